From an optimization exercise on the open Yosys and OpenROAD flow, aimed at small area, a short achievable clock period and few clock cycles; shortcuts taken in it are not production practice.
Function was checked by simulation only, so behaviour that the tests miss may differ from the original.
The runs stand in the order in which they began. Some may have run side by side, so a run need not build on the results above it, and the first need not be the original design.
Some runs may be left out. An edit can pass the tests and still lose a function that they never use.
No activity file was given, so power comes from the tool's default toggle rates.

**flow/config.mk**
```make
export PLATFORM = sky130hd
export DESIGN_NAME = Top
export DESIGN_NICKNAME = Top
export VERILOG_FILES = /design/flow/design.v
export SDC_FILE = /design/flow/constraint.sdc
export NUM_CORES = 4
export LEC_CHECK = 0
export CAP_MARGIN = 20
export CORE_MARGIN = 2
export CORE_UTILIZATION = 40
export SLEW_MARGIN = 20
```
**flow/constraint.sdc**
```tcl
create_clock -name core_clock -period 12.0 [get_ports {clk}]
set_input_delay 2.4000 -clock core_clock [delete_from_list [all_inputs] [get_ports {clk}]]
set_output_delay 2.4000 -clock core_clock [all_outputs]
set_load 0.01 [all_outputs]
```
**flow/design.v**
```verilog
`timescale 1ps/1ps
module debouncer(in,io_sel,tk_inp,start,reset,clk);
 input [3:0]in;
 input clk;
 output reg io_sel,tk_inp,start,reset;
 always@(posedge clk)
 begin
     io_sel<=in[0];
     tk_inp<=in[1];
     start<=in[2];
     reset<=in[3];
 end
endmodule
module comparator(pts,io_sel,tk_inp,led,start,clk,out,reset,wr_en,wr_a,wr_b,wr_w);
 input clk,start,reset;
 output reg [2:0]out;
 input [2:0]pts;
 input io_sel,tk_inp;
 output reg led;
 input wr_en;
 input [2:0]wr_a,wr_b;
 input [5:0]wr_w;
 localparam SEL=2'd0, RELAX=2'd1, BACK=2'd2, DONE=2'd3;
 reg [5:0]wt[63:0];
 reg [8:0]dt[7:0];
 reg [7:0]visited;
 reg [2:0]path[7:0];
 reg [2:0]i_state,f_state,p_state;
 reg [1:0]phase;
 reg [3:0]a,cnt;
 reg [3:0]ct;
 reg [9:0]best;
 reg [2:0]best_n;
 reg found;
 reg tk_d,st_d;
 integer k;
 wire [8:0]cand = dt[p_state]+{3'd0,wt[{p_state,a[2:0]}]};
 wire [8:0]back = dt[a[2:0]]+{3'd0,wt[{a[2:0],p_state}]};
 always@(posedge clk)
 begin
     if(wr_en)
     begin
         wt[{wr_a,wr_b}]<=wr_w;
         wt[{wr_b,wr_a}]<=wr_w;
     end
 end
 always@(posedge clk)
 begin
     tk_d<=tk_inp;
     st_d<=start;
     if(tk_inp && !tk_d)
     begin
         if(io_sel==1'b0)
           i_state<=pts;
         else
           f_state<=pts;
     end
 end
 always@(posedge clk)
 begin
     if(reset==1'b1)
     begin
         phase<=SEL;
         a<=4'd0;
         cnt<=4'd0;
         ct<=4'd0;
         visited<=8'd0;
         best<=10'h3ff;
         found<=1'b0;
         led<=1'b0;
         p_state<=i_state;
         for(k=0;k<8;k=k+1)
           dt[k]<=(k[2:0]==i_state)?9'd0:9'h1ff;
     end
     else
     begin
         case(phase)
             SEL : begin
                 if(a<4'd8)
                 begin
                     if(!visited[a[2:0]] && {1'b0,dt[a[2:0]]}<best)
                     begin
                         best<={1'b0,dt[a[2:0]]};
                         best_n<=a[2:0];
                     end
                     a<=a+4'd1;
                 end
                 else
                 begin
                     p_state<=best_n;
                     visited[best_n]<=1'b1;
                     best<=10'h3ff;
                     a<=4'd0;
                     phase<=RELAX;
                 end
             end
             RELAX : begin
                 if(a<4'd8)
                 begin
                     if(!visited[a[2:0]] && cand<dt[a[2:0]])
                       dt[a[2:0]]<=cand;
                     a<=a+4'd1;
                 end
                 else
                 begin
                     a<=4'd0;
                     if(cnt==4'd7)
                     begin
                         cnt<=4'd1;
                         p_state<=f_state;
                         path[0]<=f_state;
                         phase<=BACK;
                     end
                     else
                     begin
                         cnt<=cnt+4'd1;
                         phase<=SEL;
                     end
                 end
             end
             BACK : begin
                 if(p_state==i_state)
                 begin
                     led<=1'b1;
                     phase<=DONE;
                 end
                 else if(a<4'd8)
                 begin
                     if(!found && a[2:0]!=p_state && back==dt[p_state])
                     begin
                         found<=1'b1;
                         best_n<=a[2:0];
                     end
                     a<=a+4'd1;
                 end
                 else
                 begin
                     found<=1'b0;
                     a<=4'd0;
                     p_state<=best_n;
                     path[cnt[2:0]]<=best_n;
                     cnt<=cnt+4'd1;
                 end
             end
             DONE : begin
                 if(start && !st_d)
                 begin
                     out<=path[ct[2:0]];
                     if(ct+4'd1<cnt)
                       ct<=ct+4'd1;
                 end
             end
         endcase
     end
 end
endmodule
module Top(pts,led,out,clk,IN,wr_en,wr_a,wr_b,wr_w);
 input [2:0]pts;
 input [3:0]IN;
 input clk;
 output led;
 output [2:0]out;
 input wr_en;
 input [2:0]wr_a,wr_b;
 input [5:0]wr_w;
 wire io_sel,tk_inp,start,reset;
 debouncer D1(IN,io_sel,tk_inp,start,reset,clk);
 comparator c1(pts,io_sel,tk_inp,led,start,clk,out,reset,wr_en,wr_a,wr_b,wr_w);
endmodule
```
**flow/run.sh**
```bash
#!/bin/bash
# synth_recipe.tcl (not shown) runs the flow's synth.tcl, then flattens the netlist and writes it again
# the make line also repeats each setting of config.mk as NAME=value (left out here)
make -C /OpenROAD-flow-scripts/flow DESIGN_CONFIG=/design/flow/config.mk WORK_HOME=/design/flow/orfs CLKGATE_MAP_FILE= SYNTH_SCRIPT=/design/flow/synth_recipe.tcl finish
```
==> out/qor.yml, run 1 <==
clock_tree:
  cts_sinks: 373
  post_cts_buffers: 0
  cts_resized: 0
  cts_hold_buf: 0
  numCtsBuffers: 41
  cts.htree.levels: 2
  root_buffer: "clkbuf_16"
  cts_tree: "done"
  clk_latency_ns: 0.58
  clk_pin_slew_ns: 0.06
  clock_tree.buffer_depth: 3
place:
  io_buffers: 24
  dpl.hpwl_mm: 39.8
  pre_cts_slack_ns: 3.99
  gp_congestion: 0.945
  place_area_mm2: 0.0202
setup_path:
  worstPathArrival_ns: 8.17
  required_ns: 12.23
  path_class: "flop to flop"
  critPathLaunchType: "flop"
  crit_fanout: 61
  end_kind: "flop"
sta:
  worstMarginPinSlew_ns: 1.16
  setup_viol: 0
  finalMaxSlewViolations: 0
  slew_headroom: 0.221
  fin_crit_sh: 0.662
  layout_setup_ws_ns: 4.06
  min_period_ns: 7.94
  timing.hold.ws_ns: 0.365
  tns_ns: 0
  rsz0062_at_grt: "false"
  skew_ns: 0.0230
  max_freq_mhz: 126
  hold_viol: 0
detailed_routing:
  drt_first_pass_iters: 6
  viasPerCell: 6.14
  drt_iter0_markers: 1512
  vias: 13000
  drc: 0
  wirelength_mm: 56.9
  wl_per_cell_um: 26.9
  ant_nets: 0
pwr:
  leakage_nw: 7.39
  peakVddDrop_mv: 0.125
  powerDensity_mw_per_mm2: 169
synthesis:
  syn_nets: 1535
  synth.avg_cell_area_um2: 13.2
  ys_types: 82
  ys_ff_latch: 373
  synth_cells: 1468
  syn-cell-area_mm2: 0.0194
  ys_warn_count: 2
  async_flop_share: 0
  yosys_most_used_dff: "edfxtp_1"
  synth-seq-area-share: 0.554
  synth_edf_count: 327
floorplan:
  die_w_um: 224
  die_h_um: 224
  fp-row-count: 80
  die-area_mm2: 0.0502
  pin_count: 25
  initial_core_util: 0.406
  core_area_mm2: 0.0477
finish:
  final_cell_mix: "edfxtp_1 (327), mux2i_1 (121), nor2_1 (103)"
  final_nets: 1536
  antenna_cells: 0
  layout_commonest_cell: "edfxtp_1"
  fin_area_mm2: 0.0216
  area_growth_pct: 11.2
  layout-drive-gt1-share: 0.165
run:
  maxCapViolations: 0
worst_hold_path:
  min_path_type: "flop to flop"
global_routing:
  gr-total-overflow: 0
  antenna_found_initial: 0
  grt_usage: 0.227
  grt_pass1_wl_mm: 83.7
  grt_pass1_vias: 12800
  grt_max_degree: 62
status:
  status: "finished clean"
==> per-stage QoR <==
stage / power, mW / std cells / utilization
floorplan: 2.12 / 1468 / -
global placement: 2.43 / 2036 / 0.424
detailed placement: 2.45 / 2036 / 0.423
CTS: 3.65 / 2111 / 0.450
global route: 3.78 / 2116 / 0.451
finish: 3.65 / 2116 / 0.451
==> final timing paths <==
path	startpoint	endpoint	slack, ns	cells past startpoint
setup / recovery	c1.a[2]	c1.dt[7][1]	4.06	24
hold reg to reg	D1.start	c1.st_d	0.37	0
hold / removal	D1.start	c1.st_d	0.37	0
setup reg to reg	c1.a[2]	c1.dt[7][1]	4.06	24
==> metal layers <==
layer	GRT usage	routed length (µm)	up-vias
met4	0.105	2590	0
met3	0.0345	3650	145
met2	0.381	27700	559
met5	0	0	-
met1	0.290	22900	6542
li1	-	-	5740
==> cells in the mapped netlist (12+ instances only) <==
cell | n | share of area
a21oi_1 | 73 | 0.019
a221oi_1 | 19 | 0.0086
a22oi_1 | 27 | 0.010
a31oi_1 | 25 | 0.0081
buf_1 | 12 | 0.0023
buf_2 | 29 | 0.0075
clkbuf_1 | 63 | 0.012
dfxtp_1 | 46 | 0.047
edfxtp_1 | 327 | 0.51
ha_1 | 44 | 0.028
inv_1 | 43 | 0.0083
mux2_2 | 57 | 0.033
mux2i_1 | 121 | 0.062
mux4_2 | 65 | 0.076
nand2_1 | 74 | 0.014
nand2b_1 | 17 | 0.0055
nand3_1 | 24 | 0.0062
nor2_1 | 104 | 0.020
nor2b_1 | 14 | 0.0045
nor3_1 | 24 | 0.0062
nor3b_1 | 13 | 0.0050
o211ai_1 | 19 | 0.0074
o21ai_0 | 44 | 0.011
xnor2_1 | 19 | 0.0086
==> registers in the layout, summed over array words and instances, names as in the netlist, 2 cells and up, named ones only <==
register and count:
c1.a 4, c1.best 10, c1.best_n 3, c1.cnt 4
c1.ct 4, c1.dt 72, c1.f_state 3, c1.i_state 3
c1.out 3, c1.p_state 3, c1.path 24, c1.phase 2
c1.visited 8, c1.wt 216
==> where the power goes <==
| group | internal, mW | switching (mW) | total (mW) |
|---|---|---|---|
| clock network | 0.690 | 0.521 | 1.21 |
| logic | 0.362 | 0.587 | 0.948 |
| registers | 1.44 | 0.0472 | 1.49 |
| total | 2.50 | 1.15 | 3.65 |
==> final cells by class <==
class                           instances  area (µm²)
Clock buffer                           55        1100
Clock inverter                         20         180
Fill cell                            4260       26200
Inverter                               47         181
Multi-Input combinational cell        939        8030
Sequential cell                       373       10800
Tap cell                              615         769
Timing Repair Buffer                   67         541
==> cell families after synthesis <==
family	after synthesis	share of synthesized area
muxes	254	0.184
xor gates and xnor gates	32	0.0159
adders and majority gates	46	0.0305
DFF	373	0.554
and+or+nand+nor	304	0.0742
buffers and inverters	156	0.0343
AOI/OAI and AO/OA	303	0.107
==> critical path: stages (launching register included) <==
cell and delay (ns):
dfxtp_4 0.89, buf_4 0.80, nor2_1 0.23, buf_4 0.27, a22o_1 0.24, a221oi_1 0.22, o21ai_0 0.13, a21oi_1 0.15
a31oi_1 0.07, mux4_2 0.51, ha_1 0.20, inv_1 0.08, fa_1 0.21, nor2b_1 0.05, o21ai_0 0.24, nand3_1 0.12
nand2b_1 0.41, inv_1 0.11, ha_1 0.33, a21o_1 0.17, a21o_1 0.20, a2111oi_4 0.81, o211ai_1 0.44, buf_2 0.31
nand2b_1 0.37
Testbench counts, summed over its fixed seeds: cycles 41,836.
==> run 2, diff against run 1 <==
==> flow/design.v (replaced) <==
`timescale 1ps/1ps
module Top(pts,led,out,clk,IN,wr_en,wr_a,wr_b,wr_w);
 input [2:0]pts;
 input [3:0]IN;
 input clk;
 output reg led;
 output reg [2:0]out;
 input wr_en;
 input [2:0]wr_a,wr_b;
 input [5:0]wr_w;
 reg io_sel,tk_inp,start,reset;
 reg tk_d,st_d;
 always@(posedge clk)
 begin
     io_sel<=IN[0];
     tk_inp<=IN[1];
     start<=IN[2];
     reset<=IN[3];
     tk_d<=tk_inp;
     st_d<=start;
 end
 reg [2:0]i_state,f_state;
 wire ld=tk_inp&&!tk_d;
 wire ld_src=ld&&!io_sel;
 always@(posedge clk)
 begin
     if(ld_src)
       i_state<=pts;
     if(ld&&io_sel)
       f_state<=pts;
 end
 wire [2:0]src_n=ld_src?pts:i_state;
 reg [5:0]wt[27:0];
 function integer eidx(input integer i,input integer j);
   integer lo,hi;
   begin
     lo=(i<j)?i:j;
     hi=(i<j)?j:i;
     eidx=lo*7-(lo*(lo-1))/2+(hi-lo-1);
   end
 endfunction
 genvar gi,gj;
 generate
   for(gi=0;gi<8;gi=gi+1)
   begin:wi
     for(gj=gi+1;gj<8;gj=gj+1)
     begin:wj
       always@(posedge clk)
         if(wr_en&&((wr_a==gi&&wr_b==gj)||(wr_a==gj&&wr_b==gi)))
           wt[eidx(gi,gj)]<=wr_w;
     end
   end
 endgenerate
 reg [8:0]dt[7:0];
 reg [7:0]visited;
 reg [2:0]pred[7:0];
 wire restart=wr_en||ld_src;
 wire [7:0]sel;
 generate
   for(gi=0;gi<8;gi=gi+1)
   begin:sl
     wire [7:0]ok;
     for(gj=0;gj<8;gj=gj+1)
     begin:sc
       if(gj==gi) assign ok[gj]=1'b1;
       else if(gj>gi) assign ok[gj]=visited[gj]||(dt[gi]<=dt[gj]);
       else assign ok[gj]=visited[gj]||(dt[gi]<dt[gj]);
     end
     assign sel[gi]=!visited[gi]&&(&ok);
   end
 endgenerate
 wire [2:0]p={sel[4]|sel[5]|sel[6]|sel[7],sel[2]|sel[3]|sel[6]|sel[7],sel[1]|sel[3]|sel[5]|sel[7]};
 reg [8:0]dp;
 reg [5:0]wp[7:0];
 integer u,v;
 always@(*)
 begin
     dp=9'd0;
     for(u=0;u<8;u=u+1)
       dp=dp|({9{sel[u]}}&dt[u]);
     for(v=0;v<8;v=v+1)
     begin
       wp[v]=6'd0;
       for(u=0;u<8;u=u+1)
         if(u!=v)
           wp[v]=wp[v]|({6{sel[u]}}&wt[eidx(u,v)]);
     end
 end
 integer k;
 always@(posedge clk)
 begin
     if(restart)
     begin
         visited<=8'd0;
         for(k=0;k<8;k=k+1)
           dt[k]<=(k[2:0]==src_n)?9'd0:9'h1ff;
     end
     else
     begin
         visited<=visited|sel;
         for(k=0;k<8;k=k+1)
           if(!visited[k]&&!sel[k])
           begin
             if(dp+{3'd0,wp[k]}<dt[k])
             begin
               dt[k]<=dp+{3'd0,wp[k]};
               pred[k]<=p;
             end
             else if(dp+{3'd0,wp[k]}==dt[k]&&p<pred[k])
               pred[k]<=p;
           end
     end
 end
 always@(posedge clk)
 begin
     if(IN[3]&&reset)
       led<=1'b0;
     else if(!IN[3]&&(visited[f_state]||sel[f_state]))
       led<=1'b1;
 end
 reg [2:0]cur;
 always@(posedge clk)
 begin
     if(reset)
       cur<=f_state;
     else if(start&&!st_d)
     begin
         out<=cur;
         if(cur!=i_state)
           cur<=pred[cur];
     end
 end
endmodule
==> run 2 against run 1 <==
Net effect:
- still clean on timing, DRC and antenna
- final cell count up 42%
- sequential share of layout area decreased by 16 points
- area after synthesis increased by 17%
- utilization is 0.81 points lower
- critical path type unchanged
==> out/qor.yml, run 2 <==
synthesis:
  synth_top_area_cell: "edfxtp_1"
  syn_nets: 2628
  synth_top_area_share: 0.362
  ys_ff_latch: 291
  synth-seq-area-share: 0.378
  yosysMostFrequentCell: "ha_1"
  ys_warn_count: 5
  synth.avg_cell_area_um2: 10.2
  yosys_most_used_dff: "edfxtp_1"
  async_flop_share: 0
  synth.top_cells.by_count: "ha_1 (388), edfxtp_1 (273), nand2_1 (191)"
  ys_types: 81
  synth_cells: 2211
  syn-cell-area_mm2: 0.0226
  synth_edf_count: 273
  synth_area_leaders: "edfxtp_1 (36%), ha_1 (21%), a222oi_1 (3.6%), a21oi_1 (3.5%), nand2_1 (3.2%)"
floorplan:
  die_h_um: 242
  fp-row-count: 87
  pin_count: 25
  core_area_mm2: 0.0562
  die-area_mm2: 0.0585
  die_w_um: 242
  initial_core_util: 0.403
clock_tree:
  post_cts_buffers: 0
  cts_tree: "done"
  cts_resized: 0
  cts_hold_buf: 0
  numCtsBuffers: 36
  cts_sinks: 291
  root_buffer: "clkbuf_16"
  clk_latency_ns: 0.57
  clock_tree.buffer_depth: 3
  cts.htree.levels: 2
  clk_pin_slew_ns: 0.06
finish:
  fin_cells: 3005
  area_growth_pct: 9.95
  layout_commonest_cell: "ha_1"
  reg_top3: "wt x168, dt x72, pred x24"
  largest_register_ffs: 168
  final.fill_count: 5310
  final_nets: 2639
  final_cell_mix: "ha_1 (388), edfxtp_1 (273), nand2_1 (191)"
  layout-drive-gt1-share: 0.0502
  max_flop_register: "wt"
  antenna_cells: 0
sta:
  min_period_ns: 8.34
  setup_viol: 0
  hold_viol: 0
  finalMaxSlewViolations: 0
  tns_ns: 0
  rsz0062_at_grt: "false"
  max_freq_mhz: 120
  fin_crit_sh: 0.695
  skew_ns: 0.0202
  worstMarginPinSlew_ns: 1.07
  slew_headroom: 0.283
place:
  io_buffers: 24
  dpl.hpwl_mm: 64.1
  gp_congestion: 0.996
  dp.cells: 2940
setup_path:
  path_class: "flop to flop"
  end_kind: "flop"
  crit_fanout: 54
  required_ns: 12.22
  critPathLaunchType: "flop"
  worstPathArrival_ns: 8.56
detailed_routing:
  vias: 19600
  viasPerCell: 6.51
  wirelength_mm: 87.2
  ant_nets: 0
  drt_first_pass_iters: 9
  drc: 0
  drt_iter0_markers: 2877
  wl_per_cell_um: 29.0
global_routing:
  antenna_found_initial: 1
  grt_usage: 0.291
  grt_pass1_wl_mm: 126
  grt_max_degree: 56
  grt_pass1_vias: 19100
  gr-total-overflow: 0
run:
  maxCapViolations: 0
worst_hold_path:
  min_path_type: "flop to flop"
status:
  status: "finished clean"
==> run 2: worst paths after layout <==
path         slack [ns]  depth (start not counted)      from    endpoint
max reg2reg        3.66                         24  dt[5][4]  pred[1][0]
max                3.66                         24  dt[5][4]  pred[1][0]
min reg2reg        0.37                          0    tk_inp        tk_d
min                0.37                          0    tk_inp        tk_d
==> run 2: area by class of cell <==
| type | count | area, µm² | share of cell area |
|---|---|---|---|
| Timing Repair Buffer | 54 | 465 | 0.0187 |
| Sequential cell | 291 | 8560 | 0.344 |
| Clock buffer | 46 | 938 | 0.0377 |
| Clock inverter | 19 | 176 | 0.00709 |
| Inverter | 149 | 559 | 0.0225 |
| Tap cell | 756 | 946 | 0.0380 |
| Multi-Input combinational cell | 1690 | 13300 | 0.532 |
==> run 2: worst max-delay path: stages (launching register included) <==
cell and delay [ns]:
edfxtp_1 0.86, inv_1 0.21, ha_1 0.39, a22o_1 0.23, o41ai_1 0.75, o221ai_1 0.26, nor4b_2 0.60, and2_2 0.24
buf_4 0.58, a22o_1 0.24, a21oi_1 0.05, nand3_1 0.13, buf_4 0.30, ha_1 0.28, a21o_1 0.18, a21oi_1 0.27
o21bai_1 0.10, a21oi_1 0.23, nor2b_1 0.08, o32ai_1 0.16, xor2_1 0.41, ha_1 0.37, nand3b_1 0.28, o41ai_1 0.37
and3_1 0.42
==> run 2: through the flow <==
step	hold WS (ns)	utilization	worst slack [ns]	cell area (µm²)
floorplan	0.336	-	5.49	22600
global placement	0.345	0.423	3.75	23800
detailed placement	0.359	0.423	4.03	23800
CTS	0.366	0.443	3.97	24900
global route	0.396	0.443	3.44	24900
finish	0.366	0.443	3.66	24900
==> run 2: per-layer routing <==
layer  global-route usage  routed length [µm]  vias up
met5                    0                   0        -
met4                0.181                6370        0
met3               0.0471                7900      275
met2                0.469               39300     1171
met1                0.366               33600     9447
li1                     -                   -     8669
==> run 2: cells by family after synthesis <==
family                   share of synthesized area
XOR/XNOR                                    0.0232
flip-flops                                   0.378
adder cells (fa/ha/maj)                      0.221
AO/OA/AOI/OAI                                0.187
AND/OR/NAND/NOR                              0.140
buffers and inverters                       0.0392
multiplexers                                0.0109
Testbench counts for the RTL of run 2, summed over its fixed seeds: cycles 3,879.
Power of run 2 is not shown: the default activity estimate is doubtful for this run.
==> run 3, diff against run 2 <==
--- a/flow/design.v
+++ b/flow/design.v
@@ -54,59 +54,140 @@
  reg [8:0]dt[7:0];
  reg [7:0]visited;
  reg [2:0]pred[7:0];
+ reg relax;
  wire restart=wr_en||ld_src;
- wire [7:0]sel;
+ function kle(input [9:0]x,input [9:0]y);
+   integer b;
+   reg l,e;
+   begin
+     l=1'b0;
+     e=1'b1;
+     for(b=9;b>=0;b=b-1)
+     begin
+       l=l|(e&~x[b]&y[b]);
+       e=e&~(x[b]^y[b]);
+     end
+     kle=l|e;
+   end
+ endfunction
+ wire [9:0]key[7:0];
  generate
    for(gi=0;gi<8;gi=gi+1)
-   begin:sl
-     wire [7:0]ok;
-     for(gj=0;gj<8;gj=gj+1)
-     begin:sc
-       if(gj==gi) assign ok[gj]=1'b1;
-       else if(gj>gi) assign ok[gj]=visited[gj]||(dt[gi]<=dt[gj]);
-       else assign ok[gj]=visited[gj]||(dt[gi]<dt[gj]);
-     end
-     assign sel[gi]=!visited[gi]&&(&ok);
-   end
- endgenerate
- wire [2:0]p={sel[4]|sel[5]|sel[6]|sel[7],sel[2]|sel[3]|sel[6]|sel[7],sel[1]|sel[3]|sel[5]|sel[7]};
+   begin:ky
+     assign key[gi]={visited[gi],dt[gi]};
+   end
+ endgenerate
+ wire [7:0]hw;
+ wire [9:0]mh[1:0];
+ generate
+   for(gi=0;gi<2;gi=gi+1)
+   begin:hf
+     wire l01=kle(key[4*gi],key[4*gi+1]);
+     wire l02=kle(key[4*gi],key[4*gi+2]);
+     wire l03=kle(key[4*gi],key[4*gi+3]);
+     wire l12=kle(key[4*gi+1],key[4*gi+2]);
+     wire l13=kle(key[4*gi+1],key[4*gi+3]);
+     wire l23=kle(key[4*gi+2],key[4*gi+3]);
+     assign hw[4*gi]=l01&l02&l03;
+     assign hw[4*gi+1]=!l01&l12&l13;
+     assign hw[4*gi+2]=!l02&!l12&l23;
+     assign hw[4*gi+3]=!l03&!l13&!l23;
+     assign mh[gi]=({10{hw[4*gi]}}&key[4*gi])|({10{hw[4*gi+1]}}&key[4*gi+1])|
+                   ({10{hw[4*gi+2]}}&key[4*gi+2])|({10{hw[4*gi+3]}}&key[4*gi+3]);
+   end
+ endgenerate
+ wire hi=!kle(mh[0],mh[1]);
+ wire [9:0]m07=hi?mh[1]:mh[0];
+ wire any=!m07[9];
+ wire [7:0]sel={{4{any&hi}}&hw[7:4],{4{any&!hi}}&hw[3:0]};
+ reg [7:0]sel_r;
  reg [8:0]dp;
+ always@(posedge clk)
+ begin
+     sel_r<=sel;
+     dp<=m07[8:0];
+ end
+ wire [2:0]p={sel_r[4]|sel_r[5]|sel_r[6]|sel_r[7],sel_r[2]|sel_r[3]|sel_r[6]|sel_r[7],sel_r[1]|sel_r[3]|sel_r[5]|sel_r[7]};
  reg [5:0]wp[7:0];
  integer u,v;
  always@(*)
  begin
-     dp=9'd0;
-     for(u=0;u<8;u=u+1)
-       dp=dp|({9{sel[u]}}&dt[u]);
      for(v=0;v<8;v=v+1)
      begin
        wp[v]=6'd0;
        for(u=0;u<8;u=u+1)
          if(u!=v)
-           wp[v]=wp[v]|({6{sel[u]}}&wt[eidx(u,v)]);
-     end
- end
+           wp[v]=wp[v]|({6{sel_r[u]}}&wt[eidx(u,v)]);
+     end
+ end
+ function [1:0]cmp3(input [8:0]d,input [8:0]b,input [5:0]w);
+   reg [10:0]x,y,z,s,t,g,pp;
+   reg [10:0]gl,pl,gh,ph;
+   integer i,j;
+   reg c_lt,c_le;
+   begin
+     x={2'b00,d};
+     y=~{2'b00,b};
+     z=~{5'b00000,w};
+     s=x^y^z;
+     t={(x[9:0]&y[9:0])|(x[9:0]&z[9:0])|(y[9:0]&z[9:0]),1'b1};
+     g=s&t;
+     pp=s^t;
+     gl=g;
+     pl=pp;
+     for(j=1;j<10;j=j*2)
+     begin
+       gh=gl;
+       ph=pl;
+       for(i=j;i<10;i=i+1)
+       begin
+         gh[i]=gl[i]|(pl[i]&gl[i-j]);
+         ph[i]=pl[i]&pl[i-j];
+       end
+       gl=gh;
+       pl=ph;
+     end
+     c_lt=gl[9];
+     c_le=gl[9]|pl[9];
+     cmp3={~(pp[10]^c_le),~(pp[10]^c_lt)};
+   end
+ endfunction
+ wire [8:0]sum[7:0];
+ wire [7:0]r_lt,r_le;
+ generate
+   for(gi=0;gi<8;gi=gi+1)
+   begin:sm
+     assign sum[gi]=dp+{3'd0,wp[gi]};
+     assign {r_le[gi],r_lt[gi]}=cmp3(dt[gi],dp,wp[gi]);
+   end
+ endgenerate
  integer k;
  always@(posedge clk)
  begin
      if(restart)
      begin
          visited<=8'd0;
+         relax<=1'b0;
          for(k=0;k<8;k=k+1)
            dt[k]<=(k[2:0]==src_n)?9'd0:9'h1ff;
      end
+     else if(!relax)
+     begin
+         visited<=visited|sel;
+         relax<=any;
+     end
      else
      begin
-         visited<=visited|sel;
+         relax<=1'b0;
          for(k=0;k<8;k=k+1)
-           if(!visited[k]&&!sel[k])
+           if(!visited[k])
            begin
-             if(dp+{3'd0,wp[k]}<dt[k])
+             if(r_lt[k])
              begin
-               dt[k]<=dp+{3'd0,wp[k]};
+               dt[k]<=sum[k];
                pred[k]<=p;
              end
-             else if(dp+{3'd0,wp[k]}==dt[k]&&p<pred[k])
+             else if(r_le[k]&&p<pred[k])
                pred[k]<=p;
            end
      end
@@ -115,7 +196,7 @@
  begin
      if(IN[3]&&reset)
        led<=1'b0;
-     else if(!IN[3]&&(visited[f_state]||sel[f_state]))
+     else if(!IN[3]&&(visited[f_state]||(!relax&&sel[f_state])))
        led<=1'b1;
  end
  reg [2:0]cur;
==> run 3 against run 2 <==
Net effect:
- critical path type is now input pin to flop
- clock-buffer cell count fell by 5
- global-route usage fell by 3.1 points
- routed wire length fell by 15%
- design area fell by 3.9%
- synthesized cell count fell by 4.8%
- clock skew rose by 0.0018 ns
- fmax rose by 76%
- final cell count fell by 6.5%
- critical endpoint is now dt[4][7]
- register-to-register slack improved by 3.7 ns
==> out/qor.yml, run 3 <==
status:
  status: "finished clean"
sta:
  finalMaxSlewViolations: 0
  slew_headroom: 0.303
  skew_ns: 0.0220
  worstMarginPinSlew_ns: 1.04
  setup_viol: 0
  layout_setup_ws_ns: 7.27
  max_freq_mhz: 211
  min_period_ns: 4.73
  hold_viol: 0
  fin_crit_sh: 0.394
  tns_ns: 0
  rsz0062_at_grt: "false"
synthesis:
  ys_types: 96
  yosysMostFrequentCell: "inv_1"
  synth.top_cells.by_count: "inv_1 (287), edfxtp_1 (273), ha_1 (213)"
  synth.avg_cell_area_um2: 10.4
  syn_nets: 2395
  async_flop_share: 0
  synth_edf_count: 273
  synth-seq-area-share: 0.407
  ys_warn_count: 5
  yosys_most_used_dff: "edfxtp_1"
  ys_ff_latch: 309
  synth_cells: 2105
  synth_top_area_share: 0.374
  syn-cell-area_mm2: 0.0219
  synth_top_area_cell: "edfxtp_1"
  synth_area_leaders: "edfxtp_1 (37%), ha_1 (12%), fa_1 (5.1%), inv_1 (4.9%), a22oi_1 (3.7%)"
floorplan:
  pin_count: 25
  core_area_mm2: 0.0540
  die_w_um: 238
  fp-row-count: 85
  die-area_mm2: 0.0567
  initial_core_util: 0.406
  die_h_um: 238
setup_path:
  cpPeakStageDelay_ns: 0.83
  setup.worst_path.start: "pts[1]"
  end_kind: "flop"
  crit_slowest_cell: "o31ai_1"
  path_class: "input pin to flop"
  crit_fanout: 9
  path_cells: "clkdlybuf4s50_1 -> mux2i_1 -> inv_1 -> o31ai_1 -> o21ai_0"
  r2r-start: "dt[6][7]"
  required_ns: 12.23
  worstPathArrival_ns: 4.96
  critPathLaunchType: "input pin"
place:
  dpl.hpwl_mm: 55.6
  io_buffers: 24
  gp_congestion: 0.964
  pre_cts_slack_ns: 6.81
clock_tree:
  cts_tree: "done"
  cts_hold_buf: 0
  numCtsBuffers: 35
  cts_sinks: 309
  clock_tree.buffer_depth: 3
  clk_latency_ns: 0.56
  root_buffer: "clkbuf_16"
  cts.htree.levels: 2
  post_cts_buffers: 0
  cts_resized: 0
  clk_pin_slew_ns: 0.05
detailed_routing:
  drc: 0
  drt_iter0_markers: 2167
  viasPerCell: 6.14
  ant_nets: 0
  wirelength_mm: 73.8
  drt_first_pass_iters: 7
  vias: 17200
  wl_per_cell_um: 26.2
global_routing:
  grt_usage: 0.260
  grt_pass1_vias: 16900
  grt_max_degree: 75
  grt_pass1_wl_mm: 109
  gr-total-overflow: 0
  antenna_found_initial: 0
finish:
  max_flop_register: "wt"
  layout_commonest_cell: "inv_1"
  layout-drive-gt1-share: 0.0634
  reg_top3: "wt x168, dt x72, pred x24"
  final_nets: 2379
  largest_register_ffs: 168
  antenna_cells: 0
  area_growth_pct: 9.17
  final_cell_mix: "inv_1 (287), edfxtp_1 (273), ha_1 (213)"
run:
  maxCapViolations: 0
worst_hold_path:
  min_path_type: "flop to flop"
  min-delay-start: "tk_inp"
run 3: cell types whose count changed in the layout (fill, tap and decap cells not counted), sizes merged, moves of 48 or more:
cell | before | now
nand2 | 191 | 91
a21oi | 157 | 70
inv | 153 | 291
ha | 388 | 213
fa | 8 | 56
a22oi | 58 | 108
run 3: cell families (layout without fill, tap and decap cells):
group,after synthesis,count (layout),share of synthesized area
mux,10,10,0.00697
buf+inv,393,403,0.0704
flops,309,309,0.407
compound gates,576,576,0.192
fa+ha+maj,289,289,0.182
xor+xnor,96,96,0.0384
simple gates,432,432,0.103
run 3: final timing paths:
check / endpoint / slack, ns / depth (start not counted)
hold reg to reg: tk_d / 0.37 / 0
setup reg to reg: led / 7.36 / 14
setup / recovery: dt[4][7] / 7.27 / 5
hold / removal: tk_d / 0.37 / 0
run 3: layout make-up:
type                       instances  area, µm²
clock buffer                      41        898
clock inverter                    22        241
fill                            5114      30100
timing repair buffer              49        423
inverter                         291       1090
tap                              696        871
multi-input combinational       1403      11500
sequential                       309       8920
run 3: critical path: cells and delay by family:
family          cells  cell delay, ns
mux                 1            0.64
buf+inv             2            0.87
compound gates      2            1.05
run 3: routing by layer:
layer,vias to the layer above,GRT usage,wire [µm]
li1,7681,-,-
met1,8524,0.351,30600
met2,891,0.428,34500
met3,152,0.0345,5870
met4,0,0.0938,2790
met5,-,0,0
run 3: through the flow:
step | hold slack [ns] | utilization | area [µm²] | cells
final | 0.369 | 0.443 | 23900 | 2811
after global routing | 0.383 | 0.443 | 23900 | 2811
after CTS | 0.370 | 0.443 | 23900 | 2811
after detailed placement | 0.356 | 0.422 | 22800 | 2748
after global placement | 0.350 | 0.421 | 22800 | 2748
after floorplan | 0.336 | - | 21900 | 2105
Testbench counts for the RTL of run 3, summed over its fixed seeds: cycles 4,559.
Power of run 3 is not shown: the default activity estimate is doubtful for this run.
==> run 4, diff against run 3 <==
--- a/flow/design.v
+++ b/flow/design.v
@@ -10,6 +10,10 @@
  input [5:0]wr_w;
  reg io_sel,tk_inp,start,reset;
  reg tk_d,st_d;
+ reg [2:0]pts_r;
+ reg we_r;
+ reg [2:0]wa_r,wb_r;
+ reg [5:0]ww_r;
  always@(posedge clk)
  begin
      io_sel<=IN[0];
@@ -18,6 +22,11 @@
      reset<=IN[3];
      tk_d<=tk_inp;
      st_d<=start;
+     pts_r<=pts;
+     we_r<=wr_en;
+     wa_r<=wr_a;
+     wb_r<=wr_b;
+     ww_r<=wr_w;
  end
  reg [2:0]i_state,f_state;
  wire ld=tk_inp&&!tk_d;
@@ -25,11 +34,11 @@
  always@(posedge clk)
  begin
      if(ld_src)
-       i_state<=pts;
+       i_state<=pts_r;
      if(ld&&io_sel)
-       f_state<=pts;
- end
- wire [2:0]src_n=ld_src?pts:i_state;
+       f_state<=pts_r;
+ end
+ wire [2:0]src_n=ld_src?pts_r:i_state;
  reg [5:0]wt[27:0];
  function integer eidx(input integer i,input integer j);
    integer lo,hi;
@@ -46,16 +55,16 @@
      for(gj=gi+1;gj<8;gj=gj+1)
      begin:wj
        always@(posedge clk)
-         if(wr_en&&((wr_a==gi&&wr_b==gj)||(wr_a==gj&&wr_b==gi)))
-           wt[eidx(gi,gj)]<=wr_w;
+         if(we_r&&((wa_r==gi&&wb_r==gj)||(wa_r==gj&&wb_r==gi)))
+           wt[eidx(gi,gj)]<=ww_r;
      end
    end
  endgenerate
  reg [8:0]dt[7:0];
  reg [7:0]visited;
  reg [2:0]pred[7:0];
- reg relax;
- wire restart=wr_en||ld_src;
+ reg relax,first;
+ wire restart=we_r||ld_src;
  function kle(input [9:0]x,input [9:0]y);
    integer b;
    reg l,e;
@@ -104,8 +113,16 @@
  reg [8:0]dp;
  always@(posedge clk)
  begin
-     sel_r<=sel;
-     dp<=m07[8:0];
+     if(restart)
+     begin
+         sel_r<=8'd1<<src_n;
+         dp<=9'd0;
+     end
+     else
+     begin
+         sel_r<=sel;
+         dp<=m07[8:0];
+     end
  end
  wire [2:0]p={sel_r[4]|sel_r[5]|sel_r[6]|sel_r[7],sel_r[2]|sel_r[3]|sel_r[6]|sel_r[7],sel_r[1]|sel_r[3]|sel_r[5]|sel_r[7]};
  reg [5:0]wp[7:0];
@@ -120,45 +137,14 @@
            wp[v]=wp[v]|({6{sel_r[u]}}&wt[eidx(u,v)]);
      end
  end
- function [1:0]cmp3(input [8:0]d,input [8:0]b,input [5:0]w);
-   reg [10:0]x,y,z,s,t,g,pp;
-   reg [10:0]gl,pl,gh,ph;
-   integer i,j;
-   reg c_lt,c_le;
-   begin
-     x={2'b00,d};
-     y=~{2'b00,b};
-     z=~{5'b00000,w};
-     s=x^y^z;
-     t={(x[9:0]&y[9:0])|(x[9:0]&z[9:0])|(y[9:0]&z[9:0]),1'b1};
-     g=s&t;
-     pp=s^t;
-     gl=g;
-     pl=pp;
-     for(j=1;j<10;j=j*2)
-     begin
-       gh=gl;
-       ph=pl;
-       for(i=j;i<10;i=i+1)
-       begin
-         gh[i]=gl[i]|(pl[i]&gl[i-j]);
-         ph[i]=pl[i]&pl[i-j];
-       end
-       gl=gh;
-       pl=ph;
-     end
-     c_lt=gl[9];
-     c_le=gl[9]|pl[9];
-     cmp3={~(pp[10]^c_le),~(pp[10]^c_lt)};
-   end
- endfunction
  wire [8:0]sum[7:0];
  wire [7:0]r_lt,r_le;
  generate
    for(gi=0;gi<8;gi=gi+1)
    begin:sm
      assign sum[gi]=dp+{3'd0,wp[gi]};
-     assign {r_le[gi],r_lt[gi]}=cmp3(dt[gi],dp,wp[gi]);
+     assign r_lt[gi]=sum[gi]<dt[gi];
+     assign r_le[gi]=sum[gi]<=dt[gi];
    end
  endgenerate
  integer k;
@@ -166,10 +152,9 @@
  begin
      if(restart)
      begin
-         visited<=8'd0;
-         relax<=1'b0;
-         for(k=0;k<8;k=k+1)
-           dt[k]<=(k[2:0]==src_n)?9'd0:9'h1ff;
+         visited<=8'd1<<src_n;
+         relax<=1'b1;
+         first<=1'b1;
      end
      else if(!relax)
      begin
@@ -179,10 +164,11 @@
      else
      begin
          relax<=1'b0;
+         first<=1'b0;
          for(k=0;k<8;k=k+1)
            if(!visited[k])
            begin
-             if(r_lt[k])
+             if(first||r_lt[k])
              begin
                dt[k]<=sum[k];
                pred[k]<=p;
==> run 4 against run 3 <==
Net effect:
- still clean on timing, DRC and antenna
- register-to-register slack lost 0.65 ns
- synthesized cell count is 16% lower
- routed wire length shrank 19%
- die area down 11%
- critical path depth increased by 11
- global-route usage decreased by 2.4 points
- area after synthesis is 12% lower
- flip-flop and latch count is 17 higher
- non-clock buffer count fell by 2
- clock-buffer cell count up 9
- fmax down 11%
==> out/qor.yml, run 4 <==
status:
  status: "finished clean"
finish:
  final_nets: 1932
  layout_commonest_cell: "edfxtp_1"
  final_cell_mix: "edfxtp_1 (281), inv_1 (153), ha_1 (149)"
  max_flop_register: "wt"
  area_growth_pct: 10.8
  largest_register_ffs: 168
  reg_top3: "wt x168, dt x72, pred x24"
  antenna_cells: 0
  register_area_mm2: 0.00934
  final.fill_count: 4383
  layout-drive-gt1-share: 0.0667
  multiInputGateArea_mm2: 0.00908
setup_path:
  critPathLaunchType: "flop"
  r2r-start: "visited[1]"
  end_kind: "flop"
  crit_top_cell: "ha_1"
  path_class: "flop to flop"
  ff2ff_path_depth: 16
  cpPeakStageDelay_ns: 0.81
  worstPathArrival_ns: 5.69
  reg2reg_to: "visited[4]"
  crit_fanout: 25
  r2r_slack_ns: 6.71
  crit_slowest_cell: "o221a_1"
  critPathTopFamily: "compound AO/OA/AOI/OAI gates"
  path_cells: "inv_1 -> ha_1 -> and4b_1 -> or4_4 -> a41oi_1 -> a21oi_1 -> o211a_2 -> a222oi_1 -> a21boi_0 -> ha_1 -> o21ai_0 -> nor2_1 -> nand4_1 -> o221a_1 -> nand3_1 -> o221ai_1"
  required_ns: 12.40
  cp_num_buf_inv: 1
clock_tree:
  clk_pin_slew_ns: 0.06
  clock_tree.buffer_depth: 3
  numCtsBuffers: 38
  root_buffer: "clkbuf_16"
  cts_hold_buf: 0
  cts_sinks: 326
  post_cts_buffers: 0
  cts.htree.levels: 2
  cts_resized: 0
  clk_latency_ns: 0.58
  cts_tree: "done"
detailed_routing:
  viasPerCell: 6.16
  ant_nets: 0
  drc: 0
  vias: 14800
  drt_iter0_markers: 1993
  drt_first_pass_iters: 11
  wl_per_cell_um: 24.8
  wirelength_mm: 59.5
floorplan:
  core_area_mm2: 0.0477
  pin_count: 25
  die_h_um: 224
  die-area_mm2: 0.0502
  die_w_um: 224
  fp-row-count: 80
  initial_core_util: 0.406
synthesis:
  synth_top_area_cell: "edfxtp_1"
  synth_top_area_share: 0.435
  syn-cell-area_mm2: 0.0194
  synth_edf_count: 281
  synth.avg_cell_area_um2: 11.0
  synth-seq-area-share: 0.482
  async_flop_share: 0
  ys_warn_count: 5
  synth.top_cells.by_count: "edfxtp_1 (281), inv_1 (153), ha_1 (149)"
  synth_cells: 1761
  synth_area_leaders: "edfxtp_1 (44%), ha_1 (9.6%), dfxtp_1 (4.6%), a22oi_1 (4.3%), a222oi_1 (3.4%)"
  ys_types: 88
  yosys_most_used_dff: "edfxtp_1"
  ys_ff_latch: 326
  syn_nets: 1939
  yosysMostFrequentCell: "edfxtp_1"
sta:
  finalMaxSlewViolations: 0
  max_freq_mhz: 189
  hold_viol: 0
  skew_ns: 0.0238
  tns_ns: 0
  setup_viol: 0
  worstMarginPinSlew_ns: 1.13
  min_period_ns: 5.29
  rsz0062_at_grt: "false"
  fin_crit_sh: 0.441
  slew_headroom: 0.243
global_routing:
  antenna_found_initial: 1
  grt_usage: 0.236
  gr-total-overflow: 0
  grt_max_degree: 46
  grt_pass1_vias: 14200
  grt_pass1_wl_mm: 89.3
worst_hold_path:
  min_path_type: "flop to flop"
  worstHoldEndpoint: "tk_d"
  min-delay-start: "tk_inp"
  whs_path_depth: 0
place:
  dpl.hpwl_mm: 43.2
  io_buffers: 24
  gp_congestion: 0.921
run:
  maxCapViolations: 0
run 4: kinds of logic after synthesis:
logic type	synth area share
AOI/OAI and AO/OA	0.191
and+or+nand+nor	0.107
DFF	0.482
buffers and inverters	0.0513
adders and majority gates	0.115
xor gates and xnor gates	0.0438
muxes	0.00994
run 4: how the worst max path moves through the flow:
stage	startpoint	endpoint	depth (start not counted)	slack, ns
floorplan	sel_r[7]	dt[6][0]	21	7.74
global placement	visited[1]	visited[4]	16	6.83
detailed placement	visited[1]	visited[4]	16	6.75
CTS	visited[1]	visited[4]	16	6.73
global route	visited[1]	visited[6]	16	6.38
finish	visited[1]	visited[4]	16	6.71
run 4: metrics by stage:
| stage | hold WS (ns) | cell area [µm²] | cells | util | worst slack, ns |
|---|---|---|---|---|---|
| 2_1_floorplan | 0.336 | 19400 | 1761 | - | 7.74 |
| 3_3_place_gp | 0.350 | 20200 | 2328 | 0.422 | 6.83 |
| 3_5_place_dp | 0.349 | 20200 | 2328 | 0.422 | 6.75 |
| 4_1_cts | 0.359 | 21500 | 2398 | 0.450 | 6.73 |
| 5_1_grt | 0.372 | 21500 | 2399 | 0.450 | 6.38 |
| 6_report | 0.359 | 21500 | 2399 | 0.450 | 6.71 |
run 4: routing by layer:
layer / part of all wire / vias up / global-route usage / wire length, µm
li1: - / 6740 / - / -
met1: 0.42 / 7085 / 0.320 / 24900
met2: 0.47 / 811 / 0.388 / 27700
met3: 0.081 / 139 / 0.0299 / 4790
met4: 0.036 / 0 / 0.0880 / 2130
met5: 0 / - / 0 / 0
run 4: final cells by class:
type	count	share of cell area
inverters	155	0.0271
flip-flops and latches	326	0.435
repair buffers	47	0.0194
multi-input cells	1186	0.423
clock inverters	20	0.00984
well taps	615	0.0358
clock buffers	50	0.0506
Testbench counts for the RTL of run 4, summed over its fixed seeds: cycles 4,529.
Power of run 4 is not shown: the default activity estimate is doubtful for this run.
==> run 5, diff against run 4 <==
==> flow/flow/run.sh (new file) <==
#!/bin/bash
# The standard layout, with repair_timing aiming for a larger setup slack
# than the 12 ns clock needs, so that the achieved period shrinks.
set -euo pipefail
bash standard.sh SETUP_SLACK_MARGIN=8.0 finish > standard.log 2>&1
==> flow/standard.sh (new file) <==
#!/bin/bash
# synth_recipe.tcl (not shown) runs the flow's synth.tcl, then flattens the netlist and writes it again
# the make line also repeats each setting of config.mk as NAME=value (left out here)
make -C /OpenROAD-flow-scripts/flow DESIGN_CONFIG=/design/flow/config.mk WORK_HOME=/design/flow/orfs CLKGATE_MAP_FILE= SYNTH_SCRIPT=/design/flow/synth_recipe.tcl "${@:-finish}"
removed: flow/run.sh
==> run 5 against run 4 <==
Net effect:
- synthesized cell count is the same
- worst setup slack gained 0.95 ns
- fmax grew 22%
- final cell count grew 5.1%
- sequential share of layout area shrank 4.6 points
- design area grew 12%
- area after synthesis is the same
- clock skew grew 0.0077 ns
- first-iteration DRC count grew 21%
- clock-buffer cell count is the same
- non-clock buffer count grew 121
- critical path depth grew 7
==> out/qor.yml, run 5 <==
status:
  status: "finished clean"
detailed_routing:
  viasPerCell: 6.30
  drc: 0
  wl_per_cell_um: 27.1
  drt_first_pass_iters: 11
  wirelength_mm: 68.2
  drt_iter0_markers: 2406
  vias: 15900
  ant_nets: 0
finish:
  max_flop_register: "wt"
  final_cell_mix: "edfxtp_1 (281), inv_1 (136), ha_1 (130)"
  layout_commonest_cell: "edfxtp_1"
  register_area_mm2: 0.00937
  reg_top3: "wt x168, dt x72, pred x24"
  area_growth_pct: 24.3
  largest_register_ffs: 168
  antenna_cells: 0
  final.fill_count: 4083
  final_nets: 2054
  multiInputGateArea_mm2: 0.0101
  layout-drive-gt1-share: 0.216
synthesis:
  synth_cells: 1761
  async_flop_share: 0
  synth.top_cells.by_count: "edfxtp_1 (281), inv_1 (153), ha_1 (149)"
  synth_top_area_share: 0.435
  synth_edf_count: 281
  syn-cell-area_mm2: 0.0194
  ys_ff_latch: 326
  ys_warn_count: 5
  yosysMostFrequentCell: "edfxtp_1"
  ys_types: 88
  synth_area_leaders: "edfxtp_1 (44%), ha_1 (9.6%), dfxtp_1 (4.6%), a22oi_1 (4.3%), a222oi_1 (3.4%)"
  synth_top_area_cell: "edfxtp_1"
  synth-seq-area-share: 0.482
  synth.avg_cell_area_um2: 11.0
  yosys_most_used_dff: "edfxtp_1"
  syn_nets: 1939
floorplan:
  die-area_mm2: 0.0502
  core_area_mm2: 0.0477
  die_w_um: 224
  die_h_um: 224
  pin_count: 25
  initial_core_util: 0.406
  fp-row-count: 80
global_routing:
  gr-total-overflow: 0
  grt_pass1_vias: 15100
  antenna_found_initial: 3
  grt_pass1_wl_mm: 96.8
  use_met1: 0.333
  grt_usage: 0.259
  grt_busiest_layer: "met2"
  grt_max_degree: 45
  met3_usage: 0.0451
  use_met2: 0.428
sta:
  fin_crit_sh: 0.361
  slew_headroom: 0.149
  hold_viol: 0
  min_period_ns: 4.33
  max_freq_mhz: 231
  rsz0062_at_grt: "true"
  finalMaxSlewViolations: 0
  worstMarginPinSlew_ns: 1.27
  timing.hold.ws_ns: 0.362
  tns_ns: 0
  skew_ns: 0.0315
  setup_viol: 0
setup_path:
  worstPathArrival_ns: 4.62
  end_kind: "flop"
  reg2reg_to: "dt[1][1]"
  critPathLaunchType: "flop"
  required_ns: 12.29
  path_class: "flop to flop"
  crit_fanout: 7
  r2r-start: "sel_r[6]"
  r2r_slack_ns: 7.67
  ff2ff_path_depth: 23
worst_hold_path:
  worstHoldEndpoint: "tk_d"
  min-delay-start: "tk_inp"
  whs_path_depth: 0
  min_path_type: "flop to flop"
run:
  maxCapViolations: 0
clock_tree:
  root_buffer: "clkbuf_16"
  clock_tree.buffer_depth: 3
  cts.htree.levels: 2
  cts_sinks: 326
  clk_pin_slew_ns: 0.06
  cts_tree: "done"
  clk_latency_ns: 0.60
  cts_hold_buf: 0
  numCtsBuffers: 38
place:
  io_buffers: 24
  dpl.hpwl_mm: 45.6
  gp_congestion: 0.987
run 5: per-layer routing:
metal	up-vias	wire [µm]
met5	-	0
met4	0	3610
met3	225	6570
met2	1023	31700
met1	7644	26300
li1	6986	-
run 5: layout make-up:
| class | count | share of cell area |
|---|---|---|
| clock buffers | 50 | 0.0464 |
| clock inverters | 20 | 0.00841 |
| inverters | 155 | 0.0243 |
| multi-input cells | 1187 | 0.419 |
| flip-flops and latches | 326 | 0.389 |
| well taps | 615 | 0.0319 |
| repair buffers | 168 | 0.0810 |
run 5: kinds of logic (layout without fill, tap and decap cells):
kind of cell	count (synthesis)	count (layout)	synth area share
buffers and inverters	249	393	0.0513
adder cells (fa/ha/maj)	177	177	0.115
multiplexers	14	14	0.00994
AO/OA/AOI/OAI	511	512	0.191
flip-flops	326	326	0.482
AND/OR/NAND/NOR	387	387	0.107
XOR/XNOR	97	97	0.0438
run 5: metrics by stage:
| stage | cells | cell area, µm² | utilization | worst slack, ns |
|---|---|---|---|---|
| 2_1_floorplan | 1761 | 19400 | - | 8.01 |
| 6_report | 2521 | 24100 | 0.505 | 7.67 |
| 5_1_grt | 2521 | 24100 | 0.505 | 7.44 |
| 3_3_place_gp | 2322 | 20200 | 0.422 | 6.60 |
| 4_1_cts | 2465 | 23000 | 0.482 | 7.71 |
| 3_5_place_dp | 2322 | 20200 | 0.422 | 6.57 |
run 5: what timing repair did:
action	CTS	global route
cloned	11	8
gates resized for setup	150	123
setup buffers	62	48
pin swaps	53	96
setup endpoints to repair	123	123
run 5: worst max path at each step:
stage / from / end / slack, ns / cells past startpoint
floorplan: sel_r[7] / dt[6][0] / 8.01 / 21
global placement: visited[1] / sel_r[7] / 6.60 / 15
detailed placement: visited[5] / sel_r[7] / 6.57 / 16
CTS: sel_r[3] / dt[1][1] / 7.71 / 22
global route: sel_r[6] / dt[1][1] / 7.44 / 22
finish: sel_r[6] / dt[1][1] / 7.67 / 23
run 5: worst max-delay path, cell delays in order, from the launching register on:
cell and delay [ns]:
dfxtp_4 0.36, buf_12 0.15, buf_4 0.14, a22oi_1 0.30
nand3_1 0.23, ha_2 0.24, inv_2 0.05, fa_1 0.42
inv_2 0.10, ha_4 0.20, nor2b_4 0.12, o21a_1 0.17
o21a_1 0.17, o21ai_1 0.11, nand2b_1 0.08, a21oi_2 0.20
nor2b_1 0.08, o21ai_2 0.14, nand2b_1 0.08, a21oi_2 0.20
nor2_4 0.07, nor3_4 0.19, buf_6 0.14, buf_12 0.11
Power of run 5 is not shown: the default activity estimate is doubtful for this run.
==> run 6, diff against run 5 <==
==> flow/design.v (replaced) <==
`timescale 1ps/1ps
module Top(pts,led,out,clk,IN,wr_en,wr_a,wr_b,wr_w);
 input [2:0]pts;
 input [3:0]IN;
 input clk;
 output reg led;
 output reg [2:0]out;
 input wr_en;
 input [2:0]wr_a,wr_b;
 input [5:0]wr_w;
 reg tk_inp,start,reset;
 reg st_d;
 always@(posedge clk)
 begin
     tk_inp<=IN[1];
     start<=IN[2];
     reset<=IN[3];
     st_d<=start;
 end
 reg [2:0]i_state,f_state;
 wire ld=IN[1]&&!tk_inp;
 wire ld_src=ld&&!IN[0];
 always@(posedge clk)
 begin
     if(ld_src)
       i_state<=pts;
     if(ld&&IN[0])
       f_state<=pts;
 end
 wire [2:0]src_n=ld_src?pts:i_state;
 reg [5:0]wt[27:0];
 function integer eidx(input integer i,input integer j);
   integer lo,hi;
   begin
     lo=(i<j)?i:j;
     hi=(i<j)?j:i;
     eidx=lo*7-(lo*(lo-1))/2+(hi-lo-1);
   end
 endfunction
 genvar gi,gj;
 generate
   for(gi=0;gi<8;gi=gi+1)
   begin:wi
     for(gj=gi+1;gj<8;gj=gj+1)
     begin:wj
       always@(posedge clk)
         if(wr_en&&((wr_a==gi&&wr_b==gj)||(wr_a==gj&&wr_b==gi)))
           wt[eidx(gi,gj)]<=wr_w;
     end
   end
 endgenerate
 reg [6:0]dt[7:0];
 reg [7:0]visited;
 reg [2:0]pred[7:0];
 reg relax,first;
 wire restart=wr_en||ld_src;
 function mle(input [6:0]x,input [6:0]y);
   integer b;
   reg l,e;
   begin
     l=1'b0;
     e=1'b1;
     for(b=5;b>=0;b=b-1)
     begin
       l=l|(e&~x[b]&y[b]);
       e=e&~(x[b]^y[b]);
     end
     mle=(l|e)^x[6]^y[6];
   end
 endfunction
 function kle(input [7:0]x,input [7:0]y);
   begin
     kle=x[7]?y[7]:(y[7]|mle(x[6:0],y[6:0]));
   end
 endfunction
 wire [7:0]key[7:0];
 generate
   for(gi=0;gi<8;gi=gi+1)
   begin:ky
     assign key[gi]={visited[gi],dt[gi]};
   end
 endgenerate
 wire [7:0]hw;
 wire [7:0]mh[1:0];
 generate
   for(gi=0;gi<2;gi=gi+1)
   begin:hf
     wire l01=kle(key[4*gi],key[4*gi+1]);
     wire l02=kle(key[4*gi],key[4*gi+2]);
     wire l03=kle(key[4*gi],key[4*gi+3]);
     wire l12=kle(key[4*gi+1],key[4*gi+2]);
     wire l13=kle(key[4*gi+1],key[4*gi+3]);
     wire l23=kle(key[4*gi+2],key[4*gi+3]);
     assign hw[4*gi]=l01&l02&l03;
     assign hw[4*gi+1]=!l01&l12&l13;
     assign hw[4*gi+2]=!l02&!l12&l23;
     assign hw[4*gi+3]=!l03&!l13&!l23;
     assign mh[gi]=({8{hw[4*gi]}}&key[4*gi])|({8{hw[4*gi+1]}}&key[4*gi+1])|
                   ({8{hw[4*gi+2]}}&key[4*gi+2])|({8{hw[4*gi+3]}}&key[4*gi+3]);
   end
 endgenerate
 wire hi=!kle(mh[0],mh[1]);
 wire [7:0]m07=hi?mh[1]:mh[0];
 wire any=!m07[7];
 wire [7:0]sel={{4{any&hi}}&hw[7:4],{4{any&!hi}}&hw[3:0]};
 reg [7:0]sel_r;
 reg [6:0]dp;
 always@(posedge clk)
 begin
     if(restart)
     begin
         sel_r<=8'd1<<src_n;
         dp<=7'd0;
     end
     else
     begin
         sel_r<=sel;
         dp<=m07[6:0];
     end
 end
 wire [2:0]p={sel_r[4]|sel_r[5]|sel_r[6]|sel_r[7],sel_r[2]|sel_r[3]|sel_r[6]|sel_r[7],sel_r[1]|sel_r[3]|sel_r[5]|sel_r[7]};
 reg [5:0]wp[7:0];
 integer u,v;
 always@(*)
 begin
     for(v=0;v<8;v=v+1)
     begin
       wp[v]=6'd0;
       for(u=0;u<8;u=u+1)
         if(u!=v)
           wp[v]=wp[v]|({6{sel_r[u]}}&wt[eidx(u,v)]);
     end
 end
 wire [6:0]sum[7:0];
 wire [7:0]r_lt,r_le;
 generate
   for(gi=0;gi<8;gi=gi+1)
   begin:sm
     assign sum[gi]=dp+{1'b0,wp[gi]};
     assign r_lt[gi]=(sum[gi][6]==dt[gi][6])?(sum[gi][5:0]<dt[gi][5:0]):(sum[gi][5:0]>=dt[gi][5:0]);
     assign r_le[gi]=(sum[gi][6]==dt[gi][6])?(sum[gi][5:0]<=dt[gi][5:0]):(sum[gi][5:0]>dt[gi][5:0]);
   end
 endgenerate
 always@(posedge clk)
 begin
     if(restart)
     begin
         visited<=8'd1<<src_n;
         relax<=1'b1;
         first<=1'b1;
     end
     else if(!relax)
     begin
         visited<=visited|sel;
         relax<=any;
     end
     else
     begin
         relax<=1'b0;
         first<=1'b0;
     end
 end
 integer k;
 always@(posedge clk)
 begin
     if(relax)
       for(k=0;k<8;k=k+1)
         if(!visited[k])
         begin
           if(first||r_lt[k])
           begin
             dt[k]<=sum[k];
             pred[k]<=p;
           end
           else if(r_le[k]&&p<pred[k])
             pred[k]<=p;
         end
 end
 always@(posedge clk)
 begin
     if(IN[3]&&reset)
       led<=1'b0;
     else if(!IN[3]&&(visited[f_state]||(!relax&&sel[f_state])))
       led<=1'b1;
 end
 reg [2:0]cur;
 always@(posedge clk)
 begin
     if(reset)
       cur<=f_state;
     else if(start&&!st_d)
     begin
         out<=cur;
         if(cur!=i_state)
           cur<=pred[cur];
     end
 end
endmodule
==> run 6 against run 5 <==
Net effect:
- clock-buffer cell count shrank 10
- register-to-register slack gained 0.13 ns
- sequential share of layout area shrank 0.58 points
- still clean on timing, DRC and antenna
- critical endpoint is now pred[4][0]
- highest routed layer unchanged
- final cell count shrank 6.5%
- worst setup slack gained 0.13 ns
==> out/qor.yml, run 6 <==
status:
  status: "finished clean"
detailed_routing:
  drt_first_pass_iters: 10
  wirelength_mm: 61.7
  drc: 0
  vias: 14600
  drt_iter0_markers: 2150
  ant_nets: 0
  wl_per_cell_um: 26.2
  viasPerCell: 6.22
place:
  gp_congestion: 0.986
  io_buffers: 24
  dpl.hpwl_mm: 41.6
clock_tree:
  cts_tree: "done"
  clk_latency_ns: 0.60
  clock_tree.buffer_depth: 3
  numCtsBuffers: 31
  cts_hold_buf: 0
  cts.htree.levels: 1
  clk_pin_slew_ns: 0.06
  root_buffer: "clkbuf_16"
  cts_sinks: 290
global_routing:
  grt_max_degree: 46
  gr-total-overflow: 0
  grt_usage: 0.255
  antenna_found_initial: 0
  grt_pass1_vias: 14200
  grt_pass1_wl_mm: 89.1
setup_path:
  path_cells: "buf_12 -> a222oi_1 -> nand3_1 -> ha_4 -> a21oi_4 -> o21bai_1 -> a21oi_1 -> xnor2_1 -> ha_1 -> nand4_1 -> nor2_1 -> nor2_1 -> nand2_1 -> nor2_2 -> mux2i_1 -> o21a_2 -> a41o_1"
  critPathLaunchType: "flop"
  setup.worst_path.start: "sel_r[3]"
  cpPeakStageDelay_ns: 0.75
  crit_fanout: 5
  required_ns: 12.34
  r2r-start: "sel_r[3]"
  crit_slowest_cell: "a222oi_1"
  critPathTopFamily: "compound AO/OA/AOI/OAI gates"
  crit_top_cell: "nor2_1"
  worstPathArrival_ns: 4.55
  end_kind: "flop"
  path_class: "flop to flop"
  cp_num_buf_inv: 1
sta:
  hold_viol: 0
  skew_ns: 0.0171
  fin_crit_sh: 0.351
  worstMarginPinSlew_ns: 1.03
  finalMaxSlewViolations: 0
  max_freq_mhz: 238
  rsz0062_at_grt: "true"
  min_period_ns: 4.21
  slew_headroom: 0.314
  setup_viol: 0
  tns_ns: 0
floorplan:
  pin_count: 25
  die_w_um: 215
  initial_core_util: 0.404
  die_h_um: 215
  die-area_mm2: 0.0461
  fp-row-count: 77
  core_area_mm2: 0.0440
synthesis:
  synth_top_area_share: 0.448
  yosys_most_used_dff: "edfxtp_1"
  ys_types: 93
  synth_top_area_cell: "edfxtp_1"
  synth_area_leaders: "edfxtp_1 (45%), ha_1 (8.8%), a22oi_1 (4.4%), a222oi_1 (3.2%), dfxtp_1 (2.8%)"
  synth_edf_count: 265
  async_flop_share: 0
  synth.top_cells.by_count: "edfxtp_1 (265), inv_1 (130), ha_1 (125)"
  yosysMostFrequentCell: "edfxtp_1"
  synth.avg_cell_area_um2: 11.0
  ys_ff_latch: 290
  ys_warn_count: 5
  syn_nets: 1774
  syn-cell-area_mm2: 0.0178
  synth_cells: 1620
  synth-seq-area-share: 0.476
worst_hold_path:
  min_path_type: "flop to flop"
  min-delay-start: "start"
finish:
  layout_commonest_cell: "edfxtp_1"
  max_flop_register: "wt"
  reg_top3: "wt x168, dt x56, pred x24"
  layout-drive-gt1-share: 0.243
  antenna_cells: 0
  final_cell_mix: "edfxtp_1 (265), inv_1 (115), ha_1 (105)"
  register_area_mm2: 0.00848
  largest_register_ffs: 168
  final_nets: 1893
  final.fill_count: 3803
  area_growth_pct: 24.7
  multiInputGateArea_mm2: 0.00962
run:
  maxCapViolations: 0
## run 6: changes by cell type in the layout (fill, tap and decap cells not counted), sizes merged, moves of 14 or more
cell / delta
dfxtp: -20
a21oi: -24
edfxtp: -16
inv: -21
ha: -24
clkbuf: -14
xnor2: -25
o21ai: -15
## run 6: kinds of logic after synthesis
logic type               after synthesis  synth area share
AND/OR/NAND/NOR                      442             0.134
buffers and inverters                207            0.0448
flip-flops                           290             0.476
AO/OA/AOI/OAI                        435             0.185
XOR/XNOR                              76            0.0389
adder cells (fa/ha/maj)              142             0.102
multiplexers                          28            0.0190
## run 6: worst paths after layout
kind           endpoint  slack, ns  cells past startpoint
max          pred[4][0]       7.79                     17
max reg2reg  pred[4][0]       7.79                     17
min reg2reg        st_d       0.37                      0
min                st_d       0.37                      0
## run 6: what timing repair did
item	in CTS	in global routing
gates cloned	10	3
resized for setup	142	174
pin swaps	52	137
buffers inserted	46	65
setup endpoints to repair	235	195
## run 6: stage by stage
stage / hold slack [ns] / instances / util / worst slack, ns / instance area, µm²
floorplan: 0.344 / 1620 / - / 8.03 / 17800
global placement: 0.357 / 2174 / 0.421 / 6.58 / 18500
detailed placement: 0.371 / 2174 / 0.421 / 6.95 / 18600
CTS: 0.374 / 2288 / 0.474 / 7.83 / 20900
global route: 0.379 / 2356 / 0.503 / 7.65 / 22200
finish: 0.372 / 2356 / 0.503 / 7.79 / 22200
## run 6: metal layers
metal  global-route usage  wire [µm]  up-vias
li1                     -          -     6484
met1                0.332      24000     7151
met2                0.425      29300      845
met3               0.0418       5610      169
met4               0.0972       2890        0
met5                    0          0        -
## run 6: area by class of cell
| type | instances | share of cell area |
|---|---|---|
| Clock buffer | 40 | 0.0383 |
| Multi-Input combinational cell | 1123 | 0.434 |
| Timing Repair Buffer | 158 | 0.0792 |
| Inverter | 135 | 0.0230 |
| Tap cell | 592 | 0.0334 |
| Clock inverter | 18 | 0.00931 |
| Sequential cell | 290 | 0.383 |
## run 6: worst reg2reg max path: cells and delay by family (launching register included)
kind	cells	cell delay, ns
XOR/XNOR	1	0.27
flip-flops	1	0.40
multiplexers	1	0.08
adder cells (fa/ha/maj)	2	0.71
AND/OR/NAND/NOR	6	0.85
AO/OA/AOI/OAI	6	1.50
buffers and inverters	1	0.16
Testbench counts for the RTL of run 6, summed over its fixed seeds: cycles 4,371.
Power of run 6 is left out: the tool's default activity adds up to more than one toggle a clock period on the data nets, which glitch-free logic cannot reach.
==> run 7, diff against run 6 <==
--- a/flow/design.v
+++ b/flow/design.v
@@ -137,8 +137,9 @@
    for(gi=0;gi<8;gi=gi+1)
    begin:sm
      assign sum[gi]=dp+{1'b0,wp[gi]};
-     assign r_lt[gi]=(sum[gi][6]==dt[gi][6])?(sum[gi][5:0]<dt[gi][5:0]):(sum[gi][5:0]>=dt[gi][5:0]);
-     assign r_le[gi]=(sum[gi][6]==dt[gi][6])?(sum[gi][5:0]<=dt[gi][5:0]):(sum[gi][5:0]>dt[gi][5:0]);
+     wire lo=sum[gi][5:0]<dt[gi][5:0];
+     assign r_lt[gi]=(sum[gi][6]==dt[gi][6])?lo:!lo;
+     assign r_le[gi]=r_lt[gi]|(sum[gi]==dt[gi]);
    end
  endgenerate
  always@(posedge clk)
--- a/flow/config.mk
+++ b/flow/config.mk
@@ -8,4 +8,7 @@
 export CAP_MARGIN = 20
 export CORE_MARGIN = 2
 export CORE_UTILIZATION = 40
+export CTS_BUF_LIST = sky130_fd_sc_hd__clkbuf_8
+export CTS_CLUSTER_DIAMETER = 60
+export CTS_CLUSTER_SIZE = 20
 export SLEW_MARGIN = 20
==> run 7 against run 6 <==
Net effect:
- still clean on timing, DRC and antenna
- first-iteration DRC count is 12% higher
- hold slack better by 0.0034 ns
- flip-flop and latch count unchanged
- die area fell by 2.8%
- register-to-register slack got worse by 0.21 ns
- final cell count is 7.2% lower
- clock skew grew 0.031 ns
- area after synthesis decreased by 2.9%
==> out/qor.yml, run 7 <==
status:
  status: "finished clean"
detailed_routing:
  wl_per_cell_um: 26.2
  drc: 0
  vias: 13900
  viasPerCell: 6.35
  wirelength_mm: 57.4
  ant_nets: 0
  drt_first_pass_iters: 10
  drt_iter0_markers: 2408
finish:
  final_cell_mix: "edfxtp_1 (265), inv_1 (129), ha_1 (118)"
  reg_top3: "wt x168, dt x56, pred x24"
  final.fill_count: 3846
  fin_cells: 2186
  layout-drive-gt1-share: 0.195
  multiInputGateArea_mm2: 0.00863
  antenna_cells: 0
  final_nets: 1773
  area_growth_pct: 17.1
  max_flop_register: "wt"
  largest_register_ffs: 168
  register_area_mm2: 0.00847
  layout_commonest_cell: "edfxtp_1"
floorplan:
  core_area_mm2: 0.0428
  die_w_um: 212
  pin_count: 25
  die_h_um: 212
  initial_core_util: 0.403
  die-area_mm2: 0.0448
  fp-row-count: 76
sta:
  skew_ns: 0.0478
  fin_crit_sh: 0.368
  finalMaxSlewViolations: 0
  worstMarginPinSlew_ns: 1.12
  rsz0062_at_grt: "true"
  setup_viol: 0
  min_period_ns: 4.42
  max_freq_mhz: 226
  hold_viol: 0
  tns_ns: 0
  slew_headroom: 0.251
global_routing:
  antenna_found_initial: 2
  grt_usage: 0.252
  grt_max_degree: 46
  grt_pass1_wl_mm: 84.6
  grt_pass1_vias: 13400
  gr-total-overflow: 0
place:
  gp_congestion: 0.982
  dp.cells: 2038
  dpl.hpwl_mm: 39.6
  io_buffers: 24
setup_path:
  required_ns: 12.36
  r2r-start: "dt[7][0]"
  path_class: "flop to flop"
  cp_num_buf_inv: 0
  r2r_slack_ns: 7.58
  path_cells: "nor2b_1 -> o21ai_0 -> a41o_1 -> or3_1 -> o211ai_2 -> nor3_2 -> a222oi_1 -> nand2_1 -> a221oi_4 -> a21o_1 -> a21o_4 -> nor3_4 -> a221o_1"
  worstPathArrival_ns: 4.78
  critPathLaunchType: "flop"
  cpPeakStageDelay_ns: 0.66
  critPathTopFamily: "compound AO/OA/AOI/OAI gates"
  ff2ff_path_depth: 13
  reg2reg_to: "visited[6]"
  crit_fanout: 8
  end_kind: "flop"
  crit_slowest_cell: "a222oi_1"
synthesis:
  async_flop_share: 0
  ys_types: 86
  synth-seq-area-share: 0.490
  synth.avg_cell_area_um2: 11.3
  syn_nets: 1685
  synth_area_leaders: "edfxtp_1 (46%), ha_1 (9.1%), a22oi_1 (4.4%), a222oi_1 (3.2%), xnor2_1 (3.0%)"
  synth.top_cells.by_count: "edfxtp_1 (265), inv_1 (134), ha_1 (125)"
  yosys_most_used_dff: "edfxtp_1"
  synth_edf_count: 265
  yosysMostFrequentCell: "edfxtp_1"
  synth_top_area_share: 0.461
  ys_warn_count: 5
  syn-cell-area_mm2: 0.0173
  synth_top_area_cell: "edfxtp_1"
  synth_cells: 1531
  ys_ff_latch: 290
worst_hold_path:
  whs_path_depth: 0
  min-delay-start: "start"
  worstHoldEndpoint: "st_d"
  min_path_type: "flop to flop"
clock_tree:
  cts_hold_buf: 0
  clock_tree.buffer_depth: 3
  cts_tree: "done"
  cts_sinks: 290
  cts.htree.levels: 1
  clk_latency_ns: 0.64
  root_buffer: "clkbuf_8"
  clk_pin_slew_ns: 0.10
  numCtsBuffers: 27
run:
  maxCapViolations: 0
-- run 7: worst max-delay path by stage --
stage / cells after the start / slack [ns] / to / startpoint
after global routing: 17 / 7.50 / dp[3] / dt[6][6]
after floorplan: 16 / 7.97 / visited[5] / dt[5][2]
after detailed placement: 7 / 7.01 / visited[5] / IN[1]
after global placement: 7 / 7.03 / visited[4] / IN[1]
after CTS: 15 / 7.85 / visited[5] / dt[5][2]
final: 13 / 7.58 / visited[6] / dt[7][0]
-- run 7: final cells by class --
type,count,area share
Timing Repair Buffer,131,0.0649
Clock inverter,20,0.00953
Multi-Input combinational cell,1034,0.427
Sequential cell,290,0.419
Inverter,135,0.0252
Clock buffer,30,0.0204
Tap cell,546,0.0338
-- run 7: what timing repair did --
action | 4_1_cts | 5_1_grt
cloned | 4 | 3
resized for setup | 115 | 80
buffers inserted | 63 | 28
endpoints found under the setup margin | 161 | 157
pin swaps | 38 | 59
-- run 7: per-stage QoR --
stage	cell area, µm²	worst slack (ns)	hold slack [ns]	utilization
3_3_place_gp	18000	7.03	0.365	0.420
5_1_grt	20200	7.50	0.386	0.473
2_1_floorplan	17300	7.97	0.344	-
4_1_cts	19600	7.85	0.374	0.459
3_5_place_dp	18000	7.01	0.357	0.420
6_report	20200	7.58	0.375	0.473
-- run 7: logic make-up after synthesis --
family          Yosys count  share of synthesized area
compound gates          451                      0.197
xor+xnor                 80                     0.0422
fa+ha+maj               139                      0.103
buf+inv                 208                     0.0465
flops                   290                      0.490
mux                      16                     0.0151
simple gates            347                      0.106
-- run 7: routing by layer --
metal  track usage  part of all wire  up-vias
li1              -                 -     6125
met1         0.348              0.41     6815
met2         0.403              0.45      797
met3        0.0338             0.091      138
met4        0.0942             0.042        4
met5             0           0.00047        -
Testbench counts for the RTL of run 7, summed over its fixed seeds: cycles 4,371.
Power of run 7 is not shown: the default activity estimate is doubtful for this run.
==> run 8, diff against run 7 <==
--- a/flow/config.mk
+++ b/flow/config.mk
@@ -8,7 +8,4 @@
 export CAP_MARGIN = 20
 export CORE_MARGIN = 2
 export CORE_UTILIZATION = 40
-export CTS_BUF_LIST = sky130_fd_sc_hd__clkbuf_8
-export CTS_CLUSTER_DIAMETER = 60
-export CTS_CLUSTER_SIZE = 20
 export SLEW_MARGIN = 20
==> run 8 against run 7 <==
Net effect:
- register-to-register slack improved by 0.10 ns
- worst setup slack improved by 0.10 ns
- die area is the same
- final cell count is 1.1% higher
- design area increased by 3.3%
- via count up 1.4%
- hold slack lost 0.0085 ns
- utilization grew 1.6 points
- non-clock buffer count rose by 17
- routed wire length grew 0.77%
- sequential share of layout area shrank 1.4 points
- still clean on timing, DRC and antenna
==> out/qor.yml, run 8 <==
synthesis:
  synth_top_area_cell: "edfxtp_1"
  synth.avg_cell_area_um2: 11.3
  synth_edf_count: 265
  async_flop_share: 0
  synth_top_area_share: 0.461
  yosys_most_used_dff: "edfxtp_1"
  ys_warn_count: 5
  syn-cell-area_mm2: 0.0173
  synth_cells: 1531
  synth.top_cells.by_count: "edfxtp_1 (265), inv_1 (134), ha_1 (125)"
  yosysMostFrequentCell: "edfxtp_1"
  ys_types: 86
  ys_ff_latch: 290
  synth-seq-area-share: 0.490
  syn_nets: 1685
  synth_area_leaders: "edfxtp_1 (46%), ha_1 (9.1%), a22oi_1 (4.4%), a222oi_1 (3.2%), xnor2_1 (3.0%)"
clock_tree:
  cts.htree.levels: 1
  cts_tree: "done"
  cts_hold_buf: 0
  clk_latency_ns: 0.61
  cts_sinks: 290
  clock_tree.buffer_depth: 3
  clk_pin_slew_ns: 0.06
  root_buffer: "clkbuf_16"
  numCtsBuffers: 31
sta:
  max_freq_mhz: 232
  skew_ns: 0.0302
  rsz0062_at_grt: "true"
  fin_crit_sh: 0.360
  worstMarginPinSlew_ns: 1.13
  tns_ns: 0
  setup_viol: 0
  hold_viol: 0
  slew_headroom: 0.246
  finalMaxSlewViolations: 0
  min_period_ns: 4.31
worst_hold_path:
  min_path_type: "flop to flop"
  whs_path_depth: 0
place:
  dp.cells: 2038
  gp_congestion: 0.982
  io_buffers: 24
  dpl.hpwl_mm: 39.6
finish:
  fin_cells: 2210
  final.fill_count: 3788
  layout-drive-gt1-share: 0.206
  area_growth_pct: 21.0
  postLayoutCoreUtil: 0.488
  final_nets: 1794
  max_flop_register: "wt"
  final_cell_mix: "edfxtp_1 (265), inv_1 (131), ha_1 (118)"
  largest_register_ffs: 168
  reg_top3: "wt x168, dt x56, pred x24"
  antenna_cells: 0
  layout_commonest_cell: "edfxtp_1"
floorplan:
  core_area_mm2: 0.0428
  fp-row-count: 76
  pin_count: 25
  die-area_mm2: 0.0448
  die_w_um: 212
  die_h_um: 212
  initial_core_util: 0.403
setup_path:
  crit_slowest_cell: "a211oi_2"
  required_ns: 12.45
  end_kind: "flop"
  crit_fanout: 4
  crit_end: "dp[4]"
  setup.worst_path.start: "dt[5][2]"
  r2r-start: "dt[5][2]"
  path_cells: "nor2b_4 -> maj3_2 -> a221o_1 -> and3_1 -> or3_4 -> o221a_4 -> buf_4 -> a211oi_2 -> o21bai_4 -> a221oi_4 -> a2111oi_4 -> buf_4 -> a211oi_4 -> buf_6 -> buf_12 -> buf_6 -> a211oi_2"
  reg2reg_to: "dp[4]"
  cpPeakStageDelay_ns: 0.56
  path_class: "flop to flop"
  ff2ff_path_depth: 17
  r2r_slack_ns: 7.69
  worstPathArrival_ns: 4.77
  critPathLaunchType: "flop"
detailed_routing:
  drt_first_pass_iters: 9
  vias: 14100
  ant_nets: 0
  drt_iter0_markers: 2154
  viasPerCell: 6.37
  wirelength_mm: 57.8
  wl_per_cell_um: 26.2
  drc: 0
global_routing:
  grt_max_degree: 46
  antenna_found_initial: 1
  grt_usage: 0.252
  grt_pass1_vias: 13400
  gr-total-overflow: 0
  grt_pass1_wl_mm: 84.5
run:
  maxCapViolations: 0
status:
  status: "finished clean"
==> run 8: cell count changes in the layout (fill, tap and decap cells not counted), sizes merged, moves of 2 or more <==
cell,delta
buf,+17
clkbuf,+11
inv,-7
bufinv,+4
clkinvlp,-2
==> run 8: final cells by class <==
| class | instances | area, µm² | area share |
|---|---|---|---|
| inverter | 135 | 510 | 0.0244 |
| clock inverter | 16 | 221 | 0.0106 |
| sequential | 290 | 8470 | 0.405 |
| timing repair buffer | 148 | 1440 | 0.0690 |
| tap | 546 | 683 | 0.0327 |
| clock buffer | 41 | 823 | 0.0394 |
| multi-input combinational | 1034 | 8740 | 0.418 |
==> run 8: worst max-delay path: cells and delay by family (launching register included) <==
family	cells	cell delay [ns]
AOI/OAI and AO/OA	8	2.07
buffers and inverters	5	0.67
DFF	1	0.42
and+or+nand+nor	3	0.69
adders and majority gates	1	0.31
==> run 8: metal layers <==
layer	wire, µm	share of wire	track usage	up-vias
met5	13	0.00022	0	-
met2	26200	0.45	0.405	810
met4	2520	0.044	0.0920	2
met3	5260	0.091	0.0432	142
li1	-	-	-	6161
met1	23800	0.41	0.342	6957
==> run 8: worst min-delay path by stage <==
| stage | startpoint | endpoint |
|---|---|---|
| CTS | start | st_d |
| finish | start | st_d |
| detailed placement | start | st_d |
| global route | start | st_d |
| floorplan | start | st_d |
| global placement | start | st_d |
==> run 8: per-stage QoR <==
stage,cell area (µm²),setup WS (ns),hold slack (ns)
6_report,20900,7.69,0.367
5_1_grt,20900,7.53,0.378
4_1_cts,20100,7.82,0.368
3_5_place_dp,18000,7.01,0.357
3_3_place_gp,18000,7.03,0.365
2_1_floorplan,17300,7.97,0.344
==> run 8: what timing repair did <==
item / CTS / global route
gates cloned: 4 / 3
hold endpoints to repair: 0 / 0
pin swaps: 43 / 66
resized for setup: 123 / 92
setup buffers: 69 / 39
setup endpoints to repair: 191 / 164
==> run 8: logic make-up after synthesis <==
logic type | after synthesis | share of synthesized area
buffers and inverters | 208 | 0.0465
AND/OR/NAND/NOR | 347 | 0.106
AO/OA/AOI/OAI | 451 | 0.197
adder cells (fa/ha/maj) | 139 | 0.103
flip-flops | 290 | 0.490
XOR/XNOR | 80 | 0.0422
multiplexers | 16 | 0.0151
Power of run 8 is not shown: default switching activity piles up to over one toggle a cycle in this logic, so the estimate is an artifact.
==> run 9, diff against run 8 <==
--- a/flow/config.mk
+++ b/flow/config.mk
@@ -8,4 +8,7 @@
 export CAP_MARGIN = 20
 export CORE_MARGIN = 2
 export CORE_UTILIZATION = 40
+export CTS_BUF_LIST = sky130_fd_sc_hd__clkbuf_16
+export CTS_CLUSTER_DIAMETER = 80
+export CTS_CLUSTER_SIZE = 30
 export SLEW_MARGIN = 20
==> run 9 against run 8 <==
Net effect:
- still clean on timing, DRC and antenna
- clock-buffer cell count fell by 24
- critical path depth shrank 2
- global-route usage shrank 0.24 points
- area after synthesis did not move
- synthesized cell count unchanged
- largest cell class unchanged
- non-clock buffer count is 5 lower
- fmax is 0.85% higher
- via count is 2.1% lower
- routed wire length decreased by 1.2%
==> out/qor.yml, run 9 <==
worst_hold_path:
  min_path_type: "flop to flop"
  whs_path_depth: 0
place:
  pre_cts_slack_ns: 7.01
  gp_congestion: 0.982
  dpl.hpwl_mm: 39.6
  io_buffers: 24
status:
  status: "finished clean"
synthesis:
  synth_area_leaders: "edfxtp_1 (46%), ha_1 (9.1%), a22oi_1 (4.4%), a222oi_1 (3.2%), xnor2_1 (3.0%)"
  ys_types: 86
  synth.top_cells.by_count: "edfxtp_1 (265), inv_1 (134), ha_1 (125)"
  synth_edf_count: 265
  syn_nets: 1685
  ys_ff_latch: 290
  synth_cells: 1531
  yosys_most_used_dff: "edfxtp_1"
  async_flop_share: 0
  synth-seq-area-share: 0.490
  syn-cell-area_mm2: 0.0173
  synth_top_area_share: 0.461
  yosysMostFrequentCell: "edfxtp_1"
  synth.avg_cell_area_um2: 11.3
  ys_warn_count: 5
  synth_top_area_cell: "edfxtp_1"
finish:
  max_flop_register: "wt"
  final_cell_mix: "edfxtp_1 (265), inv_1 (131), ha_1 (117)"
  postLayoutCoreUtil: 0.476
  reg_top3: "wt x168, dt x56, pred x24"
  layout_commonest_cell: "edfxtp_1"
  antenna_cells: 0
  layout-drive-gt1-share: 0.195
  final_nets: 1775
  area_growth_pct: 18.1
  largest_register_ffs: 168
  final.fill_count: 3806
clock_tree:
  clk_latency_ns: 0.55
  clk_pin_slew_ns: 0.09
  clock_tree.buffer_depth: 3
  cts.htree.levels: 1
  cts_sinks: 290
  cts_tree: "done"
  cts_hold_buf: 0
  root_buffer: "clkbuf_16"
  numCtsBuffers: 17
global_routing:
  grt_max_degree: 46
  grt_pass1_vias: 13300
  antenna_found_initial: 1
  gr-total-overflow: 0
  grt_usage: 0.249
  grt_pass1_wl_mm: 83.9
detailed_routing:
  viasPerCell: 6.32
  wl_per_cell_um: 26.2
  wirelength_mm: 57.1
  vias: 13800
  ant_nets: 0
  drc: 0
  drt_iter0_markers: 2189
  drt_first_pass_iters: 8
sta:
  fin_crit_sh: 0.357
  worstMarginPinSlew_ns: 1.12
  tns_ns: 0
  setup_viol: 0
  finalMaxSlewViolations: 0
  layout_setup_ws_ns: 7.72
  rsz0062_at_grt: "true"
  max_freq_mhz: 234
  min_period_ns: 4.28
  hold_viol: 0
  slew_headroom: 0.252
  timing.hold.ws_ns: 0.370
  skew_ns: 0.0478
setup_path:
  ff2ff_path_depth: 15
  crit_fanout: 8
  path_class: "flop to flop"
  end_kind: "flop"
  worstPathArrival_ns: 4.68
  critPathLaunchType: "flop"
  required_ns: 12.40
floorplan:
  core_area_mm2: 0.0428
  die_w_um: 212
  pin_count: 25
  die_h_um: 212
  die-area_mm2: 0.0448
  fp-row-count: 76
  initial_core_util: 0.403
run:
  maxCapViolations: 0
==> run 9: final cells by class <==
class                      count  area (µm²)  area share
timing repair buffer         143        1380      0.0678
clock buffer                  17         425      0.0209
inverter                     135         510      0.0250
clock inverter                13         139     0.00681
tap                          546         683      0.0335
sequential                   290        8470       0.416
multi-input combinational   1034        8770       0.430
==> run 9: what timing repair did <==
action,in CTS,in global routing
setup endpoints to repair,214,159
gates cloned,2,3
pin swaps,52,64
resized for setup,127,93
setup buffers,64,41
==> run 9: cell families after synthesis <==
kind of cell,count (synthesis),synth area share
buffers and inverters,208,0.0465
adders and majority gates,139,0.103
and+or+nand+nor,347,0.106
AOI/OAI and AO/OA,451,0.197
DFF,290,0.490
muxes,16,0.0151
xor gates and xnor gates,80,0.0422
==> run 9: worst max-delay path: stages (launching register included) <==
cell	delay, ns
edfxtp_1	0.53
inv_1	0.26
a21oi_1	0.12
a32o_1	0.29
or3_1	0.36
o211ai_2	0.40
nor3_4	0.14
a222oi_1	0.57
nand2_1	0.22
a221oi_4	0.33
a2111oi_4	0.13
buf_4	0.16
a211oi_4	0.23
buf_6	0.16
mux2i_1	0.18
nor2_1	0.07
==> run 9: metal layers <==
metal	global-route usage	up-vias	wire length, µm
met3	0.0352	107	5060
li1	-	6107	-
met4	0.0777	2	2060
met2	0.409	788	26300
met1	0.342	6770	23600
met5	0	-	13
==> run 9: per-stage QoR <==
stage,instances,area (µm²)
6_report,2178,20400
5_1_grt,2178,20400
4_1_cts,2134,19600
3_5_place_dp,2038,18000
3_3_place_gp,2038,18000
2_1_floorplan,1531,17300
==> run 9: final timing paths <==
path,from,end,slack [ns]
max,dt[7][2],dp[3],7.72
min,start,st_d,0.37
max reg2reg,dt[7][2],dp[3],7.72
min reg2reg,start,st_d,0.37
Power of run 9 is left out for the same reason.
==> run 10, diff against run 9 <==
==> flow/flow/run.sh (replaced) <==
#!/bin/bash
# The standard layout, with repair_timing aiming for a larger setup slack
# than the 12 ns clock needs, so that the achieved period shrinks, and
# buf_4 cells as the port buffers.
set -euo pipefail
bash standard.sh SETUP_SLACK_MARGIN=8.0 "BUFFER_PORTS_ARGS=-buffer_cell sky130_fd_sc_hd__buf_4" finish > standard.log 2>&1
==> run 10 against run 9 <==
Net effect:
- sequential share of layout area fell by 0.13 points
- still clean on timing, DRC and antenna
- utilization grew 0.14 points
- fmax decreased by 0.55%
- design area up 0.29%
- worst setup slack lost 0.024 ns
- non-clock buffer count up 17
- register-to-register slack got worse by 0.02 ns
- first-iteration DRC count is 11% lower
==> out/qor.yml, run 10 <==
synthesis:
  yosys_most_used_dff: "edfxtp_1"
  ys_ff_latch: 290
  yosysMostFrequentCell: "edfxtp_1"
  async_flop_share: 0
  synth-seq-area-share: 0.490
  syn-cell-area_mm2: 0.0173
  synth_top_area_share: 0.461
  synth.top_cells.by_count: "edfxtp_1 (265), inv_1 (134), ha_1 (125)"
  synth_edf_count: 265
  ys_warn_count: 5
  synth_top_area_cell: "edfxtp_1"
  syn_nets: 1685
  ys_types: 86
  synth_area_leaders: "edfxtp_1 (46%), ha_1 (9.1%), a22oi_1 (4.4%), a222oi_1 (3.2%), xnor2_1 (3.0%)"
  synth_cells: 1531
  synth.avg_cell_area_um2: 11.3
detailed_routing:
  ant_nets: 0
  drc: 0
  wl_per_cell_um: 26.0
  drt_first_pass_iters: 8
  vias: 13900
  viasPerCell: 6.33
  drt_iter0_markers: 1945
  wirelength_mm: 57.1
place:
  gp_congestion: 0.934
  io_buffers: 24
  dpl.hpwl_mm: 39.0
  dp.cells: 2037
setup_path:
  end_kind: "flop"
  setup.worst_path.start: "dt[5][1]"
  crit_fanout: 8
  path_class: "flop to flop"
  worstPathArrival_ns: 4.58
  critPathLaunchType: "flop"
  required_ns: 12.28
  path_cells: "buf_4 -> nand2b_1 -> a221oi_1 -> a2111oi_0 -> a211oi_1 -> buf_4 -> nor2_1 -> and2_2 -> a222oi_1 -> nand2_1 -> ha_2 -> o21bai_4 -> a221oi_4 -> buf_4 -> a21o_4 -> a21o_4 -> nor3_4 -> a221o_1"
  crit_slowest_cell: "edfxtp_1"
  crit_top_cell: "buf_4"
  r2r-start: "dt[5][1]"
  cpPeakStageDelay_ns: 0.42
worst_hold_path:
  min-delay-start: "start"
  min_path_type: "flop to flop"
floorplan:
  initial_core_util: 0.403
  die_h_um: 212
  pin_count: 25
  die-area_mm2: 0.0448
  core_area_mm2: 0.0428
  die_w_um: 212
  fp-row-count: 76
global_routing:
  gr-total-overflow: 0
  grt_max_degree: 44
  met3_usage: 0.0285
  use_met2: 0.408
  use_met1: 0.343
  grt_usage: 0.249
  grt_pass1_wl_mm: 83.0
  grt_pass1_vias: 13200
  antenna_found_initial: 1
  grt_busiest_layer: "met2"
clock_tree:
  cts_hold_buf: 0
  cts_sinks: 290
  clock_tree.buffer_depth: 3
  clk_pin_slew_ns: 0.11
  clk_latency_ns: 0.55
  cts_tree: "done"
  root_buffer: "clkbuf_16"
  cts.htree.levels: 1
  numCtsBuffers: 18
finish:
  final_cell_mix: "edfxtp_1 (265), buf_4 (136), inv_1 (132)"
  layout_commonest_cell: "edfxtp_1"
  largest_register_ffs: 168
  final_nets: 1793
  reg_top3: "wt x168, dt x56, pred x24"
  max_flop_register: "wt"
  area_growth_pct: 18.4
  fin_cells: 2198
  postLayoutCoreUtil: 0.478
  layout-drive-gt1-share: 0.208
sta:
  min_period_ns: 4.30
  timing.hold.ws_ns: 0.383
  setup_viol: 0
  max_freq_mhz: 232
  rsz0062_at_grt: "true"
  finalMaxSlewViolations: 0
  hold_viol: 0
  skew_ns: 0.0425
  fin_crit_sh: 0.358
  slew_headroom: 0.249
  worstMarginPinSlew_ns: 1.12
  tns_ns: 0
status:
  status: "finished clean"
run:
  maxCapViolations: 0
-- run 10: cell types whose count changed in the layout (fill, tap and decap cells not counted), sizes merged --
cell,before,now
inv,137,142
bufbuf,1,6
clkinv,9,5
clkbuf,20,22
bufinv,1,0
diode,0,1
clkdlybuf4s50,24,0
buf,115,151
-- run 10: path summary, 6_finish.rpt --
kind                     end  slack, ns  depth (start not counted)
setup reg to reg  visited[6]       7.70                         18
hold / removal          st_d       0.38                          0
setup / recovery  visited[6]       7.70                         18
hold reg to reg         st_d       0.38                          0
-- run 10: timing repair --
action	4_1_cts	5_1_grt
setup endpoints to repair	105	90
resized for setup	106	74
pin swaps	38	61
gates cloned	8	3
buffers inserted	73	43
-- run 10: kinds of logic after synthesis --
kind of cell,Yosys count,synth area share
AO/OA/AOI/OAI,451,0.197
AND/OR/NAND/NOR,347,0.106
flip-flops,290,0.490
buffers and inverters,208,0.0465
adder cells (fa/ha/maj),139,0.103
XOR/XNOR,80,0.0422
multiplexers,16,0.0151
-- run 10: area by class of cell --
cell class / instances / area (µm²)
inverters: 135 / 510
clock buffers: 19 / 475
clock inverters: 13 / 149
fillers: 3819 / 22300
multi-input cells: 1034 / 8620
repair buffers: 160 / 1530
well taps: 546 / 683
diodes: 1 / 2.50
flip-flops and latches: 290 / 8470
-- run 10: critical path, delay by kind of cell (launching register included) --
family                     cells  cell delay [ns]
DFF                            1             0.42
and+or+nand+nor                5             0.69
buffers and inverters          3             0.52
adders and majority gates      1             0.21
AOI/OAI and AO/OA              9             2.19
-- run 10: per-layer routing --
| layer | part of all wire | up-vias |
|---|---|---|
| met1 | 0.42 | 6853 |
| met2 | 0.46 | 786 |
| li1 | - | 6143 |
| met5 | 0 | - |
| met4 | 0.040 | 0 |
| met3 | 0.082 | 123 |
-- run 10: metrics by stage --
| stage | instance area, µm² | worst slack (ns) |
|---|---|---|
| after floorplan | 17300 | 7.97 |
| after global placement | 17900 | 7.25 |
| after detailed placement | 17900 | 7.30 |
| after CTS | 19700 | 7.85 |
| after global routing | 20400 | 7.60 |
| final | 20400 | 7.70 |
Power of run 10 is left out for the same reason.
==> run 11, diff against run 10 <==
--- a/flow/design.v
+++ b/flow/design.v
@@ -80,29 +80,38 @@
      assign key[gi]={visited[gi],dt[gi]};
    end
  endgenerate
- wire [7:0]hw;
- wire [7:0]mh[1:0];
- generate
-   for(gi=0;gi<2;gi=gi+1)
-   begin:hf
-     wire l01=kle(key[4*gi],key[4*gi+1]);
-     wire l02=kle(key[4*gi],key[4*gi+2]);
-     wire l03=kle(key[4*gi],key[4*gi+3]);
-     wire l12=kle(key[4*gi+1],key[4*gi+2]);
-     wire l13=kle(key[4*gi+1],key[4*gi+3]);
-     wire l23=kle(key[4*gi+2],key[4*gi+3]);
-     assign hw[4*gi]=l01&l02&l03;
-     assign hw[4*gi+1]=!l01&l12&l13;
-     assign hw[4*gi+2]=!l02&!l12&l23;
-     assign hw[4*gi+3]=!l03&!l13&!l23;
-     assign mh[gi]=({8{hw[4*gi]}}&key[4*gi])|({8{hw[4*gi+1]}}&key[4*gi+1])|
-                   ({8{hw[4*gi+2]}}&key[4*gi+2])|({8{hw[4*gi+3]}}&key[4*gi+3]);
-   end
- endgenerate
- wire hi=!kle(mh[0],mh[1]);
- wire [7:0]m07=hi?mh[1]:mh[0];
- wire any=!m07[7];
- wire [7:0]sel={{4{any&hi}}&hw[7:4],{4{any&!hi}}&hw[3:0]};
+ wire [7:0]le[7:0];
+ wire [7:0]sel;
+ generate
+   for(gi=0;gi<8;gi=gi+1)
+   begin:cm
+     for(gj=0;gj<8;gj=gj+1)
+     begin:cj
+       if(gj>gi) assign le[gi][gj]=kle(key[gi],key[gj]);
+       else assign le[gi][gj]=1'b0;
+     end
+   end
+   for(gi=0;gi<8;gi=gi+1)
+   begin:sl
+     wire [7:0]ok;
+     for(gj=0;gj<8;gj=gj+1)
+     begin:sc
+       if(gj==gi) assign ok[gj]=!visited[gi];
+       else if(gj>gi) assign ok[gj]=le[gi][gj];
+       else assign ok[gj]=!le[gj][gi];
+     end
+     assign sel[gi]=&ok;
+   end
+ endgenerate
+ wire any=!(&visited);
+ reg [6:0]m07;
+ integer q;
+ always@(*)
+ begin
+     m07=7'd0;
+     for(q=0;q<8;q=q+1)
+       m07=m07|({7{sel[q]}}&dt[q]);
+ end
  reg [7:0]sel_r;
  reg [6:0]dp;
  always@(posedge clk)
@@ -115,7 +124,7 @@
      else
      begin
          sel_r<=sel;
-         dp<=m07[6:0];
+         dp<=m07;
      end
  end
  wire [2:0]p={sel_r[4]|sel_r[5]|sel_r[6]|sel_r[7],sel_r[2]|sel_r[3]|sel_r[6]|sel_r[7],sel_r[1]|sel_r[3]|sel_r[5]|sel_r[7]};
==> run 11 against run 10 <==
Net effect:
- via count rose by 11%
- clock skew rose by 0.0079 ns
- routed wire length rose by 20%
- critical endpoint is now pred[2][2]
- register-to-register slack improved by 0.35 ns
- highest routed layer unchanged
- flip-flop and latch count did not move
- hold slack improved by 0.0011 ns
- non-clock buffer count fell by 92
==> out/qor.yml, run 11 <==
setup_path:
  path_cells: "buf_12 -> a222oi_1 -> nand3_1 -> ha_2 -> fa_1 -> a21oi_1 -> nor2_1 -> nor2_2 -> buf_4 -> o21bai_1 -> a21oi_1 -> xnor2_1 -> xor2_1 -> xnor2_1 -> o21a_2 -> or2_2"
  reg2reg_to: "pred[2][2]"
  crit_fanout: 42
  ff2ff_path_depth: 16
  worstPathArrival_ns: 4.23
  crit_slowest_cell: "fa_1"
  r2r_slack_ns: 8.05
  cpPeakStageDelay_ns: 0.42
  required_ns: 12.27
  path_class: "flop to flop"
  end_kind: "flop"
  critPathLaunchType: "flop"
  r2r-start: "sel_r[0]"
clock_tree:
  cts_hold_buf: 0
  clk_latency_ns: 0.55
  cts_sinks: 290
  numCtsBuffers: 14
  clock_tree.buffer_depth: 3
  cts_tree: "done"
  clk_pin_slew_ns: 0.11
  cts.htree.levels: 1
  root_buffer: "clkbuf_16"
sta:
  skew_ns: 0.0504
  worstMarginPinSlew_ns: 1.01
  slew_headroom: 0.327
  tns_ns: 0
  max_freq_mhz: 253
  finalMaxSlewViolations: 0
  hold_viol: 0
  fin_crit_sh: 0.329
  setup_viol: 0
  rsz0062_at_grt: "true"
  min_period_ns: 3.95
detailed_routing:
  viasPerCell: 6.64
  highest_layer: "met4"
  drt-met1-wl_mm: 27.0
  drt_first_pass_iters: 10
  wl_per_cell_um: 29.3
  wl_met3_mm: 5.67
  wirelength_mm: 68.3
  drt_iter0_markers: 2713
  vias: 15500
  drc: 0
  ant_nets: 0
  wl_met2_mm: 31.7
global_routing:
  grt_usage: 0.266
  gr-total-overflow: 0
  grt_pass1_wl_mm: 97.7
  antenna_found_initial: 1
  grt_pass1_vias: 14600
  grt_max_degree: 46
finish:
  final_cell_mix: "edfxtp_1 (265), ha_1 (135), a22oi_1 (108)"
  final_nets: 1891
  layout_commonest_cell: "edfxtp_1"
  area_growth_pct: 8.47
  max_flop_register: "wt"
  layout-drive-gt1-share: 0.113
  antenna_cells: 0
  largest_register_ffs: 168
  reg_top3: "wt x168, dt x56, pred x24"
synthesis:
  ys_types: 93
  async_flop_share: 0
  synth_top_area_cell: "edfxtp_1"
  ys_warn_count: 5
  yosysMostFrequentCell: "edfxtp_1"
  synth.avg_cell_area_um2: 10.8
  synth_top_area_share: 0.420
  yosys_most_used_dff: "edfxtp_1"
  synth.top_cells.by_count: "edfxtp_1 (265), ha_1 (140), a22oi_1 (110)"
  ys_ff_latch: 290
  synth-seq-area-share: 0.446
  synth_edf_count: 265
  synth_cells: 1749
  syn_nets: 1918
  syn-cell-area_mm2: 0.0189
  synth_area_leaders: "edfxtp_1 (42%), ha_1 (9.2%), a22oi_1 (4.4%), a222oi_1 (3.5%), xnor2_1 (3.4%)"
floorplan:
  fp-row-count: 79
  die-area_mm2: 0.0491
  pin_count: 25
  initial_core_util: 0.406
  die_h_um: 222
  core_area_mm2: 0.0467
  die_w_um: 222
worst_hold_path:
  whs_path_depth: 0
  worstHoldEndpoint: "st_d"
  min_path_type: "flop to flop"
  min-delay-start: "start"
place:
  gp_congestion: 0.981
  dpl.hpwl_mm: 49.2
  io_buffers: 24
run:
  maxCapViolations: 0
status:
  status: "finished clean"
-- run 11: cell count changes after synthesis, sizes merged, moves of 9 or more --
cell	before	now
buf	7	42
o21ai	36	52
xor2	19	28
xnor2	59	75
nor2	63	79
a21oi	66	76
nand2b	24	37
a222oi	56	66
ha	125	140
a31oi	7	25
a21boi	4	18
a22oi	101	110
o221ai	2	11
inv	135	112
-- run 11: through the flow --
step	hold WS [ns]	cells	area (µm²)	setup WS [ns]	util
after global placement	0.354	2284	19500	7.37	0.417
after CTS	0.384	2317	20100	8.00	0.432
final	0.384	2335	20500	8.05	0.440
after global routing	0.390	2335	20500	7.92	0.440
after detailed placement	0.362	2284	19500	7.22	0.417
after floorplan	0.344	1749	18900	8.05	-
-- run 11: how the worst max path moves through the flow --
stage                     startpoint         end  depth (start not counted)
after floorplan              wr_b[1]   wt[25][0]                          4
after global placement      sel_r[0]  pred[4][0]                         16
after detailed placement    sel_r[0]  pred[7][1]                         17
after CTS                   sel_r[0]  pred[5][0]                         15
after global routing        sel_r[0]  pred[2][2]                         16
final                       sel_r[0]  pred[2][2]                         16
-- run 11: routing by layer --
layer / track usage / up-vias
met2: 0.445 / 982
met1: 0.349 / 7547
li1: - / 6751
met4: 0.121 / 0
met3: 0.0299 / 223
met5: 0 / -
-- run 11: cell type report --
class,count,area (µm²)
inverters,117,439
repair buffers,68,698
clock buffers,14,350
clock inverters,8,75.1
flip-flops and latches,290,8470
multi-input cells,1231,9750
well taps,607,759
fillers,4388,26100
-- run 11: worst max-delay path, delay by kind of cell, from the launching register on --
kind | cells | cell delay [ns]
adder cells (fa/ha/maj) | 2 | 0.65
AND/OR/NAND/NOR | 4 | 0.78
XOR/XNOR | 3 | 0.65
AO/OA/AOI/OAI | 5 | 0.91
buffers and inverters | 2 | 0.33
flip-flops | 1 | 0.38
-- run 11: timing repair --
action | in CTS | in global routing
pin swaps | 16 | 31
gates resized for setup | 41 | 51
buffers inserted | 11 | 15
cloned | 0 | 3
endpoints found under the setup margin | 89 | 91
-- run 11: cell families (layout without fill, tap and decap cells) --
family	Yosys count	in the layout	share of synthesized area
simple gates	412	412	0.120
fa+ha+maj	161	161	0.108
xor+xnor	103	103	0.0480
mux	16	16	0.0127
compound gates	539	539	0.213
buf+inv	228	207	0.0512
flops	290	290	0.446
Testbench counts for the RTL of run 11, summed over its fixed seeds: cycles 4,371.
Power of run 11 is not shown: the default activity estimate is doubtful for this run.
==> run 12, diff against run 11 <==
==> flow/flow/run.sh (replaced) <==
#!/bin/bash
# The standard layout, with repair_timing aiming for a larger setup slack
# than the 12 ns clock needs, so that the achieved period shrinks, and
# buf_4 cells as the port buffers.
set -euo pipefail
bash standard.sh SETUP_SLACK_MARGIN=8.5 "BUFFER_PORTS_ARGS=-buffer_cell sky130_fd_sc_hd__buf_4" finish > standard.log 2>&1
==> run 12 against run 11 <==
Net effect:
- flip-flop and latch count did not move
- utilization increased by 4.2 points
- fmax rose by 1.8%
- first-iteration DRC count rose by 6.1%
- area after synthesis is the same
- sequential share of layout area down 3.6 points
- die area stayed put
- register-to-register slack improved by 0.07 ns
- clock skew shrank 0.0027 ns
- final cell count is 5.4% higher
- critical path type unchanged
- highest routed layer unchanged
==> out/qor.yml, run 12 <==
detailed_routing:
  drc: 0
  vias: 16100
  ant_nets: 0
  viasPerCell: 6.53
  drt_first_pass_iters: 12
  wirelength_mm: 68.8
  drt_iter0_markers: 2878
  wl_per_cell_um: 27.9
floorplan:
  die_w_um: 222
  die-area_mm2: 0.0491
  initial_core_util: 0.406
  die_h_um: 222
  fp-row-count: 79
  core_area_mm2: 0.0467
  pin_count: 25
synthesis:
  syn-cell-area_mm2: 0.0189
  yosys_most_used_dff: "edfxtp_1"
  ys_types: 93
  synth_cells: 1749
  synth-seq-area-share: 0.446
  yosysMostFrequentCell: "edfxtp_1"
  syn_nets: 1918
  ys_warn_count: 5
  async_flop_share: 0
  synth.avg_cell_area_um2: 10.8
  ys_ff_latch: 290
  synth_edf_count: 265
  synth.top_cells.by_count: "edfxtp_1 (265), ha_1 (140), a22oi_1 (110)"
  synth_area_leaders: "edfxtp_1 (42%), ha_1 (9.2%), a22oi_1 (4.4%), a222oi_1 (3.5%), xnor2_1 (3.4%)"
  synth_top_area_share: 0.420
  synth_top_area_cell: "edfxtp_1"
clock_tree:
  cts.htree.levels: 1
  root_buffer: "clkbuf_16"
  clock_tree.buffer_depth: 3
  numCtsBuffers: 16
  clk_latency_ns: 0.54
  cts_sinks: 290
  clk_pin_slew_ns: 0.12
  cts_tree: "done"
place:
  io_buffers: 24
  gp_congestion: 1.02
  dpl.hpwl_mm: 48.6
sta:
  worstMarginPinSlew_ns: 0.836
  slew_headroom: 0.437
  skew_ns: 0.0478
  setup_viol: 0
  rsz0062_at_grt: "true"
  tns_ns: 0
  hold_viol: 0
  max_freq_mhz: 258
  fin_crit_sh: 0.324
  min_period_ns: 3.88
  finalMaxSlewViolations: 0
finish:
  max_flop_register: "wt"
  reg_top3: "wt x168, dt x56, pred x24"
  layout_commonest_cell: "edfxtp_1"
  layout-drive-gt1-share: 0.237
  final_cell_mix: "edfxtp_1 (265), buf_4 (149), ha_1 (123)"
  final.fill_count: 4178
  final_nets: 2013
  area_growth_pct: 18.8
  postLayoutCoreUtil: 0.483
  largest_register_ffs: 168
setup_path:
  reg2reg_to: "pred[7][2]"
  ff2ff_path_depth: 15
  r2r_slack_ns: 8.12
  r2r-start: "sel_r[0]"
  end_kind: "flop"
  worstPathArrival_ns: 4.14
  critPathLaunchType: "flop"
  crit_fanout: 6
  path_class: "flop to flop"
  required_ns: 12.26
worst_hold_path:
  worstHoldEndpoint: "st_d"
  min-delay-start: "start"
  whs_path_depth: 0
  min_path_type: "flop to flop"
run:
  maxCapViolations: 0
global_routing:
  grt_pass1_vias: 15100
  antenna_found_initial: 0
  grt_max_degree: 46
  grt_usage: 0.271
  gr-total-overflow: 0
  grt_pass1_wl_mm: 99.8
status:
  status: "finished clean"
[run 12: critical path, stage by stage (launching register included)]
cell and delay, ns:
dfxtp_4 0.42, buf_12 0.16, a222oi_1 0.31, nand3_1 0.18
ha_1 0.32, a21o_1 0.17, a21oi_2 0.08, buf_4 0.13
xnor2_1 0.28, ha_1 0.31, a21o_1 0.18, a21o_1 0.20
a211oi_4 0.32, xnor2_2 0.14, a21boi_4 0.22, o21bai_4 0.17
[run 12: cells by family after synthesis]
group / Yosys count / synth area share
flip-flops: 290 / 0.446
AO/OA/AOI/OAI: 539 / 0.213
AND/OR/NAND/NOR: 412 / 0.120
buffers and inverters: 228 / 0.0512
adder cells (fa/ha/maj): 161 / 0.108
multiplexers: 16 / 0.0127
XOR/XNOR: 103 / 0.0480
[run 12: per-layer routing]
metal | wire [µm] | track usage | share of wire | vias to the layer above
li1 | - | - | - | 6994
met1 | 27600 | 0.358 | 0.40 | 7839
met2 | 30500 | 0.426 | 0.44 | 1013
met3 | 6130 | 0.0421 | 0.089 | 226
met4 | 4550 | 0.148 | 0.066 | 0
met5 | 0 | 0 | 0 | -
[run 12: worst max-delay path by stage]
stage              from          to
5_1_grt        sel_r[0]    dt[1][3]
4_1_cts        sel_r[3]  pred[1][1]
2_1_floorplan     IN[1]  visited[0]
3_5_place_dp   sel_r[0]  pred[7][0]
6_report       sel_r[0]  pred[7][2]
3_3_place_gp   sel_r[0]  pred[7][1]
[run 12: stage by stage]
stage,hold WS (ns),instances,setup WS [ns],cell area (µm²)
final,0.380,2462,8.12,22500
after global routing,0.394,2461,7.95,22500
after CTS,0.382,2387,8.17,21600
after detailed placement,0.365,2284,7.55,19800
after global placement,0.355,2284,7.55,19800
after floorplan,0.344,1749,8.32,19400
[run 12: final cells by class]
type                    count  area (µm²)  share of cell area
inverters                 117         459              0.0204
diodes                      1        2.50            0.000111
well taps                 607         759              0.0337
repair buffers            187        1830              0.0814
multi-input cells        1232       10400               0.463
clock inverters            11         125             0.00556
flip-flops and latches    290        8480               0.377
clock buffers              17         425              0.0189
[run 12: what timing repair did]
item | 4_1_cts | 5_1_grt
resized for setup | 104 | 66
pin swaps | 105 | 77
setup buffers | 66 | 72
endpoints found under the setup margin | 103 | 107
hold endpoints to repair | 0 | 0
gates cloned | 9 | 2
hold buffers | 0 | 0
Power of run 12 is not shown: the default activity estimate is doubtful for this run.
==> run 13, diff against run 12 <==
==> flow/flow/run.sh (replaced) <==
#!/bin/bash
# The standard layout, with repair_timing aiming for a larger setup slack
# than the 12 ns clock needs, so that the achieved period shrinks, and
# buf_4 cells as the port buffers.
set -euo pipefail
bash standard.sh SETUP_SLACK_MARGIN=7.7 "BUFFER_PORTS_ARGS=-buffer_cell sky130_fd_sc_hd__buf_4" finish > standard.log 2>&1
==> run 13 against run 12 <==
Net effect:
- worst setup slack got worse by 0.25 ns
- critical path type unchanged
- area after synthesis is the same
- global-route usage shrank 1.2 points
- still clean on timing, DRC and antenna
==> out/qor.yml, run 13 <==
status:
  status: "finished clean"
synthesis:
  synth_edf_count: 265
  ys_ff_latch: 290
  ys_warn_count: 5
  async_flop_share: 0
  yosysMostFrequentCell: "edfxtp_1"
  yosys_most_used_dff: "edfxtp_1"
  synth_top_area_share: 0.420
  synth.avg_cell_area_um2: 10.8
  ys_types: 93
  synth-seq-area-share: 0.446
  synth.top_cells.by_count: "edfxtp_1 (265), ha_1 (140), a22oi_1 (110)"
  synth_cells: 1749
  synth_top_area_cell: "edfxtp_1"
  syn_nets: 1918
  synth_area_leaders: "edfxtp_1 (42%), ha_1 (9.2%), a22oi_1 (4.4%), a222oi_1 (3.5%), xnor2_1 (3.4%)"
  syn-cell-area_mm2: 0.0189
setup_path:
  r2r_slack_ns: 7.87
  critPathTopFamily: "compound AO/OA/AOI/OAI gates"
  path_class: "flop to flop"
  required_ns: 12.28
  reg2reg_to: "pred[0][2]"
  cpPeakStageDelay_ns: 0.45
  crit_top_cell: "a21oi_1"
  end_kind: "flop"
  critPathLaunchType: "flop"
  worstPathArrival_ns: 4.41
  ff2ff_path_depth: 16
  cp_num_buf_inv: 1
  path_cells: "buf_6 -> a222oi_1 -> nand3_1 -> ha_2 -> fa_1 -> a21oi_1 -> nor2_1 -> nor2_2 -> xnor2_2 -> ha_1 -> a21o_1 -> a21oi_1 -> o21ai_0 -> xnor2_1 -> o21a_2 -> or2_2"
  r2r-start: "sel_r[3]"
  crit_fanout: 44
  crit_slowest_cell: "fa_1"
detailed_routing:
  ant_nets: 0
  drt_iter0_markers: 2764
  wl_per_cell_um: 28.2
  drt_first_pass_iters: 8
  drc: 0
  vias: 15200
  viasPerCell: 6.55
  wirelength_mm: 65.6
finish:
  reg_top3: "wt x168, dt x56, pred x24"
  fin_area_mm2: 0.0204
  layout-drive-gt1-share: 0.0908
  fin_cells: 2328
  largest_register_ffs: 168
  area_growth_pct: 7.60
  max_flop_register: "wt"
  final.fill_count: 4367
  final_nets: 1876
  layout_commonest_cell: "edfxtp_1"
  final_cell_mix: "edfxtp_1 (265), ha_1 (138), a22oi_1 (110)"
clock_tree:
  root_buffer: "clkbuf_16"
  cts_tree: "done"
  clk_pin_slew_ns: 0.10
  clock_tree.buffer_depth: 3
  clk_latency_ns: 0.54
  cts.htree.levels: 1
  cts_sinks: 290
  numCtsBuffers: 18
sta:
  max_freq_mhz: 242
  skew_ns: 0.0269
  hold_viol: 0
  finalMaxSlewViolations: 0
  fin_crit_sh: 0.344
  setup_viol: 0
  timing.hold.ws_ns: 0.387
  slew_headroom: 0.218
  tns_ns: 0
  rsz0062_at_grt: "true"
  worstMarginPinSlew_ns: 1.17
  min_period_ns: 4.13
floorplan:
  initial_core_util: 0.406
  core_area_mm2: 0.0467
  fp-row-count: 79
  die_w_um: 222
  pin_count: 25
  die_h_um: 222
  die-area_mm2: 0.0491
worst_hold_path:
  worstHoldEndpoint: "st_d"
  min-delay-start: "start"
  whs_path_depth: 0
  min_path_type: "flop to flop"
place:
  dp.cells: 2283
  gp_congestion: 1.02
  io_buffers: 24
  dpl.hpwl_mm: 48.5
  place_area_mm2: 0.0195
global_routing:
  grt_pass1_wl_mm: 95.2
  grt_pass1_vias: 14300
  gr-total-overflow: 0
  antenna_found_initial: 1
  grt_max_degree: 46
  grt_usage: 0.259
run:
  maxCapViolations: 0
==> run 13: how the worst max path moves through the flow <==
stage,start,to,slack [ns],cells past startpoint
finish,sel_r[3],pred[0][2],7.87,16
global route,sel_r[0],pred[7][0],7.65,17
CTS,sel_r[2],pred[5][0],7.71,15
detailed placement,sel_r[4],pred[3][0],7.08,15
global placement,sel_r[4],pred[3][0],7.14,14
floorplan,sel_r[4],pred[3][0],7.84,15
==> run 13: logic make-up after synthesis <==
family / Yosys count / synth area share
AO/OA/AOI/OAI: 539 / 0.213
AND/OR/NAND/NOR: 412 / 0.120
flip-flops: 290 / 0.446
buffers and inverters: 228 / 0.0512
adder cells (fa/ha/maj): 161 / 0.108
XOR/XNOR: 103 / 0.0480
multiplexers: 16 / 0.0127
==> run 13: metal layers <==
layer	up-vias	share of wire	track usage
met5	-	0	0
met1	7521	0.41	0.348
met3	136	0.090	0.0421
met2	869	0.45	0.414
met4	0	0.048	0.108
li1	6714	-	-
==> run 13: repair_timing <==
item                                    CTS  global route
hold buffers                              0             0
resized for setup                        16            22
endpoints found under the setup margin   45            57
pin swaps                                 3            14
setup buffers                             2             9
==> run 13: layout make-up <==
class	instances	area [µm²]	share of cell area
Inverter	117	439	0.0215
Tap cell	607	759	0.0373
Clock buffer	19	475	0.0233
Sequential cell	290	8460	0.415
Antenna cell	2	5.00	0.000246
Timing Repair Buffer	49	400	0.0196
Multi-Input combinational cell	1231	9630	0.472
Clock inverter	13	219	0.0107
==> run 13: through the flow <==
stage                util  setup slack [ns]
floorplan               -              7.84
global placement    0.417              7.14
detailed placement  0.417              7.08
CTS                 0.433              7.71
global route        0.437              7.65
finish              0.437              7.87
Power of run 13 is not shown: the default activity estimate is doubtful for this run.
==> run 14, diff against run 13 <==
==> flow/flow/run.sh (replaced) <==
#!/bin/bash
# The standard layout, with repair_timing aiming for a larger setup slack
# than the 12 ns clock needs, so that the achieved period shrinks, and
# buf_4 cells as the port buffers.
set -euo pipefail
bash standard.sh SETUP_SLACK_MARGIN=8.0 "BUFFER_PORTS_ARGS=-buffer_cell sky130_fd_sc_hd__buf_4" finish > standard.log 2>&1
--- a/flow/config.mk
+++ b/flow/config.mk
@@ -7,7 +7,7 @@
 export LEC_CHECK = 0
 export CAP_MARGIN = 20
 export CORE_MARGIN = 2
-export CORE_UTILIZATION = 40
+export CORE_UTILIZATION = 55
 export CTS_BUF_LIST = sky130_fd_sc_hd__clkbuf_16
 export CTS_CLUSTER_DIAMETER = 80
 export CTS_CLUSTER_SIZE = 30
==> run 14 against run 13 <==
Net effect:
- still clean
- final cell count shrank 6.1%
- area after synthesis unchanged
- fmax increased by 4.0%
- flip-flop and latch count unchanged
- design area is 0.74% higher
- worst setup slack better by 0.16 ns
- critical path depth fell by 1
- global-route usage up 11 points
- hold slack got worse by 0.0098 ns
- die area shrank 27%
==> out/qor.yml, run 14 <==
floorplan:
  fp-row-count: 67
  die_h_um: 190
  die-area_mm2: 0.0359
  core_area_mm2: 0.0337
  initial_core_util: 0.562
  pin_count: 25
  die_w_um: 190
synthesis:
  synth_compound_area_frac: 0.213
  synth_top_area_cell: "edfxtp_1"
  syn_nets: 1918
  synth_fa_ha_area_frac: 0.108
  async_flop_share: 0
  synth.top_cells.by_count: "edfxtp_1 (265), ha_1 (140), a22oi_1 (110)"
  yosysMostFrequentCell: "edfxtp_1"
  synth.avg_cell_area_um2: 10.8
  ys_warn_count: 5
  synth_area_leaders: "edfxtp_1 (42%), ha_1 (9.2%), a22oi_1 (4.4%), a222oi_1 (3.5%), xnor2_1 (3.4%)"
  syn-cell-area_mm2: 0.0189
  synthSimpleGateAreaFrac: 0.120
  synth-seq-area-share: 0.446
  ys_ff_latch: 290
  synth_top_family_by_area: "compound AO/OA/AOI/OAI gates"
  synth_edf_count: 265
  synth_xor_area_frac: 0.0480
  ys_types: 93
  synth_cells: 1749
  yosys_most_used_dff: "edfxtp_1"
  synthMuxAreaShare: 0.0127
  synth_top_area_share: 0.420
sta:
  hold_viol: 0
  finalMaxSlewViolations: 0
  min_period_ns: 3.97
  tns_ns: 0
  skew_ns: 0.0395
  rsz0062_at_grt: "true"
  worstMarginPinSlew_ns: 1.16
  fin_crit_sh: 0.331
  setup_viol: 0
  slew_headroom: 0.225
  max_freq_mhz: 252
finish:
  postLayoutCoreUtil: 0.609
  area_growth_pct: 8.40
  fin_cells: 2187
  max_flop_register: "wt"
  reg_top3: "wt x168, dt x56, pred x24"
  final.fill_count: 2787
  antenna_cells: 0
  final_nets: 1897
  largest_register_ffs: 168
  final_cell_mix: "edfxtp_1 (265), ha_1 (136), a22oi_1 (110)"
  layout_commonest_cell: "edfxtp_1"
  layout-drive-gt1-share: 0.120
detailed_routing:
  vias: 15400
  drc: 0
  drt_first_pass_iters: 9
  viasPerCell: 7.03
  wirelength_mm: 65.7
  wl_per_cell_um: 30.0
  ant_nets: 0
  drt_iter0_markers: 2327
global_routing:
  antenna_found_initial: 2
  grt_max_degree: 46
  grt_pass1_vias: 14700
  grt_pass1_wl_mm: 96.7
  grt_usage: 0.365
  gr-total-overflow: 0
setup_path:
  reg2reg_to: "pred[2][2]"
  path_class: "flop to flop"
  crit_fanout: 42
  ff2ff_path_depth: 15
  r2r-start: "sel_r[0]"
  critPathLaunchType: "flop"
  r2r_slack_ns: 8.03
  worstPathArrival_ns: 4.29
  required_ns: 12.32
  crit_end: "pred[2][2]"
  end_kind: "flop"
  setup.worst_path.start: "sel_r[0]"
clock_tree:
  clk_pin_slew_ns: 0.11
  cts_tree: "done"
  clock_tree.buffer_depth: 3
  clk_latency_ns: 0.56
  cts_sinks: 290
  root_buffer: "clkbuf_16"
  numCtsBuffers: 18
  cts.htree.levels: 1
  cts_hold_buf: 0
place:
  gp_congestion: 0.984
  dp.cells: 2124
  dpl.hpwl_mm: 48.7
  io_buffers: 24
run:
  maxCapViolations: 0
status:
  status: "finished clean"
worst_hold_path:
  min_path_type: "flop to flop"
## run 14: cell counts after synthesis
No cell type changed its count.
## run 14: repair_timing
action | in CTS | in global routing
pin swaps | 12 | 32
resized for setup | 28 | 55
cloned | 0 | 1
setup endpoints to repair | 73 | 84
buffers inserted | 7 | 24
## run 14: critical path, stage by stage (launching register included)
cell and delay [ns]:
dfxtp_2 0.38, buf_12 0.18, a222oi_1 0.62, nand3_2 0.29, ha_4 0.36, inv_1 0.06
nor2_2 0.16, nor2_4 0.08, xnor2_4 0.21, ha_1 0.28, a21o_1 0.17, a21oi_1 0.13
o21ai_1 0.09, xnor2_1 0.13, o21a_2 0.21, or2_2 0.35
## run 14: cell type report
| cell class | count | area [µm²] | share of cell area |
|---|---|---|---|
| tap | 448 | 561 | 0.0273 |
| timing repair buffer | 70 | 612 | 0.0298 |
| multi-input combinational | 1231 | 9760 | 0.475 |
| inverter | 117 | 450 | 0.0219 |
| sequential | 290 | 8460 | 0.412 |
| clock inverter | 13 | 235 | 0.0115 |
| clock buffer | 18 | 450 | 0.0219 |
## run 14: kinds of logic after synthesis
group,after synthesis
compound gates,539
xor+xnor,103
fa+ha+maj,161
buf+inv,228
flops,290
mux,16
simple gates,412
## run 14: worst min-delay path by stage
stage | from | endpoint | slack (ns) | depth (start not counted)
final | start | st_d | 0.38 | 0
after detailed placement | start | st_d | 0.36 | 0
after CTS | start | st_d | 0.37 | 0
after global routing | start | st_d | 0.40 | 0
after global placement | start | st_d | 0.36 | 0
after floorplan | start | st_d | 0.34 | 0
## run 14: metal layers
| metal | GRT usage | part of all wire | routed length, µm |
|---|---|---|---|
| met4 | 0.196 | 0.068 | 4450 |
| met2 | 0.602 | 0.47 | 30600 |
| met5 | 0 | 0.00012 | 8 |
| met3 | 0.0483 | 0.083 | 5430 |
| met1 | 0.470 | 0.38 | 25200 |
## run 14: stage by stage
step / setup slack (ns) / cell area, µm² / hold WS (ns)
finish: 8.03 / 20500 / 0.377
floorplan: 8.05 / 18900 / 0.344
global placement: 7.31 / 19300 / 0.357
detailed placement: 7.29 / 19300 / 0.357
CTS: 8.00 / 20100 / 0.374
global route: 7.96 / 20500 / 0.400
Power of run 14 is not shown: the default activity estimate is doubtful for this run.
==> run 15, diff against run 14 <==
--- a/flow/config.mk
+++ b/flow/config.mk
@@ -7,8 +7,9 @@
 export LEC_CHECK = 0
 export CAP_MARGIN = 20
 export CORE_MARGIN = 2
-export CORE_UTILIZATION = 55
+export CORE_UTILIZATION = 40
 export CTS_BUF_LIST = sky130_fd_sc_hd__clkbuf_16
 export CTS_CLUSTER_DIAMETER = 80
 export CTS_CLUSTER_SIZE = 30
+export PLACE_DENSITY = 0.75
 export SLEW_MARGIN = 20
==> run 15 against run 14 <==
Net effect:
- clock skew grew 0.015 ns
- fmax decreased by 0.66%
- register-to-register slack worse by 0.03 ns
- routed wire length down 1.8%
- synthesized cell count unchanged
- non-clock buffer count decreased by 2
- worst setup slack worse by 0.026 ns
- via count increased by 2.3%
- critical path depth decreased by 4
- sequential share of layout area barely moved
- critical endpoint is now visited[2]
- largest cell class unchanged
==> out/qor.yml, run 15 <==
synthesis:
  synth_edf_count: 265
  syn-cell-area_mm2: 0.0189
  synth.avg_cell_area_um2: 10.8
  yosysMostFrequentCell: "edfxtp_1"
  synth-seq-area-share: 0.446
  async_flop_share: 0
  syn_nets: 1918
  synth.top_cells.by_count: "edfxtp_1 (265), ha_1 (140), a22oi_1 (110)"
  yosys_most_used_dff: "edfxtp_1"
  ys_ff_latch: 290
  ys_warn_count: 5
  synth_area_leaders: "edfxtp_1 (42%), ha_1 (9.2%), a22oi_1 (4.4%), a222oi_1 (3.5%), xnor2_1 (3.4%)"
  synth_top_area_share: 0.420
  ys_types: 93
  synth_top_area_cell: "edfxtp_1"
  synth_cells: 1749
setup_path:
  crit_slowest_cell: "a2111oi_1"
  r2r_slack_ns: 8.00
  cpPeakStageDelay_ns: 0.86
  critPathTopFamily: "compound AO/OA/AOI/OAI gates"
  cp_num_buf_inv: 1
  worstPathArrival_ns: 4.27
  crit_top_cell: "a311o_1"
  crit_fanout: 9
  critPathLaunchType: "flop"
  path_class: "flop to flop"
  required_ns: 12.27
  end_kind: "flop"
  path_cells: "inv_1 -> ha_1 -> and3b_1 -> a311o_1 -> and2_1 -> a2111oi_1 -> a311o_1 -> nor4_4 -> nand2_1 -> o21ai_0 -> a21o_1"
global_routing:
  grt_pass1_vias: 14800
  grt_max_degree: 46
  gr-total-overflow: 0
  grt_usage: 0.248
  grt_pass1_wl_mm: 93.2
  antenna_found_initial: 3
finish:
  area_growth_pct: 8.49
  register_area_mm2: 0.00847
  largest_register_ffs: 168
  layout_commonest_cell: "edfxtp_1"
  final.fill_count: 4250
  max_flop_register: "wt"
  reg_top3: "wt x168, dt x56, pred x24"
  antenna_cells: 0
  layout-drive-gt1-share: 0.112
  multiInputGateArea_mm2: 0.00975
  final_nets: 1891
  final_cell_mix: "edfxtp_1 (265), ha_1 (136), a22oi_1 (110), inv_1 (110), nor2_1 (76)"
floorplan:
  core_area_mm2: 0.0467
  die_w_um: 222
  fp-row-count: 79
  initial_core_util: 0.406
  die_h_um: 222
  pin_count: 25
  die-area_mm2: 0.0491
detailed_routing:
  wirelength_mm: 64.5
  vias: 15700
  drt_iter0_markers: 2897
  ant_nets: 0
  viasPerCell: 6.73
  drc: 0
  drt_first_pass_iters: 10
  wl_per_cell_um: 27.6
clock_tree:
  cts_tree: "done"
  root_buffer: "clkbuf_16"
  clk_latency_ns: 0.54
  cts_hold_buf: 0
  clock_tree.buffer_depth: 3
  numCtsBuffers: 14
  clk_pin_slew_ns: 0.11
  cts_sinks: 290
  cts.htree.levels: 1
sta:
  max_freq_mhz: 250
  min_period_ns: 4.00
  slew_headroom: 0.245
  fin_crit_sh: 0.333
  skew_ns: 0.0546
  hold_viol: 0
  finalMaxSlewViolations: 0
  setup_viol: 0
  rsz0062_at_grt: "true"
  tns_ns: 0
  worstMarginPinSlew_ns: 1.13
worst_hold_path:
  min_path_type: "flop to flop"
place:
  io_buffers: 24
  dpl.hpwl_mm: 46.1
  gp_congestion: 0.995
status:
  status: "finished clean"
run:
  maxCapViolations: 0
## run 15: cell counts after synthesis
Identical to the previous run, type by type.
## run 15: worst paths after layout
path            start          to  depth (start not counted)
min reg2reg     start        st_d                          0
min             start        st_d                          0
max reg2reg  dt[2][5]  visited[2]                         11
max          dt[2][5]  visited[2]                         11
## run 15: what timing repair did
item	in CTS	in global routing
resized for setup	41	52
endpoints found under the setup margin	84	81
gates cloned	0	5
pin swaps	16	37
setup buffers	8	20
## run 15: layer usage
metal / global-route usage / share of wire / wire length (µm) / vias to the layer above
met5: 0 / 0.00020 / 13 / -
met4: 0.127 / 0.062 / 4020 / 2
met3: 0.0508 / 0.13 / 8540 / 263
met2: 0.383 / 0.43 / 28000 / 1254
met1: 0.330 / 0.37 / 23900 / 7477
li1: - / - / - / 6731
## run 15: metrics by stage
stage          instance area, µm²  std cells  hold WS, ns   util  worst slack [ns]
2_1_floorplan               18900       1749        0.344      -              8.05
3_3_place_gp                19400       2280        0.356  0.417              7.42
3_5_place_dp                19400       2280        0.360  0.417              7.29
4_1_cts                     20100       2312        0.371  0.430              7.97
5_1_grt                     20600       2337        0.376  0.441              7.98
6_report                    20600       2337        0.371  0.441              8.00
## run 15: logic make-up (layout without fill, tap and decap cells)
kind of cell / Yosys count / after routing / synth area share
compound gates: 539 / 539 / 0.213
simple gates: 412 / 412 / 0.120
flops: 290 / 290 / 0.446
buf+inv: 228 / 209 / 0.0512
fa+ha+maj: 161 / 161 / 0.108
xor+xnor: 103 / 103 / 0.0480
mux: 16 / 16 / 0.0127
## run 15: final cells by class
| class | count | area share |
|---|---|---|
| Tap cell | 607 | 0.0370 |
| Clock buffer | 14 | 0.0170 |
| Clock inverter | 10 | 0.00377 |
| Multi-Input combinational cell | 1231 | 0.475 |
| Sequential cell | 290 | 0.412 |
| Timing Repair Buffer | 68 | 0.0338 |
| Inverter | 117 | 0.0215 |
Power of run 15 is not shown: the default activity estimate is doubtful for this run.

what the ideal ports hide:
No port has a modelled driver above. Below, the same layouts with a new extraction and two added sets of constraints.
Step 1 (the two cells are an assumption about what drives the block):
set clk [get_ports {clk}]
set_driving_cell -lib_cell sky130_fd_sc_hd__clkbuf_16 $clk
set_driving_cell -lib_cell sky130_fd_sc_hd__buf_2 [delete_from_list [all_inputs] $clk]
Step 2 adds t to the input delays and takes it off the output delays; t is the mean of the earliest and latest rising clock arrival at the registers after step 1. Input paths then give back, and output paths get back, about the clock's delay inside the block.
Three values: ideal, step 1, step 2; two values: the first two.
run	t (ns)	setup slack, ns	slew at the worst register clock pin (ns)	worst data-port slew with drivers (ns)
run 1	0.631	4.058 / 4.058 / 4.058	0.07 / 0.07	0.04
run 2	0.611	3.660 / 3.660 / 3.660	0.06 / 0.06	0.06
run 3	0.607	7.270 / 7.308 / 6.700	0.06 / 0.06	0.05
run 4	0.621	6.712 / 6.712 / 6.712	0.06 / 0.06	0.04
run 5	0.639	7.666 / 7.666 / 7.666	0.07 / 0.07	0.04
run 6	0.648	7.793 / 7.793 / 7.377	0.07 / 0.07	0.04
run 7	0.667	7.582 / 7.582 / 7.301	0.11 / 0.11	0.06
run 8	0.646	7.685 / 7.685 / 7.315	0.07 / 0.07	0.06
run 9	0.583	7.722 / 7.722 / 7.338	0.11 / 0.11	0.06
run 10	0.576	7.698 / 7.698 / 7.597	0.12 / 0.12	0.10
run 11	0.581	8.047 / 8.047 / 7.655	0.12 / 0.12	0.05
run 12	0.575	8.118 / 8.118 / 7.985	0.12 / 0.12	0.05
run 13	0.582	7.867 / 7.867 / 7.324	0.11 / 0.11	0.04
run 14	0.597	8.028 / 8.028 / 7.599	0.11 / 0.11	0.07
run 15	0.567	8.002 / 8.002 / 7.581	0.11 / 0.11	0.04
After both steps every run listed still meets setup and hold. The setup slack of run 3, which loses most, moves by +0.038 ns with the drivers and by -0.570 ns with both steps.
